Source: an optimization exercise on an open RTL-to-GDS flow (aim: small area). Production flows keep margins and buffers that such runs may drop.
RTL that was checked went through simulation tests only; none was proved equivalent to the original.
Order is by start time. A run may have started before the one above it ended, and the first run may already hold edits.
The series may have gaps, and a smaller design here may also do less where the tests do not look.
The RTL of run 1 was laid out without a check of its function. The flow treats the clock pin as an ideal source, which a real chip does not have.

File: flow/run.sh
#!/bin/bash
# synth_recipe.tcl (not shown) runs the flow's synth.tcl, then flattens the netlist and writes it again
# the make line also repeats each setting of config.mk as NAME=value (left out here)
make -C /OpenROAD-flow-scripts/flow DESIGN_CONFIG=/design/flow/config.mk WORK_HOME=/design/flow/orfs CLKGATE_MAP_FILE= SYNTH_SCRIPT=/design/flow/synth_recipe.tcl finish
File: flow/config.mk
export PLATFORM = sky130hd
export DESIGN_NAME = ECC_array
export DESIGN_NICKNAME = ECC_array
export VERILOG_FILES = /design/flow/design.v
export SDC_FILE = /design/flow/constraint.sdc
export NUM_CORES = 4
export LEC_CHECK = 0
export CAP_MARGIN = 20
export CORE_MARGIN = 2
export CORE_UTILIZATION = 40
export SLEW_MARGIN = 20
File: flow/constraint.sdc
create_clock -name core_clock -period 3.2 [get_ports {clk}]
set_input_delay 0.6400 -clock core_clock [delete_from_list [all_inputs] [get_ports {clk}]]
set_output_delay 0.6400 -clock core_clock [all_outputs]
set_load 0.01 [all_outputs]
File: flow/design.v
`timescale 1ns / 1ps
module ECC_MODULE(
input clk,
input rst_n,
input [7:0] axis_ins_tdata,
input axis_ins_tvalid,
output axis_ins_tready,
output reg [7:0] axis_ous_tdata,
output reg axis_ous_valid,
input axis_ous_ready 
    );
assign axis_ins_tready=1'b1;
reg rst_n_1;
reg rst_n_2;
reg rst_n_3;
always@(posedge clk or negedge rst_n) begin
    if(rst_n==1'b0) begin
        rst_n_1<=1'b0;
        rst_n_2<=1'b0;
        rst_n_3<=1'b0;
    end
    else begin
        rst_n_3<=rst_n_2;
        rst_n_2<=rst_n_1;
        rst_n_1<=1'b1;
    end
end
reg [7:0] m1;
reg valid1;
always@(posedge clk) begin
    if(rst_n_3==1'b0) begin
        valid1<=1'b0;
    end
    else if(axis_ins_tvalid==1'b1)begin
        valid1<=1'b1;
    end
    else begin
        valid1<=1'b0;
    end
end
always@(posedge clk) begin
   m1<=axis_ins_tdata;
end
reg [7:0] f2;
wire [7:0] r22;
reg [7:0] m2;
reg valid2;
always@(posedge clk) begin
    if(rst_n_3==1'b0) begin
        valid2<=1'b0;
    end
    else if (valid1==1'b1) begin
        valid2<=1'b1;
    end
    else begin
        valid2<=1'b0;
    end
end
always@(posedge clk) begin
    f2<=m1^r22;
    m2<=m1;
end
reg [7:0] r23;
assign r22=r23;
reg [7:0] r13;
reg [7:0] r03;
reg [7:0] m3;
reg valid3;
always@(posedge clk) begin
    if(rst_n_3==1'b0) begin
        valid3<=1'b0;
    end
    else if (valid2==1'b1) begin
        valid3<=1'b1;
    end
    else begin
        valid3<=1'b0;
    end
end
always@(posedge clk) begin
    m3<=m2;
end
always@(posedge clk) begin
    if(rst_n_3==1'b0) begin
        r23<=8'd0;
    end
    else if (valid2==1'b1) begin
                r23[7] <= (f2[6] ^ f2[5]) ^ (f2[4]                   ^ r13[7]);
                r23[6] <= (f2[7] ^ f2[5]) ^ (f2[4] ^ f2[3])          ^ r13[6] ;
                r23[5] <= (f2[6] ^ f2[4]) ^ (f2[3] ^ f2[2])          ^ r13[5] ; 
                r23[4] <= (f2[7] ^ f2[5]) ^ (f2[3] ^ f2[2]) ^ (f2[1] ^ r13[4]);
                r23[3] <= (f2[5] ^ f2[2]) ^ (f2[1] ^ f2[0])          ^ r13[3] ;
                r23[2] <= (f2[6] ^ f2[5]) ^ (f2[1] ^ f2[0])          ^ r13[2] ;
                r23[1] <= (f2[7] ^ f2[6]) ^ (f2[0]                   ^ r13[1]);
                r23[0] <= (f2[7] ^ f2[6]) ^ (f2[5]                   ^ r13[0]);
    end
    else begin
        r23<=8'd0;
    end
end
always@(posedge clk) begin
    if(rst_n_3==1'b0) begin
        r13<=8'd0;
    end
    else if (valid2==1'b1) begin
        r13[7] <= (f2[6] ^ f2[4]) ^ (f2[3] ^ f2[2]) ^          r03[7] ;
        r13[6] <= (f2[7] ^ f2[5]) ^ (f2[3] ^ f2[2]) ^ (f2[1] ^ r03[6]);
        r13[5] <= (f2[6] ^ f2[4]) ^ (f2[2] ^ f2[1]) ^ (f2[0] ^ r03[5]);
        r13[4] <= (f2[7] ^ f2[5]) ^ (f2[3] ^ f2[1]) ^ (f2[0] ^ r03[4]);
        r13[3] <= (f2[3] ^ f2[0])                            ^ r03[3] ;          
        r13[2] <= (f2[6] ^ f2[4]) ^ (f2[3]                   ^ r03[2]);
        r13[1] <= (f2[6] ^ f2[5]) ^ (f2[4]                   ^ r03[1]);
        r13[0] <= (f2[7] ^ f2[5]) ^ (f2[4] ^ f2[3])          ^ r03[0] ;
    end
    else begin
        r13<=8'd0;
    end
end
always@(posedge clk) begin
    if(rst_n_3==1'b0) begin
        r03<=8'd0;
    end
    else if (valid2==1'b1) begin
                r03[7] <= (f2[7] ^ f2[6]) ^ (f2[5] ^ f2[1]);
                r03[6] <= (f2[6] ^ f2[5]) ^ (f2[4] ^ f2[0]);
                r03[5] <= (f2[5] ^ f2[4]) ^  f2[3];
                r03[4] <= (f2[4] ^ f2[3]) ^  f2[2];   
                r03[3] <= (f2[6] ^ f2[5]) ^ (f2[3] ^ f2[2]);
                r03[2] <= (f2[7] ^ f2[6]) ^ (f2[4] ^ f2[2]);
                r03[1] <= (f2[7] ^ f2[3]);  
                r03[0] <= (f2[7] ^ f2[6]) ^  f2[2];
    end
    else begin
        r03<=8'd0;
    end
end
reg [7:0] counter;
wire _SE4_1=(counter==8'd251)?1'b1:1'b0;
wire _SE4_2=_SE4_1;
wire _SE4_2_n=~_SE4_1;
reg SE4;
reg SE4_n;
reg [7:0] r24;
reg [7:0] r14;
reg [7:0] r04;
(* KEEP="TRUE" *)reg [7:0] m4_e;
(* KEEP="TRUE" *)reg [7:0] m4_00;
(* KEEP="TRUE" *)reg [7:0] m4_01;
reg valid4;
always@(posedge clk) begin
    if(rst_n_3==1'b0) begin
        valid4<=1'b0;
    end
    else if (valid3==1'b1) begin
        valid4<=1'b1;
    end
    else begin
        valid4<=1'b0;
    end
end
always@(posedge clk) begin
    m4_e<=m3;
end
always@(posedge clk) begin
    m4_00<=m3;
    m4_01<=m3;
end
always@(posedge clk) begin
    r24<=r23;
end
always@(posedge clk) begin
    r14<=r13;
end
always@(posedge clk) begin
    r04<=r03;
end
always@(posedge clk) begin
    if(rst_n_3==1'b0) begin
        counter<=8'd0;
    end
    else if(_SE4_1==1'b1) begin
        counter<=8'd0;
    end
    else if (valid3==1'b1) begin
        counter<=counter+8'd1;
    end
end
always@(posedge clk) begin
    if(rst_n_3==1'b0) begin
        SE4<=1'd0;
    end
    else begin
        SE4<=_SE4_2;
    end
end
always@(posedge clk) begin
    if(rst_n_3==1'b0) begin
        SE4_n<=1'd0;
    end
    else begin
        SE4_n<=_SE4_2_n;
    end
end
wire [7:0] rp; 
reg [7:0] rpe1;
reg [7:0] roe1;
reg [7:0] r0e1;
reg [7:0] r1e1;
reg [7:0] r2e1;
reg valide1;
always@(posedge clk) begin
    if(rst_n_3==1'b0) begin
        valide1<=1'b0;
    end
    else if ((valid4&SE4)==1'b1) begin
        valide1<=1'b1;
    end
    else begin
        valide1<=1'b0;
    end
end
always@(posedge clk) begin
    rpe1<=rp^r24;
end
always@(posedge clk) begin
    roe1<=m4_e;
end
always@(posedge clk) begin
    r0e1<=r04;
end
always@(posedge clk) begin
    r1e1<=r14;
end
always@(posedge clk) begin
    r2e1<=r24;
end
reg valide2;
reg [7:0] roe2;
reg [7:0] rpe2;
reg [7:0] r0e2;
reg [7:0] r1e2;
always@(posedge clk) begin
    if(rst_n_3==1'b0) begin
        valide2<=1'b0;
    end
    else if (valide1==1'b1) begin
        valide2<=1'b1;
    end
    else begin
        valide2<=1'b0;
    end
end
always@(posedge clk) begin
    rpe2<=rpe1^r1e1;
end
always@(posedge clk) begin
    r0e2<=r0e1;
end
always@(posedge clk) begin
    r1e2<=r1e1;
end
always@(posedge clk) begin
    roe2<=r2e1;
end
reg valide3;
reg [7:0] roe3;
reg [7:0] rpe3;
reg [7:0] r0e3;
always@(posedge clk) begin
    if(rst_n_3==1'b0) begin
        valide3<=1'b0;
    end
    else if (valide2==1'b1) begin
        valide3<=1'b1;
    end
    else begin
        valide3<=1'b0;
    end
end
always@(posedge clk) begin
    rpe3<=rpe2^r0e2;
end
always@(posedge clk) begin
    r0e3<=r0e2;
end
always@(posedge clk) begin
    roe3<=r1e2;
end
reg valide4;
reg [7:0] roe4;
reg [7:0] rpe4;
always@(posedge clk) begin
    if(rst_n_3==1'b0) begin
        valide4<=1'b0;
    end
    else if (valide3==1'b1) begin
        valide4<=1'b1;
    end
    else begin
        valide4<=1'b0;
    end
end
always@(posedge clk) begin
    rpe4<=rpe3;
end
always@(posedge clk) begin
    roe4<=r0e3;
end
reg valide5;
reg [7:0] roe5;
always@(posedge clk) begin
    if(rst_n_3==1'b0) begin
        valide5<=1'b0;
    end
    else if (valide4==1'b1) begin
        valide5<=1'b1;
    end
    else begin
        valide5<=1'b0;
    end
end
always@(posedge clk) begin
    roe5<=rpe4;
end
reg valid5;
reg [7:0] ro5;
reg [7:0] rp5;
assign rp=rp5;
always@(posedge clk) begin
    if(rst_n_3==1'b0) begin
        valid5<=1'b0;
    end
    else if (valid4&SE4_n==1'b1) begin
        valid5<=1'b1;
    end
    else begin
        valid5<=1'b0;
    end
end
always@(posedge clk) begin
    ro5<=m4_00;
end
always@(posedge clk) begin
    if(rst_n_3==1'b0) begin
        rp5<=8'b0;
    end
    else if (valid4&SE4_n==1'b1) begin
        rp5<=rp5^m4_01;
    end
    else begin
        rp5<=8'd0;
    end
end
reg [7:0] Ro;
reg valid;
wire [7:0] _Ro={8{valid5}}&ro5|
           {8{valide1}}& roe1|
           {8{valide2}}& roe2|
           {8{valide3}}& roe3|
           {8{valide4}}& roe4|
           {8{valide5}}& roe5;
always@(posedge clk) begin
    Ro<=_Ro;
end
wire _valid=(valid5|valide1|valide2|valide3|valide4|valide5)?1'b1:1'b0;
always@(posedge clk) begin
    if(rst_n_3==1'b0) begin
        valid<=1'b0;
    end
    else begin
        valid<=_valid;
    end
end
always@(posedge clk) begin
    axis_ous_tdata<=Ro;
end
always@(posedge clk) begin
    if(rst_n_3==1'b0) begin
        axis_ous_valid<=1'b0;
    end
    else begin
        axis_ous_valid<=valid;
    end
end
endmodule
`timescale 1ns / 1ps
module ECC_array(
input clk,
input rst_n,
input [127:0] axis_ins_tdata,
input axis_ins_tvalid,
output axis_ins_tready,
output [127:0] axis_ous_tdata,
output axis_ous_valid,
input axis_ous_ready 
    );
wire [7:0] axis_ous_tdata0;
ECC_MODULE v_ECC_MODULE_0(
.clk(clk),
.rst_n(rst_n),
.axis_ins_tdata(axis_ins_tdata[7:0]),
.axis_ins_tvalid(axis_ins_tvalid),
.axis_ins_tready(axis_ins_tready),
.axis_ous_tdata(axis_ous_tdata0),
.axis_ous_valid(axis_ous_valid),
.axis_ous_ready() 
);
wire [7:0] axis_ous_tdata1;
ECC_MODULE v_ECC_MODULE_1(
.clk(clk),
.rst_n(rst_n),
.axis_ins_tdata(axis_ins_tdata[15:8]),
.axis_ins_tvalid(axis_ins_tvalid),
.axis_ins_tready(),
.axis_ous_tdata(axis_ous_tdata1),
.axis_ous_valid(),
.axis_ous_ready() 
);
wire [7:0] axis_ous_tdata2;
ECC_MODULE v_ECC_MODULE_2(
.clk(clk),
.rst_n(rst_n),
.axis_ins_tdata(axis_ins_tdata[23:16]),
.axis_ins_tvalid(axis_ins_tvalid),
.axis_ins_tready(),
.axis_ous_tdata(axis_ous_tdata2),
.axis_ous_valid(),
.axis_ous_ready() 
);
wire [7:0] axis_ous_tdata3;
ECC_MODULE v_ECC_MODULE_3(
.clk(clk),
.rst_n(rst_n),
.axis_ins_tdata(axis_ins_tdata[31:24]),
.axis_ins_tvalid(axis_ins_tvalid),
.axis_ins_tready(),
.axis_ous_tdata(axis_ous_tdata3),
.axis_ous_valid(),
.axis_ous_ready() 
);
wire [7:0] axis_ous_tdata4;
ECC_MODULE v_ECC_MODULE_4(
.clk(clk),
.rst_n(rst_n),
.axis_ins_tdata(axis_ins_tdata[39:32]),
.axis_ins_tvalid(axis_ins_tvalid),
.axis_ins_tready(),
.axis_ous_tdata(axis_ous_tdata4),
.axis_ous_valid(),
.axis_ous_ready() 
);
wire [7:0] axis_ous_tdata5;
ECC_MODULE v_ECC_MODULE_5(
.clk(clk),
.rst_n(rst_n),
.axis_ins_tdata(axis_ins_tdata[47:40]),
.axis_ins_tvalid(axis_ins_tvalid),
.axis_ins_tready(),
.axis_ous_tdata(axis_ous_tdata5),
.axis_ous_valid(),
.axis_ous_ready() 
);
wire [7:0] axis_ous_tdata6;
ECC_MODULE v_ECC_MODULE_6(
.clk(clk),
.rst_n(rst_n),
.axis_ins_tdata(axis_ins_tdata[55:48]),
.axis_ins_tvalid(axis_ins_tvalid),
.axis_ins_tready(),
.axis_ous_tdata(axis_ous_tdata6),
.axis_ous_valid(),
.axis_ous_ready() 
);
wire [7:0] axis_ous_tdata7;
ECC_MODULE v_ECC_MODULE_7(
.clk(clk),
.rst_n(rst_n),
.axis_ins_tdata(axis_ins_tdata[63:56]),
.axis_ins_tvalid(axis_ins_tvalid),
.axis_ins_tready(),
.axis_ous_tdata(axis_ous_tdata7),
.axis_ous_valid(),
.axis_ous_ready() 
);
wire [7:0] axis_ous_tdata8;
ECC_MODULE v_ECC_MODULE_8(
.clk(clk),
.rst_n(rst_n),
.axis_ins_tdata(axis_ins_tdata[71:64]),
.axis_ins_tvalid(axis_ins_tvalid),
.axis_ins_tready(),
.axis_ous_tdata(axis_ous_tdata8),
.axis_ous_valid(),
.axis_ous_ready() 
);
wire [7:0] axis_ous_tdata9;
ECC_MODULE v_ECC_MODULE_9(
.clk(clk),
.rst_n(rst_n),
.axis_ins_tdata(axis_ins_tdata[79:72]),
.axis_ins_tvalid(axis_ins_tvalid),
.axis_ins_tready(),
.axis_ous_tdata(axis_ous_tdata9),
.axis_ous_valid(),
.axis_ous_ready() 
);
wire [7:0] axis_ous_tdata10;
ECC_MODULE v_ECC_MODULE_10(
.clk(clk),
.rst_n(rst_n),
.axis_ins_tdata(axis_ins_tdata[87:80]),
.axis_ins_tvalid(axis_ins_tvalid),
.axis_ins_tready(),
.axis_ous_tdata(axis_ous_tdata10),
.axis_ous_valid(),
.axis_ous_ready() 
);
wire [7:0] axis_ous_tdata11;
ECC_MODULE v_ECC_MODULE_11(
.clk(clk),
.rst_n(rst_n),
.axis_ins_tdata(axis_ins_tdata[95:88]),
.axis_ins_tvalid(axis_ins_tvalid),
.axis_ins_tready(),
.axis_ous_tdata(axis_ous_tdata11),
.axis_ous_valid(),
.axis_ous_ready() 
);
wire [7:0] axis_ous_tdata12;
ECC_MODULE v_ECC_MODULE_12(
.clk(clk),
.rst_n(rst_n),
.axis_ins_tdata(axis_ins_tdata[103:96]),
.axis_ins_tvalid(axis_ins_tvalid),
.axis_ins_tready(),
.axis_ous_tdata(axis_ous_tdata12),
.axis_ous_valid(),
.axis_ous_ready() 
);
wire [7:0] axis_ous_tdata13;
ECC_MODULE v_ECC_MODULE_13(
.clk(clk),
.rst_n(rst_n),
.axis_ins_tdata(axis_ins_tdata[111:104]),
.axis_ins_tvalid(axis_ins_tvalid),
.axis_ins_tready(),
.axis_ous_tdata(axis_ous_tdata13),
.axis_ous_valid(),
.axis_ous_ready() 
);
wire [7:0] axis_ous_tdata14;
ECC_MODULE v_ECC_MODULE_14(
.clk(clk),
.rst_n(rst_n),
.axis_ins_tdata(axis_ins_tdata[119:112]),
.axis_ins_tvalid(axis_ins_tvalid),
.axis_ins_tready(),
.axis_ous_tdata(axis_ous_tdata14),
.axis_ous_valid(),
.axis_ous_ready() 
);
wire [7:0] axis_ous_tdata15;
ECC_MODULE v_ECC_MODULE_15(
.clk(clk),
.rst_n(rst_n),
.axis_ins_tdata(axis_ins_tdata[127:120]),
.axis_ins_tvalid(axis_ins_tvalid),
.axis_ins_tready(),
.axis_ous_tdata(axis_ous_tdata15),
.axis_ous_valid(),
.axis_ous_ready() 
);
assign axis_ous_tdata=
{axis_ous_tdata0,
axis_ous_tdata1,
axis_ous_tdata2,
axis_ous_tdata3,
axis_ous_tdata4,
axis_ous_tdata5,
axis_ous_tdata6,
axis_ous_tdata7,
axis_ous_tdata8,
axis_ous_tdata9,
axis_ous_tdata10,
axis_ous_tdata11,
axis_ous_tdata12,
axis_ous_tdata13,
axis_ous_tdata14,
axis_ous_tdata15
};
endmodule
==> results of run 1 <==
[metal layers]
metal / track usage (%) / vias to the layer above
met4: 4.77 / 2
met5: 0 / -
met3: 2.32 / 306
met1: 16.1 / 23013
met2: 21.0 / 727
li1: - / 24491
[cells in the mapped netlist]
cell | n | area, um2
mux2i_1 | 18 | 180
nor2_1 | 573 | 2150
nand3_1 | 192 | 961
dfxtp_1 | 3974 | 79600
dfrtp_1 | 3 | 75.1
xnor3_1 | 132 | 2970
nand3b_1 | 16 | 120
conb_1 | 1 | 3.75
xnor2_4 | 16 | 440
xor3_1 | 48 | 1140
a22oi_1 | 256 | 1920
o21a_1 | 16 | 120
ha_1 | 16 | 200
xnor2_1 | 393 | 3440
or3_1 | 32 | 200
or2_2 | 38 | 238
buf_6 | 10 | 113
or2_1 | 2 | 12.5
o221a_2 | 15 | 169
inv_1 | 50 | 188
buf_4 | 8 | 60.1
xnor2_2 | 31 | 504
and3_1 | 16 | 100
nor3_1 | 52 | 260
nor3b_1 | 3 | 22.5
and2_1 | 103 | 644
nand4_1 | 35 | 219
nand2b_1 | 18 | 113
a31oi_1 | 32 | 200
and2_0 | 1 | 6.26
or2_0 | 10 | 62.6
xor2_1 | 689 | 6030
a21oi_1 | 35 | 175
buf_1 | 25 | 93.8
clkbuf_2 | 1 | 5.00
nand4_2 | 13 | 163
nand2_1 | 248 | 931
buf_2 | 118 | 591
o21ai_1 | 16 | 80.1
o221a_1 | 1 | 11.3
xnor3_2 | 13 | 309
clkbuf_1 | 94 | 353
[stage by stage]
step / utilization, % / hold slack (ns) / std cells / area [um2]
3_5_place_dp: 42.5 / 0.312 / 10901 / 111000
6_report: 47.5 / 0.164 / 11600 / 124000
5_1_grt: 47.5 / 0.0995 / 11599 / 124000
4_1_cts: 47.5 / 0.0560 / 11598 / 124000
2_1_floorplan: - / 0.310 / 7364 / 105000
3_3_place_gp: 42.5 / 0.309 / 10901 / 111000
[cells by family (layout without fill, tap and decap cells)]
| group | Yosys count | count (layout) |
|---|---|---|
| AND/OR/NAND/NOR | 1352 | 1352 |
| multiplexers | 18 | 18 |
| XOR/XNOR | 1322 | 1322 |
| flip-flops | 3977 | 3977 |
| adder cells (fa/ha/maj) | 16 | 16 |
| other | 1 | 4 |
| AO/OA/AOI/OAI | 371 | 371 |
| buffers and inverters | 306 | 1025 |
[layout by cell type, fill, tap and decap left out, types with 19 or more instances in the layout]
cell type	netlist	routed
nand4_1	35	35
xor3_1	48	48
nand2_1	248	247
clkinvlp_4	0	19
and2_1	103	102
clkbuf_8	0	67
nor2_1	573	573
a31oi_1	32	32
dfxtp_1	3974	3972
a22oi_1	256	256
clkdlybuf4s50_1	0	259
clkbuf_1	94	76
inv_1	50	49
xnor2_1	393	393
or2_2	38	38
xnor2_2	31	31
a21oi_1	35	35
xnor3_1	132	132
nand3_1	192	192
clkbuf_16	0	388
xor2_1	689	689
bufinv_16	0	41
nor3_1	52	52
clkinv_2	0	63
or3_1	32	32
[final timing paths]
path | from | to | slack, ns
setup / recovery | v_ECC_MODULE_4.axis_ous_tdata[5]$_DFF_P_ | axis_ous_tdata[93] | 0.59
min in group asynchronous | rst_n | v_ECC_MODULE_11.rst_n_2$_DFF_PN0_ | 0.52
max in group asynchronous | rst_n | v_ECC_MODULE_11.rst_n_3$_DFF_PN0_ | 2.47
setup reg to reg | v_ECC_MODULE_11.rst_n_3$_DFF_PN0_ | v_ECC_MODULE_2.rp5[0]$_SDFF_PN0_ | 1.17
hold reg to reg | v_ECC_MODULE_10.m2[3]$_DFF_P_ | v_ECC_MODULE_10.m3[3]$_DFF_P_ | 0.30
hold / removal | axis_ins_tdata[81] | v_ECC_MODULE_10.m1[1]$_DFF_P_ | 0.16
[cell type report]
class,instances,share of cell area (%)
clock buffers,531,8.77
well taps,3515,3.53
flip-flops and latches,3977,64.0
diodes,2,0.00402
inverters,50,0.151
clock inverters,165,1.87
multi-input cells,3081,19.4
repair buffers,279,2.29
[worst reg2reg max path: cells and delay by family, from the launching register on]
family | cells | cell delay, ns
buf+inv | 1 | 0.33
simple gates | 3 | 1.15
flops | 1 | 0.48
==> flow_summary.ini, run 1 <==
[sta]
fin_crit_sh_pct = 81.5
finClkSkew_ns = 0.0510
fmax_mhz = 384
slew_headroom_pct = 46.7
rsz0062_at_grt = no
tns_ns = 0
finalHoldViolCount = 0
worst_pin_slew_ns = 0.800
report.final.setup_viol = 0
period_needed_ns = 2.61
setup_ws_ns = 0.593
slew_violations = 0

[yosys]
synth-seq-cells = 3977
synth-compound-area-share_pct = 2.55
ys_seq_area_share_pct = 75.7
ys.warnings.count = 1
synth_area_um2 = 105000
synth_fa_ha_area_share_pct = 0.190
avgSynthCellArea_um2 = 14.3
synthSimpleGateAreaFrac_pct = 5.90
muxShareOfSynthArea_pct = 0.171
synth_xor_area_share_pct = 14.1
syn-instance-count = 7363
yosysUniqueCellTypes = 42
synth_top_family_by_area = XOR/XNOR gates

[die]
rows = 188
die_w_um = 517
ios = 262
fp.dieArea_um2 = 267000
die_y_um = 517
initial_core_util_pct = 40.2
coreArea_um2 = 262000

[finish]
drive_above_1_share_pct = 9.54
multiInputGateArea_um2 = 24100
seqCellArea_um2 = 79600
nets = 7917
area_growth_syn_to_layout_pct = 18.3
fillerInstances = 22620

[routing]
avgViaCountPerCell = 4.18
met2WireLength_um = 79700
drcViolationCount = 0
routed_wl_um = 170000
drt-met1-wl_um = 78900
ant_nets = 0
firstDrtPassIters = 5
post_drt_wl_per_cell_um = 14.7
route.met3.wl_um = 6570
drtIter0Drc = 1758
vias = 48539
top_layer_used = met5

[worst_setup_path]
cp_max_fo = 1
worstSetupPathDepth = 1
worstPathRequired_ns = 2.56
slowest_stage = clkdlybuf4s50_1
arrival_ns = 1.97
crit_type = flop to output port
critical_path.max_stage_delay_ns = 0.59
crit_chain = clkdlybuf4s50_1
rr_worst_depth = 4
crit_family = buffers and inverters
path_buf_inv = 1
endpoint_kind = output port
worstSetupStartpointType = flop

[place]
gp_congestion = 0.732
dp_hpwl_um = 106000
port_buffers = 259
place_ws_ns = 1.06

[hold_path]
whs_path_depth = 1
min_path_type = input pin to flop

[cts]
post_cts.repair.setup_buffers = 0
post_cts_resize_count = 0
cts_sinks = 3977
clockBufferDepth = 4
cts_tree = built
cts.htree.levels = 5
numCtsBuffers = 380
clkLatencyLatePin_ns = 0.92
clk_pin_slew_worst_paths_ns = 0.06
root_buffer = clkbuf_16
hold_buffers = 1

[run]
drv_cap = 0

[grt]
antenna_found_initial = 10
grt_pass1_vias = 49802
groute.usage.overall_pct = 12.6
grt-ovfl-total = 0
grt_first_pass_wirelength_um = 267000
grt_start_max_net_pins = 118

[outcome]
outcome = complete, no violations
Power of run 1 is not shown: the default activity estimate is doubtful for this run.
==> inputs of run 2 (changes only) <==
==> flow/design.v (replaced) <==
module ECC_MODULE(
input clk,
input [7:0] din,
input en,           
input acc_d,        
input acc_a,        
input clr_x,        
input sel_x,        
input sel_a,        
output [7:0] dout
);
reg [7:0] d, q, a2, a1, a0, x;
wire [7:0] f = {8{en}} & (d ^ q);
wire [7:0] g2, g1, g0;
assign g2[7] = f[6] ^ f[5] ^ f[4];
assign g2[6] = f[7] ^ f[5] ^ f[4] ^ f[3];
assign g2[5] = f[6] ^ f[4] ^ f[3] ^ f[2];
assign g2[4] = f[7] ^ f[5] ^ f[3] ^ f[2] ^ f[1];
assign g2[3] = f[5] ^ f[2] ^ f[1] ^ f[0];
assign g2[2] = f[6] ^ f[5] ^ f[1] ^ f[0];
assign g2[1] = f[7] ^ f[6] ^ f[0];
assign g2[0] = f[7] ^ f[6] ^ f[5];
assign g1[7] = f[6] ^ f[4] ^ f[3] ^ f[2];
assign g1[6] = f[7] ^ f[5] ^ f[3] ^ f[2] ^ f[1];
assign g1[5] = f[6] ^ f[4] ^ f[2] ^ f[1] ^ f[0];
assign g1[4] = f[7] ^ f[5] ^ f[3] ^ f[1] ^ f[0];
assign g1[3] = f[3] ^ f[0];
assign g1[2] = f[6] ^ f[4] ^ f[3];
assign g1[1] = f[6] ^ f[5] ^ f[4];
assign g1[0] = f[7] ^ f[5] ^ f[4] ^ f[3];
assign g0[7] = f[7] ^ f[6] ^ f[5] ^ f[1];
assign g0[6] = f[6] ^ f[5] ^ f[4] ^ f[0];
assign g0[5] = f[5] ^ f[4] ^ f[3];
assign g0[4] = f[4] ^ f[3] ^ f[2];
assign g0[3] = f[6] ^ f[5] ^ f[3] ^ f[2];
assign g0[2] = f[7] ^ f[6] ^ f[4] ^ f[2];
assign g0[1] = f[7] ^ f[3];
assign g0[0] = f[7] ^ f[6] ^ f[2];
always @(posedge clk) begin
    d  <= din;
    q  <= a2;
    a2 <= g2 ^ a1;
    a1 <= g1 ^ a0;
    a0 <= g0;
    x  <= {8{~clr_x}} & (x ^ ({8{acc_d}} & d) ^ ({8{acc_a}} & a2));
end
assign dout = ({8{en}} & d) | ({8{sel_x}} & x) | ({8{sel_a}} & a2);
endmodule
module ECC_array(
input clk,
input rst_n,
input [127:0] axis_ins_tdata,
input axis_ins_tvalid,
output axis_ins_tready,
output [127:0] axis_ous_tdata,
output axis_ous_valid,
input axis_ous_ready 
    );
assign axis_ins_tready = 1'b1;
reg v, t1, t2, t3, t4;
always @(posedge clk or negedge rst_n) begin
    if (!rst_n) begin
        v  <= 1'b0;
        t1 <= 1'b0;
        t2 <= 1'b0;
        t3 <= 1'b0;
        t4 <= 1'b0;
    end else begin
        v  <= axis_ins_tvalid;
        t1 <= v & ~axis_ins_tvalid;
        t2 <= t1;
        t3 <= t2;
        t4 <= t3;
    end
end
wire acc_d = axis_ins_tvalid & v;
wire clr_x = axis_ins_tvalid & ~v;
wire acc_a = ~v;
wire sel_a = t1 | t2 | t3;
assign axis_ous_valid = v | t1 | t2 | t3 | t4;
genvar l;
generate
for (l = 0; l < 16; l = l + 1) begin : lane
    ECC_MODULE u (
        .clk(clk),
        .din(axis_ins_tdata[8*l+7:8*l]),
        .en(v),
        .acc_d(acc_d),
        .acc_a(acc_a),
        .clr_x(clr_x),
        .sel_x(t4),
        .sel_a(sel_a),
        .dout(axis_ous_tdata[127-8*l:120-8*l])
    );
end
endgenerate
endmodule
==> flow_summary.ini, run 2 <==
[yosys]
synth_edf_count = 0
synth_top_cells_by_area = dfxtp_1 (48%), xnor2_1 (14%), xor2_1 (9.5%)
avgSynthCellArea_um2 = 10.0
yosysMostFrequentCell = dfxtp_1
synth_area_um2 = 31900
ys.warnings.count = 2
synth_top_cell_by_area = dfxtp_1
ys_seq_area_share_pct = 48.5
async_flop_share_pct = 0.647
yosysUniqueCellTypes = 30
synth_top_area_share_pct = 48.1
synth-seq-cells = 773
ys.flop_type = dfxtp_1
syn-instance-count = 3194
synth_common_cells = dfxtp_1 (768), xnor2_1 (495), nand2_1 (374), xor2_1 (345), a21oi_1 (256)

[cts]
root_buffer = clkbuf_16
clk_pin_slew_worst_paths_ns = 0.06
hold_buffers = 0
clockBufferDepth = 3
numCtsBuffers = 85
cts.htree.levels = 3
cts_sinks = 773
clkLatencyLatePin_ns = 0.62
cts_tree = built

[routing]
avgViaCountPerCell = 4.82
post_drt_wl_per_cell_um = 15.5
firstDrtPassIters = 8
routed_wl_um = 70400
drcViolationCount = 0
ant_nets = 0
vias = 21892
drtIter0Drc = 1516

[grt]
antenna_found_initial = 2
grt_first_pass_wirelength_um = 114000
groute.usage.overall_pct = 16.9
grt-ovfl-total = 0
grt_start_max_net_pins = 123
grt_pass1_vias = 21061

[sta]
fmax_mhz = 321
finClkSkew_ns = 0.0192
fin_crit_sh_pct = 97.2
period_needed_ns = 3.11
finalHoldViolCount = 0
hold_slack_ns = 0.247
slew_headroom_pct = 42.6
rsz0062_at_grt = yes
slew_violations = 0
report.final.setup_viol = 0
worst_pin_slew_ns = 0.855

[finish]
fillerInstances = 7304
final_common_cell = dfxtp_1
drive_above_1_share_pct = 8.37
nets = 3550
finalNonFillerCells = 4540
fin_util_pct = 48.7
final_cell_mix = dfxtp_1 (768), xnor2_1 (495), nand2_1 (374)
area_growth_syn_to_layout_pct = 20.5

[worst_setup_path]
crit_type = flop to output port
worstSetupStartpointType = flop
worstPathRequired_ns = 2.56
crit_chain = or3_4, buf_12, buf_16, a222oi_1, inv_1, clkbuf_2
r2r_slack_ns = 0.90
path_buf_inv = 4
slowest_stage = a222oi_1
endpoint_kind = output port
critical_path.max_stage_delay_ns = 0.49
cp_max_fo = 21
arrival_ns = 2.47
crit_family = buffers and inverters

[die]
die_y_um = 287
initial_core_util_pct = 40.4
die_w_um = 287
ios = 262
coreArea_um2 = 79000
fp.dieArea_um2 = 82100
rows = 103

[place]
dp_hpwl_um = 45100
gp_congestion = 0.790
dp_cells = 4373
port_buffers = 259

[run]
drv_cap = 0

[hold_path]
min_path_type = input pin to async pin

[outcome]
outcome = complete, no violations
run 2: final cells by class:
type / instances / area [um2] / share of cell area [%]
Sequential cell: 773 / 15500 / 40.3
Multi-Input combinational cell: 2126 / 15300 / 39.8
Timing Repair Buffer: 305 / 2920 / 7.57
Clock buffer: 132 / 2620 / 6.80
Tap cell: 1050 / 1310 / 3.41
Inverter: 127 / 477 / 1.24
Clock inverter: 26 / 339 / 0.881
Antenna cell: 1 / 2.50 / 0.00650
run 2: repair_timing:
action | CTS | global route
pin swaps | 66 | 53
hold endpoints to repair | 0 | 0
gates cloned | 2 | 0
endpoints found under the setup margin | 129 | 89
setup buffers | 7 | 0
gates resized for setup | 191 | 70
run 2: kinds of logic after synthesis:
family,Yosys count,share of synthesized area (%)
simple gates,707,9.97
compound gates,512,11.0
flops,773,48.5
xor+xnor,906,26.9
buf+inv,295,3.56
other cells,1,0.0117
run 2: path summary, 6_finish.rpt:
path | start | end | cells after the start
setup / recovery | t1$_DFF_PN0_ | axis_ous_tdata[61] | 6
hold / removal | rst_n | t4$_DFF_PN0_ | 1
setup reg to reg | v$_DFF_PN0_ | lane[15].u.x[2]$_DFF_P_ | 6
hold reg to reg | lane[4].u.a2[0]$_DFF_P_ | lane[4].u.q[0]$_DFF_P_ | 0
max in group asynchronous | rst_n | v$_DFF_PN0_ | 1
min in group core_clock | lane[4].u.a2[0]$_DFF_P_ | lane[4].u.q[0]$_DFF_P_ | 0
run 2: per-layer routing:
layer | global-route usage (%) | vias up | wire length (um)
li1 | - | 11044 | -
met1 | 23.4 | 10250 | 33600
met2 | 26.5 | 480 | 31300
met3 | 3.60 | 114 | 3700
met4 | 5.12 | 4 | 1690
met5 | 0 | - | 22
run 2: through the flow:
| stage | cell area, um2 | worst slack [ns] | setup TNS (ns) |
|---|---|---|---|
| floorplan | 31900 | 1.02 | 0 |
| global placement | 35700 | 0.320 | 0 |
| detailed placement | 35700 | 0.296 | 0 |
| CTS | 38700 | -0.0676 | -0.0725 |
| global route | 38500 | -0.0712 | -0.218 |
| finish | 38500 | 0.0884 | 0 |
Power of run 2 is not shown: the default activity estimate is doubtful for this run.
==> inputs of run 3 (changes only) <==
==> flow/design.v (replaced) <==
module ECC_MODULE(
input clk,
input [7:0] din,
input en,           
input sel_a,        
input sel_x,        
input acc,          
output [7:0] dout
);
reg [7:0] d, q, a2, a1, a0, x;
wire [7:0] f = {8{en}} & (d ^ q);
wire [7:0] g2, g1, g0;
wire s0 = f[4] ^ f[6];
wire s1 = f[3] ^ f[5];
wire s2 = f[7] ^ s1;
wire s3 = f[2] ^ s0;
wire s4 = f[6] ^ f[7];
wire s5 = f[0] ^ f[1];
wire s6 = f[5] ^ s0;
wire s7 = f[5] ^ s5;
wire s8 = f[1] ^ s2;
wire s9 = f[3] ^ s3;
wire s10 = f[4] ^ s2;
wire s11 = f[5] ^ s4;
wire s12 = f[2] ^ s8;
assign g2[7] = s6;
assign g2[6] = s10;
assign g2[5] = s9;
assign g2[4] = s12;
assign g2[3] = f[2] ^ s7;
assign g2[2] = f[6] ^ s7;
assign g2[1] = f[0] ^ s4;
assign g2[0] = s11;
assign g1[7] = s9;
assign g1[6] = s12;
assign g1[5] = s3 ^ s5;
assign g1[4] = s2 ^ s5;
assign g1[3] = f[0] ^ f[3];
assign g1[2] = f[3] ^ s0;
assign g1[1] = s6;
assign g1[0] = s10;
assign g0[7] = f[1] ^ s11;
assign g0[6] = f[0] ^ s6;
assign g0[5] = f[4] ^ s1;
assign g0[4] = f[2] ^ f[3] ^ f[4];
assign g0[3] = f[2] ^ f[6] ^ s1;
assign g0[2] = f[7] ^ s3;
assign g0[1] = f[3] ^ f[7];
assign g0[0] = f[2] ^ s4;
always @(posedge clk) begin
    d  <= din;
    q  <= a2;
    a2 <= g2 ^ a1;
    a1 <= g1 ^ a0;
    a0 <= g0;
    x  <= x ^ ({8{acc}} & dout);
end
assign dout = ({8{en}} & d) | ({8{sel_x}} & x) | ({8{sel_a}} & a2);
endmodule
module ECC_array(
input clk,
input rst_n,
input [127:0] axis_ins_tdata,
input axis_ins_tvalid,
output axis_ins_tready,
output [127:0] axis_ous_tdata,
output axis_ous_valid,
input axis_ous_ready 
    );
assign axis_ins_tready = 1'b1;
reg v, t1, t2, t3, t4, rs;
always @(posedge clk or negedge rst_n) begin
    if (!rst_n) begin
        v  <= 1'b0;
        t1 <= 1'b0;
        t2 <= 1'b0;
        t3 <= 1'b0;
        t4 <= 1'b0;
    end else begin
        v  <= axis_ins_tvalid;
        t1 <= v & ~axis_ins_tvalid;
        t2 <= t1;
        t3 <= t2;
        t4 <= t3;
    end
end
always @(posedge clk or negedge rst_n) begin
    if (!rst_n)
        rs <= 1'b1;
    else
        rs <= 1'b0;
end
wire acc = ~(v & ~axis_ins_tvalid);
wire sel_a = t1 | t2 | t3;
wire sel_x = t4 | rs;
assign axis_ous_valid = v | t1 | t2 | t3 | t4;
genvar l;
generate
for (l = 0; l < 16; l = l + 1) begin : lane
    ECC_MODULE u (
        .clk(clk),
        .din(axis_ins_tdata[8*l+7:8*l]),
        .en(v),
        .sel_a(sel_a),
        .sel_x(sel_x),
        .acc(acc),
        .dout(axis_ous_tdata[127-8*l:120-8*l])
    );
end
endgenerate
endmodule
==> flow_summary.ini, run 3 <==
[yosys]
ys.warnings.count = 2
syn-instance-count = 2930
ys.flop_type = dfxtp_1
avgSynthCellArea_um2 = 10.5
async_flop_share_pct = 0.775
synth_top_cell_by_area = dfxtp_1
synth_fa_ha_area_share_pct = 0
synth_edf_count = 0
synthSimpleGateAreaFrac_pct = 11.2
synth_xor_area_share_pct = 28.1
synth-compound-area-share_pct = 8.31
yosysMostFrequentCell = dfxtp_1
synth-seq-cells = 774
synth_common_cells = dfxtp_1 (768), xnor2_1 (565), nand2_1 (471), xor2_1 (228), nor2b_1 (156)
synth_top_area_share_pct = 49.9
ys_seq_area_share_pct = 50.3
muxShareOfSynthArea_pct = 0.357
synth_top_cells_by_area = dfxtp_1 (50%), xnor2_1 (16%), xor2_1 (6.5%)
synth_top_family_by_area = XOR/XNOR gates
synth_area_um2 = 30800
yosysUniqueCellTypes = 33

[worst_setup_path]
r2r_slack_ns = 0.69
cp_max_fo = 16
r2r-end = lane[8].u.x[0]$_DFF_P_
worstPathRequired_ns = 2.56
crit_start = t1$_DFF_PN0_
crit_chain = or3_4, buf_16, a22oi_2, nand2_1, clkdlybuf4s50_1
crit_type = flop to output port
arrival_ns = 2.55
rr_worst_depth = 7
worstSetupPathDepth = 5
endpoint_kind = output port
r2r_start = v$_DFF_PN0_
crit_family = buffers and inverters
slowest_stage = or3_4
critical_path.max_stage_delay_ns = 0.50
endpoint = axis_ous_tdata[110]
worstSetupStartpointType = flop
path_buf_inv = 2

[routing]
routed_wl_um = 69000
drtIter0Drc = 813
firstDrtPassIters = 7
vias = 20047
ant_nets = 0
post_drt_wl_per_cell_um = 15.9
drcViolationCount = 0
avgViaCountPerCell = 4.63

[grt]
antenna_found_initial = 3
grt_first_pass_wirelength_um = 108000
grt-ovfl-total = 0
groute.usage.overall_pct = 17.0
grt_pass1_vias = 20505
grt_start_max_net_pins = 107

[cts]
clkLatencyLatePin_ns = 0.63
clk_pin_slew_worst_paths_ns = 0.06
clockBufferDepth = 3
cts_sinks = 774
numCtsBuffers = 83
cts.htree.levels = 3
cts_tree = built
root_buffer = clkbuf_16
hold_buffers = 0

[finish]
nets = 3356
drive_above_1_share_pct = 13.5
area_growth_syn_to_layout_pct = 25.6
fillerInstances = 6887
final_common_cell = dfxtp_1
multiInputGateArea_um2 = 15500
final_cell_mix = dfxtp_1 (768), xnor2_1 (565), nand2_1 (464)
seqCellArea_um2 = 15500

[sta]
slew_headroom_pct = 42.1
rsz0062_at_grt = yes
worst_pin_slew_ns = 0.863
fin_crit_sh_pct = 99.7
finClkSkew_ns = 0.0190
slew_violations = 0
report.final.setup_viol = 0
period_needed_ns = 3.19
tns_ns = 0
finalHoldViolCount = 0
fmax_mhz = 313

[run]
drv_cap = 0

[place]
gp_congestion = 0.798
dp_hpwl_um = 42500
port_buffers = 259

[hold_path]
min_path_type = input pin to async pin

[die]
initial_core_util_pct = 40.5
rows = 101
ios = 262
fp.dieArea_um2 = 79300
die_w_um = 282
die_y_um = 282
coreArea_um2 = 76100

[outcome]
outcome = complete, no violations
-- run 3: worst min-delay path by stage --
stage	start	to	slack, ns	cells after the start
4_1_cts	rst_n	t4$_DFF_PN0_	0.25	1
3_3_place_gp	lane[9].u.a2[2]$_DFF_P_	lane[9].u.q[2]$_DFF_P_	0.34	0
3_5_place_dp	lane[11].u.a2[1]$_DFF_P_	lane[11].u.q[1]$_DFF_P_	0.34	0
5_1_grt	rst_n	t4$_DFF_PN0_	0.28	1
2_1_floorplan	lane[0].u.a2[0]$_DFF_P_	lane[0].u.q[0]$_DFF_P_	0.33	0
6_report	rst_n	t4$_DFF_PN0_	0.29	1
-- run 3: repair_timing --
item,in CTS,in global routing
pin swaps,58,39
endpoints found under the hold margin,0,0
endpoints found under the setup margin,129,61
buffers inserted,3,24
resized for setup,212,77
gates cloned,4,3
-- run 3: worst reg2reg max path: stages (launching register included) --
cell and delay (ns):
dfrtp_4 0.59, buf_4 0.39, inv_2 0.26, nor2_4 0.21, buf_4 0.30, buf_12 0.30
o21ai_0 0.26, o31ai_1 0.10
-- run 3: stage by stage --
step           setup WS, ns  hold WS (ns)  utilization (%)  cells  cell area [um2]
3_3_place_gp          0.397         0.336             45.6   4136            34700
5_1_grt             -0.0867         0.277             50.9   4324            38700
3_5_place_dp          0.371         0.337             45.6   4136            34700
4_1_cts              -0.212         0.247             50.3   4296            38200
6_report            0.00890         0.286             50.9   4327            38700
2_1_floorplan         0.923         0.331                -   2930            30800
-- run 3: logic make-up after synthesis --
logic type                after synthesis
AOI/OAI and AO/OA                     384
DFF                                   774
and+or+nand+nor                       750
muxes                                  11
other                                   2
xor gates and xnor gates              883
buffers and inverters                 126
-- run 3: cell type report --
cell class              instances  share of cell area [%]
well taps                    1030                    3.33
flip-flops and latches        774                    40.1
clock buffers                 111                    6.10
diodes                          5                  0.0323
clock inverters                42                    1.60
multi-input cells            2030                    40.0
repair buffers                334                    8.82
inverters                       1                 0.00969
-- run 3: per-layer routing --
layer | vias up | GRT usage, % | wire, um
li1 | 10056 | - | -
met1 | 9563 | 22.2 | 31700
met2 | 331 | 28.9 | 33000
met3 | 97 | 2.90 | 3030
met4 | 0 | 5.14 | 1350
met5 | - | 0 | 0
Power of run 3 is not shown: the default activity estimate is doubtful for this run.
==> inputs of run 4 (changes only) <==
==> flow/design.v (replaced) <==
module ECC_MODULE(
input clk,
input [7:0] din,
input en,           
input sel_a,        
input sel_x,        
input acc,          
output [7:0] dout
);
reg [7:0] d, q, a2, a1, a0, x;
wire [7:0] f = {8{en}} & (d ^ q);
wire [7:0] g2, g1, g0;
wire s0 = f[5] ^ f[6];
wire s1 = f[3] ^ f[4];
wire s2 = f[2] ^ f[6];
wire s3 = f[1] ^ s0;
wire s4 = f[7] ^ s2;
wire s5 = f[0] ^ s3;
wire s6 = f[4] ^ s0;
wire s7 = f[5] ^ s1;
wire s8 = s2 ^ s5;
wire s9 = f[2] ^ s1;
wire s10 = f[4] ^ s4;
wire s11 = f[6] ^ s9;
wire s12 = f[2] ^ s11;
wire s13 = f[0] ^ s6;
wire s14 = f[7] ^ s7;
wire s15 = s13 ^ s14;
wire s16 = f[7] ^ s3;
wire s17 = f[1] ^ s16;
wire s18 = f[3] ^ f[7];
wire s19 = s10 ^ s14;
wire s20 = s3 ^ s15;
wire s21 = f[3] ^ s15;
wire s22 = f[0] ^ f[3];
wire s23 = s6 ^ s8;
wire s24 = s4 ^ s5;
wire s25 = s22 ^ s24;
assign g2[7] = s6;
assign g2[6] = s14;
assign g2[5] = s11;
assign g2[4] = s25;
assign g2[3] = s8;
assign g2[2] = s5;
assign g2[1] = s21;
assign g2[0] = s17;
assign g1[7] = s11;
assign g1[6] = s25;
assign g1[5] = s23;
assign g1[4] = s20;
assign g1[3] = s22;
assign g1[2] = s12;
assign g1[1] = s6;
assign g1[0] = s14;
assign g0[7] = s16;
assign g0[6] = s13;
assign g0[5] = s7;
assign g0[4] = s9;
assign g0[3] = s19;
assign g0[2] = s10;
assign g0[1] = s18;
assign g0[0] = s4;
always @(posedge clk) begin
    d  <= din;
    q  <= a2;
    a2 <= g2 ^ a1;
    a1 <= g1 ^ a0;
    a0 <= g0;
    x  <= x ^ ({8{acc}} & dout);
end
assign dout = ({8{en}} & d) | ({8{sel_x}} & x) | ({8{sel_a}} & a2);
endmodule
module ECC_array(
input clk,
input rst_n,
input [127:0] axis_ins_tdata,
input axis_ins_tvalid,
output axis_ins_tready,
output [127:0] axis_ous_tdata,
output axis_ous_valid,
input axis_ous_ready 
    );
assign axis_ins_tready = 1'b1;
reg v, t1, t2, t3, t4, sa, vo, rs;
wire last = v & ~axis_ins_tvalid;
always @(posedge clk or negedge rst_n) begin
    if (!rst_n) begin
        v  <= 1'b0;
        t1 <= 1'b0;
        t2 <= 1'b0;
        t3 <= 1'b0;
        t4 <= 1'b0;
        sa <= 1'b0;
        vo <= 1'b0;
    end else begin
        v  <= axis_ins_tvalid;
        t1 <= last;
        t2 <= t1;
        t3 <= t2;
        t4 <= t3;
        sa <= last | t1 | t2;
        vo <= axis_ins_tvalid | v | t1 | t2 | t3;
    end
end
always @(posedge clk or negedge rst_n) begin
    if (!rst_n)
        rs <= 1'b1;
    else
        rs <= 1'b0;
end
wire acc = ~last;
wire sel_x = t4 | rs;
assign axis_ous_valid = vo;
genvar l;
generate
for (l = 0; l < 16; l = l + 1) begin : lane
    ECC_MODULE u (
        .clk(clk),
        .din(axis_ins_tdata[8*l+7:8*l]),
        .en(v),
        .sel_a(sa),
        .sel_x(sel_x),
        .acc(acc),
        .dout(axis_ous_tdata[127-8*l:120-8*l])
    );
end
endgenerate
endmodule
==> flow/flow/run.sh (new file) <==
#!/bin/bash
# Standard ORFS layout (standard.sh) with three changes:
#  - synthesis maps the logic with an area-oriented ABC script (flow/synth.tcl)
#  - ports are buffered with the smallest buffer, sky130_fd_sc_hd__buf_1
#  - CTS uses clkbuf_16 buffers, larger sink clusters and no dummy loads
# Each tool's output goes to a log file in the work folder.
set -euo pipefail
W=$(pwd)
export OWN_ABC_SCRIPT=$W/flow/abc_area.script
export BUFFER_PORTS_ARGS="-buffer_cell sky130_fd_sc_hd__buf_1"
export CTS_ARGS="-sink_clustering_enable -repair_clock_nets -buf_list sky130_fd_sc_hd__clkbuf_16 -sink_clustering_size 35 -sink_clustering_max_diameter 70 -dont_use_dummy_load"
bash standard.sh SYNTH_SCRIPT=$W/flow/synth.tcl finish > $W/standard_make.log 2>&1
==> flow/flow/abc_area.script (new file) <==
strash
&get -n
&st
&dch
&nf -R 1000
&put
topo
==> flow/flow/synth.tcl (new file) <==
# The standard synthesis (synth_recipe.tcl), with an area-oriented ABC
# mapping script in place of ORFS's: only the combinational mapping changes.
proc synth {args} { yosys synth -nofsm -noshare {*}$args }
proc abc {args} {
  set i [lsearch -exact $args -script]
  if { $i >= 0 } {
    set args [lreplace $args [expr {$i + 1}] [expr {$i + 1}] $::env(OWN_ABC_SCRIPT)]
  }
  yosys abc {*}$args
}
source $::env(SCRIPTS_DIR)/synth.tcl
# left out here: clear keep_hierarchy, flatten, clean up, hide names made inside functions, write 1_2_yosys.v
==> flow/standard.sh (new file) <==
#!/bin/bash
# synth_recipe.tcl (not shown) runs the flow's synth.tcl, then flattens the netlist and writes it again
# the make line also repeats each setting of config.mk as NAME=value (left out here)
make -C /OpenROAD-flow-scripts/flow DESIGN_CONFIG=/design/flow/config.mk WORK_HOME=/design/flow/orfs CLKGATE_MAP_FILE= SYNTH_SCRIPT=/design/flow/synth_recipe.tcl "${@:-finish}"
--- a/flow/config.mk
+++ b/flow/config.mk
@@ -8,4 +8,4 @@
 export CAP_MARGIN = 20
 export CORE_MARGIN = 2
-export CORE_UTILIZATION = 40
+export CORE_UTILIZATION = 60
 export SLEW_MARGIN = 20
removed: flow/run.sh
==> flow_summary.ini, run 4 <==
[sta]
fin_crit_sh_pct = 94.1
rsz0062_at_grt = no
slew_headroom_pct = 56.0
slew_violations = 0
worst_pin_slew_ns = 0.660
finClkSkew_ns = 0.0400
finalHoldViolCount = 0
report.final.setup_viol = 0
fmax_mhz = 332
hold_slack_ns = 0.146
period_needed_ns = 3.01

[routing]
drcViolationCount = 0
ant_nets = 0
vias = 15851
post_drt_wl_per_cell_um = 15.4
drtIter0Drc = 687
avgViaCountPerCell = 4.83
routed_wl_um = 50500
firstDrtPassIters = 4

[yosys]
synthSimpleGateAreaFrac_pct = 7.31
synth_top_area_share_pct = 57.7
synth_top_family_by_area = XOR/XNOR gates
synth-compound-area-share_pct = 3.65
synth_edf_count = 0
synth_top_cells_by_area = dfxtp_1 (58%), xor2_1 (15%), xnor2_1 (15%)
synth-seq-cells = 776
synth_xor_area_share_pct = 30.5
synth_fa_ha_area_share_pct = 0
yosysMostFrequentCell = dfxtp_1
ys.flop_type = dfxtp_1
yosysUniqueCellTypes = 16
synth_common_cells = dfxtp_1 (768), nand2_1 (513), xor2_1 (471), xnor2_1 (456), a22oi_1 (128)
synth_area_um2 = 26600
syn-instance-count = 2354
avgSynthCellArea_um2 = 11.3
synth_top_cell_by_area = dfxtp_1
ys.warnings.count = 2
async_flop_share_pct = 1.03
ys_seq_area_share_pct = 58.5
muxShareOfSynthArea_pct = 0

[place]
gp_congestion = 0.804
port_buffers = 259
dp_cells = 3240
dp_hpwl_um = 35900

[die]
coreArea_um2 = 44000
die_w_um = 215
rows = 77
initial_core_util_pct = 60.5
die_y_um = 215
ios = 262
fp.dieArea_um2 = 46100

[cts]
clkLatencyLatePin_ns = 0.59
numCtsBuffers = 37
cts.htree.levels = 2
clk_pin_slew_worst_paths_ns = 0.12
clockBufferDepth = 3
post_cts_resize_count = 0
cts_tree = built
cts_sinks = 776
root_buffer = clkbuf_16

[grt]
groute.usage.overall_pct = 21.9
grt_start_max_net_pins = 48
grt_first_pass_wirelength_um = 82600
grt-ovfl-total = 0
antenna_found_initial = 1
grt_pass1_vias = 16454

[finish]
finalNonFillerCells = 3279
final_cell_mix = dfxtp_1 (768), nand2_1 (513), xor2_1 (423)
final_common_cell = dfxtp_1
area_growth_syn_to_layout_pct = 14.7
fillerInstances = 3492
drive_above_1_share_pct = 7.33
nets = 2820

[outcome]
outcome = complete, no violations

[worst_setup_path]
cp_max_fo = 38
crit_type = flop to output port
endpoint_kind = output port
arrival_ns = 2.37
worstPathRequired_ns = 2.56
rr_worst_depth = 7
worstSetupStartpointType = flop

[run]
drv_cap = 0

[hold_path]
min_path_type = input pin to flop
whs_path_depth = 1
run 4: routing by layer:
metal | track usage (%) | share of wire, % | vias to the layer above
met1 | 29.5 | 46 | 7563
met5 | 0 | 0.032 | -
met3 | 3.30 | 3.9 | 66
met2 | 37.0 | 47 | 214
met4 | 6.20 | 2.3 | 2
li1 | - | - | 8006
run 4: area by class of cell:
class                   instances  area, um2  area share [%]
multi-input cells            1576      11900            39.1
clock buffers                  37        926            3.03
repair buffers                296       1350            4.43
diodes                          1       2.50         0.00819
flip-flops and latches        776      15600            51.0
well taps                     592        741            2.42
inverters                       1       3.75          0.0123
run 4: critical path, cell delays in order (launching register included):
cell     delay, ns
dfstp_2       0.54
or2_4         0.46
buf_4         0.38
nand2_1       0.08
nand2_1       0.13
buf_1         0.17
run 4: repair_timing:
item | in CTS | in global routing
hold buffers | 1 | 0
endpoints found under the setup margin | 0 | 0
setup buffers | 0 | 0
hold endpoints to repair | 7 | 0
run 4: cells by family after synthesis:
logic type / Yosys count
xor+xnor: 927
flops: 776
simple gates: 517
compound gates: 130
buf+inv: 2
other cells: 2
run 4: final timing paths:
kind	endpoint	slack, ns	from
worst min-delay path	lane[7].u.d[3]$_DFF_P_	0.15	axis_ins_tdata[59]
worst max-delay path	axis_ous_tdata[120]	0.19	rs$_DFF_PN1_
worst min register to register	lane[15].u.q[0]$_DFF_P_	0.33	lane[15].u.a2[0]$_DFF_P_
max in group asynchronous	sa$_DFF_PN0_	2.33	rst_n
min in group asynchronous	t2$_DFF_PN0_	0.51	rst_n
worst max register to register	lane[2].u.a1[5]$_DFF_P_	0.43	v$_DFF_PN0_
run 4: per-stage QoR:
stage | utilization, % | setup TNS, ns | worst slack [ns] | instance area (um2)
final | 69.4 | 0 | 0.189 | 30600
after global placement | 67.3 | 0 | 0.563 | 29600
after CTS | 69.4 | 0 | 0.160 | 30600
after global routing | 69.4 | 0 | 0.0424 | 30600
after detailed placement | 67.3 | 0 | 0.459 | 29600
after floorplan | - | -201.39 | -1.21 | 27500
Power of run 4 is not shown: the default activity estimate is doubtful for this run.
==> inputs of run 5 (changes only) <==
==> flow/flow/run.sh (replaced) <==
#!/bin/bash
# Standard ORFS layout (standard.sh) with these changes:
#  - synthesis maps the logic with an area-oriented ABC script (flow/synth.tcl)
#  - ports are buffered with the smallest buffer, sky130_fd_sc_hd__buf_1
#  - CTS uses clkbuf_16 buffers, larger sink clusters and no dummy loads
#  - the floorplan step does not resize gates for timing before placement
#    (REMOVE_ABC_BUFFERS=1; the ABC script above inserts no buffers)
# Each tool's output goes to a log file in the work folder.
set -euo pipefail
W=$(pwd)
export OWN_ABC_SCRIPT=$W/flow/abc_area.script
export REMOVE_ABC_BUFFERS=1
export BUFFER_PORTS_ARGS="-buffer_cell sky130_fd_sc_hd__buf_1"
export CTS_ARGS="-sink_clustering_enable -repair_clock_nets -buf_list sky130_fd_sc_hd__clkbuf_16 -sink_clustering_size 30 -sink_clustering_max_diameter 100 -dont_use_dummy_load"
bash standard.sh SYNTH_SCRIPT=$W/flow/synth.tcl finish > $W/standard_make.log 2>&1
==> flow_summary.ini, run 5 <==
[place]
port_buffers = 259
gp_congestion = 0.849
dp_cells = 3255
dp_hpwl_um = 35800

[yosys]
synth-seq-cells = 776
synth_xor_area_share_pct = 30.5
synth_area_um2 = 26600
synth_common_cells = dfxtp_1 (768), nand2_1 (513), xor2_1 (471), xnor2_1 (456), a22oi_1 (128)
synthSimpleGateAreaFrac_pct = 7.31
ys.flop_type = dfxtp_1
synth_top_cell_by_area = dfxtp_1
muxShareOfSynthArea_pct = 0
synth-compound-area-share_pct = 3.65
ys.warnings.count = 2
async_flop_share_pct = 1.03
yosysUniqueCellTypes = 16
avgSynthCellArea_um2 = 11.3
ys_seq_area_share_pct = 58.5
yosysMostFrequentCell = dfxtp_1
synth_fa_ha_area_share_pct = 0
synth_edf_count = 0
synth_top_cells_by_area = dfxtp_1 (58%), xor2_1 (15%), xnor2_1 (15%)
synth_top_family_by_area = XOR/XNOR gates
syn-instance-count = 2354
synth_top_area_share_pct = 57.7

[finish]
drive_above_1_share_pct = 3.16
final_cell_mix = dfxtp_1 (768), nand2_1 (513), xor2_1 (471)
final_common_cell = dfxtp_1
finalNonFillerCells = 3289
nets = 2827
area_growth_syn_to_layout_pct = 11.2

[routing]
firstDrtPassIters = 4
ant_nets = 0
routed_wl_um = 49800
post_drt_wl_per_cell_um = 15.1
drtIter0Drc = 757
drcViolationCount = 0
vias = 15883
avgViaCountPerCell = 4.83

[sta]
finClkSkew_ns = 0.0140
fmax_mhz = 329
report.final.setup_viol = 0
rsz0062_at_grt = no
worst_pin_slew_ns = 0.681
slew_violations = 0
finalHoldViolCount = 0
slew_headroom_pct = 54.6
period_needed_ns = 3.04
fin_crit_sh_pct = 94.8

[cts]
clockBufferDepth = 3
cts_sinks = 776
root_buffer = clkbuf_16
post_cts.repair.setup_buffers = 0
hold_buffers = 1
cts.htree.levels = 1
cts_tree = built
clkLatencyLatePin_ns = 0.61
post_cts_resize_count = 0
numCtsBuffers = 29
clk_pin_slew_worst_paths_ns = 0.11

[worst_setup_path]
crit_chain = or2_4, buf_4, nand2_1, nand2_1, buf_1
crit_type = flop to output port
crit_start = rs$_DFF_PN1_
worstPathRequired_ns = 2.56
crit_family = simple AND/OR/NAND/NOR gates
arrival_ns = 2.40
cp_max_fo = 34
r2r_start = v$_DFF_PN0_
slowest_stage = dfstp_2
path_buf_inv = 2
critical_path.max_stage_delay_ns = 0.54
endpoint_kind = output port
cp_common_cell = nand2_1
worstSetupStartpointType = flop

[run]
drv_cap = 0

[die]
ios = 262
fp.dieArea_um2 = 46100
coreArea_um2 = 44000
initial_core_util_pct = 60.5
rows = 77
die_y_um = 215
die_w_um = 215

[grt]
grt_start_max_net_pins = 67
grt_pass1_vias = 16298
grt-ovfl-total = 0
grt_first_pass_wirelength_um = 81600
groute.usage.overall_pct = 21.5
antenna_found_initial = 6

[hold_path]
min_path_type = input pin to flop
hold_start = axis_ins_tdata[89]

[outcome]
outcome = complete, no violations
## run 5: cell counts after synthesis
No cell type changed its count.
## run 5: final cells by class
| class | count | area (um2) |
|---|---|---|
| fill | 3660 | 14400 |
| tap | 592 | 741 |
| timing repair buffer | 311 | 1490 |
| inverter | 1 | 3.75 |
| multi-input combinational | 1576 | 11100 |
| sequential | 776 | 15600 |
| clock buffer | 29 | 726 |
| antenna | 4 | 10.0 |
## run 5: routing by layer
metal  GRT usage (%)  share of wire [%]  vias up
met1            29.1                 47     7524
li1                -                  -     8058
met4            5.86                2.7        4
met2            36.4                 47      225
met3            2.78                3.2       72
met5               0              0.054        -
## run 5: worst reg2reg max path: cells and delay by family, from the launching register on
kind	cells	cell delay (ns)
and+or+nand+nor	1	0.22
xor gates and xnor gates	5	1.53
DFF	1	0.66
buffers and inverters	1	0.26
## run 5: cell families (layout without fill, tap and decap cells)
kind of cell / Yosys count / after routing
AO/OA/AOI/OAI: 130 / 130
flip-flops: 776 / 776
other: 2 / 6
AND/OR/NAND/NOR: 517 / 517
buffers and inverters: 2 / 341
XOR/XNOR: 927 / 927
## run 5: worst paths after layout
check / to / slack, ns / cells after the start
max: axis_ous_tdata[21] / 0.16 / 5
min: lane[11].u.d[1]$_DFF_P_ / 0.11 / 1
max reg2reg: lane[3].u.a1[4]$_DFF_P_ / 0.45 / 7
min reg2reg: lane[4].u.q[0]$_DFF_P_ / 0.35 / 0
max in group asynchronous: v$_DFF_PN0_ / 2.41 / 2
min in group asynchronous: t4$_DFF_PN0_ / 0.47 / 2
## run 5: stage by stage
| step | instance area [um2] | setup WS (ns) | utilization, % | hold WS (ns) | setup TNS, ns |
|---|---|---|---|---|---|
| 2_1_floorplan | 26600 | -5.15 | - | 0.331 | -2000.98 |
| 3_3_place_gp | 28900 | 0.513 | 65.6 | 0.335 | 0 |
| 3_5_place_dp | 28900 | 0.454 | 65.6 | 0.337 | 0 |
| 4_1_cts | 29600 | 0.123 | 67.2 | 0.0750 | 0 |
| 5_1_grt | 29600 | 0.0738 | 67.2 | 0.0837 | 0 |
| 6_report | 29600 | 0.165 | 67.2 | 0.114 | 0 |
Power of run 5 is not shown: the default activity estimate is doubtful for this run.
==> inputs of run 6 (changes only) <==
--- a/flow/design.v
+++ b/flow/design.v
@@ -82,5 +82,5 @@
     );
 assign axis_ins_tready = 1'b1;
-reg v, t1, t2, t3, t4, sa, vo, rs;
+reg v, t1, t2, t3, sa, sx, vo;
 wire last = v & ~axis_ins_tvalid;
 always @(posedge clk or negedge rst_n) begin
@@ -90,5 +90,4 @@
         t2 <= 1'b0;
         t3 <= 1'b0;
-        t4 <= 1'b0;
         sa <= 1'b0;
         vo <= 1'b0;
@@ -98,5 +97,4 @@
         t2 <= t1;
         t3 <= t2;
-        t4 <= t3;
         sa <= last | t1 | t2;
         vo <= axis_ins_tvalid | v | t1 | t2 | t3;
@@ -105,10 +103,9 @@
 always @(posedge clk or negedge rst_n) begin
     if (!rst_n)
-        rs <= 1'b1;
+        sx <= 1'b1;
     else
-        rs <= 1'b0;
+        sx <= t3;
 end
 wire acc = ~last;
-wire sel_x = t4 | rs;
 assign axis_ous_valid = vo;
 genvar l;
@@ -120,5 +117,5 @@
         .en(v),
         .sel_a(sa),
-        .sel_x(sel_x),
+        .sel_x(sx),
         .acc(acc),
         .dout(axis_ous_tdata[127-8*l:120-8*l])
--- a/flow/flow/run.sh
+++ b/flow/flow/run.sh
@@ -12,4 +12,4 @@
 export REMOVE_ABC_BUFFERS=1
 export BUFFER_PORTS_ARGS="-buffer_cell sky130_fd_sc_hd__buf_1"
-export CTS_ARGS="-sink_clustering_enable -repair_clock_nets -buf_list sky130_fd_sc_hd__clkbuf_16 -sink_clustering_size 30 -sink_clustering_max_diameter 100 -dont_use_dummy_load"
+export CTS_ARGS="-sink_clustering_enable -repair_clock_nets -buf_list sky130_fd_sc_hd__clkbuf_16 -sink_clustering_size 34 -sink_clustering_max_diameter 120 -dont_use_dummy_load"
 bash standard.sh SYNTH_SCRIPT=$W/flow/synth.tcl finish > $W/standard_make.log 2>&1
--- a/flow/config.mk
+++ b/flow/config.mk
@@ -9,3 +9,4 @@
 export CORE_MARGIN = 2
 export CORE_UTILIZATION = 60
+export GPL_TIMING_DRIVEN = 0
 export SLEW_MARGIN = 20
==> flow_summary.ini, run 6 <==
[outcome]
outcome = complete, no violations

[sta]
worst_pin_slew_ns = 0.634
report.final.setup_viol = 0
fin_crit_sh_pct = 95.3
period_needed_ns = 3.05
finClkSkew_ns = 0.0336
slew_violations = 0
finalHoldViolCount = 0
fmax_mhz = 328
slew_headroom_pct = 57.4
tns_ns = 0

[worst_setup_path]
worstPathRequired_ns = 2.56
worstSetupStartpointType = flop
cp_max_fo = 39
crit_type = flop to output port
rr_worst_depth = 8
arrival_ns = 2.41
crit_family = buffers and inverters
slowest_stage = dfrtp_4
path_buf_inv = 3
critical_path.max_stage_delay_ns = 0.79
endpoint_kind = output port
crit_chain = buf_12, buf_12, a22oi_1, nand2_1, buf_1
worstSetupPathDepth = 5
cp_common_cell = buf_12

[cts]
cts_tree = built
clk_pin_slew_worst_paths_ns = 0.12
numCtsBuffers = 26
clockBufferDepth = 3
cts.htree.levels = 1
clkLatencyLatePin_ns = 0.60
root_buffer = clkbuf_16
cts_sinks = 775

[routing]
drt-met1-wl_um = 23900
route.met3.wl_um = 1990
drtIter0Drc = 659
post_drt_wl_per_cell_um = 15.7
met2WireLength_um = 24100
vias = 15798
ant_nets = 0
avgViaCountPerCell = 4.87
routed_wl_um = 51000
firstDrtPassIters = 5
top_layer_used = met5
drcViolationCount = 0

[place]
port_buffers = 259
dp_hpwl_um = 35200
gp_congestion = 0.805

[yosys]
ys.flop_type = dfxtp_1
synth_common_cells = dfxtp_1 (768), nand2_1 (492), xnor2_1 (468), xor2_1 (459), a22oi_1 (121)
ys.warnings.count = 2
synth_edf_count = 0
synth_area_um2 = 26600
syn-instance-count = 2344
synth-seq-cells = 775
synth_top_cells_by_area = dfxtp_1 (58%), xnor2_1 (15%), xor2_1 (15%)
yosysMostFrequentCell = dfxtp_1
yosysUniqueCellTypes = 16
synth_top_cell_by_area = dfxtp_1
synth_top_area_share_pct = 57.8
ys_seq_area_share_pct = 58.5
async_flop_share_pct = 0.903
avgSynthCellArea_um2 = 11.3

[die]
ios = 262
coreArea_um2 = 43900
initial_core_util_pct = 60.5
die_w_um = 215
die_y_um = 215
fp.dieArea_um2 = 46000
rows = 77

[finish]
nets = 2779
fillerInstances = 3513
final_common_cell = dfxtp_1
drive_above_1_share_pct = 2.65
final_cell_mix = dfxtp_1 (768), nand2_1 (492), xnor2_1 (456)
area_growth_syn_to_layout_pct = 11.0

[run]
drv_cap = 0

[hold_path]
whs_path_depth = 1
min_path_type = input pin to flop

[grt]
groute.usage.overall_pct = 21.7
antenna_found_initial = 5
grt_first_pass_wirelength_um = 82100
grt_pass1_vias = 16166
grt_start_max_net_pins = 66
grt-ovfl-total = 0
run 6: stage by stage:
stage | instances | hold slack [ns] | cell area [um2] | setup slack [ns] | util [%]
3_5_place_dp | 3204 | 0.338 | 28600 | -0.195 | 65.0
4_1_cts | 3234 | 0.0765 | 29300 | 0.0216 | 66.6
2_1_floorplan | 2343 | 0.331 | 26600 | -5.15 | -
6_report | 3241 | 0.114 | 29500 | 0.151 | 67.2
3_3_place_gp | 3194 | 0.334 | 28300 | -13.69 | 64.4
5_1_grt | 3239 | 0.0811 | 29500 | -0.0327 | 67.2
run 6: final cells by class:
type | count | area, um2 | area share (%)
tap | 592 | 741 | 2.51
antenna | 4 | 10.0 | 0.0339
sequential | 775 | 15600 | 52.7
timing repair buffer | 276 | 1330 | 4.49
multi-input combinational | 1560 | 11200 | 37.9
inverter | 8 | 30.0 | 0.102
clock buffer | 26 | 651 | 2.20
run 6: routing by layer:
layer	up-vias	global-route usage, %
met5	-	0
met4	4	5.16
met3	53	3.28
met2	223	36.8
met1	7563	29.2
li1	7955	-
run 6: path summary, 6_finish.rpt:
path	from	endpoint	slack, ns
min	axis_ins_tdata[6]	lane[0].u.d[6]$_DFF_P_	0.11
max in group asynchronous	rst_n	sx$_DFF_PN1_	2.38
max	sa$_DFF_PN0_	axis_ous_tdata[103]	0.15
min in group asynchronous	rst_n	v$_DFF_PN0_	0.51
max reg2reg	v$_DFF_PN0_	lane[12].u.a2[3]$_DFF_P_	0.17
min reg2reg	lane[4].u.a2[5]$_DFF_P_	lane[4].u.q[5]$_DFF_P_	0.36
run 6: cell families (layout without fill, tap and decap cells):
group / after synthesis / after routing / share of synthesized area (%)
flops: 775 / 775 / 58.5
compound gates: 130 / 130 / 3.72
other cells: 1 / 5 / 0.0141
xor+xnor: 927 / 927 / 30.5
buf+inv: 9 / 310 / 0.141
simple gates: 502 / 502 / 7.10
run 6: what timing repair did:
| item | 4_1_cts | 5_1_grt |
|---|---|---|
| hold endpoints to repair | 6 | 0 |
| cloned | 0 | 1 |
| buffers inserted | 3 | 2 |
| gates resized for setup | 0 | 24 |
| hold buffers | 1 | 0 |
| setup endpoints to repair | 67 | 70 |
Power of run 6 is not shown: the default activity estimate is doubtful for this run.
==> inputs of run 7 (changes only) <==
==> flow/design.v (replaced) <==
module ECC_MODULE(
input clk,
input [7:0] din,
input en,           
input sel_d,        
input sel_a,        
input sel_x,        
input acc,          
output [7:0] dout
);
reg [7:0] d, f, a2, a1, a0, x;
wire [7:0] fe = {8{en}} & f;
wire [7:0] g2, g1, g0;
wire s0 = fe[3] ^ fe[7];
wire s1 = fe[0] ^ fe[3];
wire s2 = fe[4] ^ fe[6];
wire s3 = fe[6] ^ fe[7];
wire s4 = fe[5] ^ s3;
wire s5 = fe[3] ^ s2;
wire s6 = fe[2] ^ s5;
wire s7 = fe[1] ^ s4;
wire s8 = fe[5] ^ s2;
wire s9 = fe[6] ^ s6;
wire s10 = fe[2] ^ s3;
wire s11 = s4 ^ s5;
wire s12 = s7 ^ s10;
wire s13 = s1 ^ s7;
wire s14 = fe[0] ^ s8;
wire s15 = s8 ^ s9;
wire s16 = s0 ^ s12;
wire s17 = s0 ^ s6;
wire s18 = s0 ^ s13;
wire s19 = s12 ^ s14;
wire s20 = fe[7] ^ s11;
wire s21 = fe[0] ^ s3;
wire s22 = fe[6] ^ s13;
wire s23 = fe[0] ^ s12;
assign g2[7] = s8;
assign g2[6] = s11;
assign g2[5] = s6;
assign g2[4] = s16;
assign g2[3] = s23;
assign g2[2] = s18;
assign g2[1] = s21;
assign g2[0] = s4;
assign g1[7] = s6;
assign g1[6] = s16;
assign g1[5] = s19;
assign g1[4] = s22;
assign g1[3] = s1;
assign g1[2] = s5;
assign g1[1] = s8;
assign g1[0] = s11;
assign g0[7] = s7;
assign g0[6] = s14;
assign g0[5] = s20;
assign g0[4] = s9;
assign g0[3] = s15;
assign g0[2] = s17;
assign g0[1] = s0;
assign g0[0] = s10;
always @(posedge clk) begin
    d  <= din;
    f  <= din ^ a2;
    a2 <= g2 ^ a1;
    a1 <= g1 ^ a0;
    a0 <= g0;
    x  <= x ^ ({8{acc}} & dout);
end
assign dout = ({8{sel_d}} & d) | ({8{sel_a}} & a2) | ({8{sel_x}} & x);
endmodule
module ECC_array(
input clk,
input rst_n,
input [127:0] axis_ins_tdata,
input axis_ins_tvalid,
output axis_ins_tready,
output [127:0] axis_ous_tdata,
output axis_ous_valid,
input axis_ous_ready 
    );
assign axis_ins_tready = 1'b1;
reg v, t1, t2, t3, sa, sx, rs, sd, vo;
wire last = v & ~axis_ins_tvalid;
always @(posedge clk or negedge rst_n) begin
    if (!rst_n) begin
        v  <= 1'b0;
        t1 <= 1'b0;
        t2 <= 1'b0;
        t3 <= 1'b0;
        sa <= 1'b0;
        sd <= 1'b0;
        vo <= 1'b0;
    end else begin
        v  <= axis_ins_tvalid;
        t1 <= last;
        t2 <= t1;
        t3 <= t2;
        sa <= last | t1 | t2;
        sd <= ~(last | t1 | t2 | t3 | rs);
        vo <= axis_ins_tvalid | v | t1 | t2 | t3;
    end
end
always @(posedge clk or negedge rst_n) begin
    if (!rst_n) begin
        sx <= 1'b1;
        rs <= 1'b1;
    end else begin
        sx <= t3;
        rs <= 1'b0;
    end
end
wire acc = (v & axis_ins_tvalid) | sa | sx;
assign axis_ous_valid = vo;
genvar l;
generate
for (l = 0; l < 16; l = l + 1) begin : lane
    ECC_MODULE u (
        .clk(clk),
        .din(axis_ins_tdata[8*l+7:8*l]),
        .en(v),
        .sel_d(sd),
        .sel_a(sa),
        .sel_x(sx),
        .acc(acc),
        .dout(axis_ous_tdata[127-8*l:120-8*l])
    );
end
endgenerate
endmodule
==> flow_summary.ini, run 7 <==
[sta]
slew_violations = 0
fin_crit_sh_pct = 96.0
finClkSkew_ns = 0.0260
period_needed_ns = 3.07
slew_headroom_pct = 60.2
hold_slack_ns = 0.167
finalHoldViolCount = 0
worst_pin_slew_ns = 0.595
fmax_mhz = 325
rsz0062_at_grt = no
report.final.setup_viol = 0

[place]
gp_congestion = 0.799
port_buffers = 259
dp_hpwl_um = 34600

[yosys]
yosysUniqueCellTypes = 15
synth_top_area_share_pct = 58.5
synth_area_um2 = 26300
synth_xor_area_share_pct = 29.9
synth-compound-area-share_pct = 4.90
synth-seq-cells = 777
muxShareOfSynthArea_pct = 0
synth_top_family_by_area = XOR/XNOR gates
syn-instance-count = 2211
ys.warnings.count = 2
avgSynthCellArea_um2 = 11.9
synth_common_cells = dfxtp_1 (768), xor2_1 (656), xnor2_1 (240), clkinv_1 (144)
ys_seq_area_share_pct = 59.4
synthSimpleGateAreaFrac_pct = 3.77
synth_top_cells_by_area = dfxtp_1 (58%), xor2_1 (22%), xnor2_1 (8.0%)
synth_fa_ha_area_share_pct = 0
yosysMostFrequentCell = dfxtp_1
synth_edf_count = 0
synth_top_cell_by_area = dfxtp_1
ys.flop_type = dfxtp_1
async_flop_share_pct = 1.16

[worst_setup_path]
crit_chain = buf_16, a222oi_1, buf_4, clkinv_1, buf_1
critical_path.max_stage_delay_ns = 0.94
worstSetupStartpointType = flop
crit_type = flop to output port
arrival_ns = 2.43
cp_max_fo = 59
endpoint_kind = output port
slowest_stage = dfstp_4
worstPathRequired_ns = 2.56

[routing]
drtIter0Drc = 1318
ant_nets = 0
avgViaCountPerCell = 5.00
vias = 15562
post_drt_wl_per_cell_um = 16.6
routed_wl_um = 51600
firstDrtPassIters = 9
drcViolationCount = 0

[grt]
grt_pass1_vias = 15362
antenna_found_initial = 7
grt_first_pass_wirelength_um = 79500
groute.usage.overall_pct = 21.9
grt_start_max_net_pins = 64
grt-ovfl-total = 0

[die]
fp.dieArea_um2 = 45500
initial_core_util_pct = 60.9
coreArea_um2 = 43200
rows = 76
ios = 262
die_y_um = 213
die_w_um = 213

[finish]
drive_above_1_share_pct = 4.16
area_growth_syn_to_layout_pct = 12.0
seqCellArea_um2 = 15600
fillerInstances = 3423
multiInputGateArea_um2 = 10400
nets = 2660
final_common_cell = dfxtp_1
final_cell_mix = dfxtp_1 (768), xor2_1 (636), buf_1 (259)

[cts]
cts_sinks = 777
clockBufferDepth = 3
cts_tree = built
clkLatencyLatePin_ns = 0.60
root_buffer = clkbuf_16
clk_pin_slew_worst_paths_ns = 0.12
numCtsBuffers = 26
cts.htree.levels = 1

[run]
drv_cap = 0

[outcome]
outcome = complete, no violations

[hold_path]
min_path_type = input pin to flop
run 7: critical path, delay by kind of cell (launching register included):
kind | cells | cell delay [ns]
buffers and inverters | 4 | 0.72
AOI/OAI and AO/OA | 1 | 0.15
DFF | 1 | 0.94
run 7: cell type report:
class	instances	area share, %
multi-input combinational	1289	35.5
tap	585	2.49
timing repair buffer	290	4.96
clock buffer	26	2.21
inverter	144	1.84
sequential	777	53.0
antenna	1	0.00850
run 7: kinds of logic after synthesis:
kind of cell           after synthesis
AO/OA/AOI/OAI                      129
buffers and inverters              145
flip-flops                         777
AND/OR/NAND/NOR                    262
XOR/XNOR                           896
other                                2
run 7: what timing repair did:
item,in CTS,in global routing
hold endpoints to repair,7,0
endpoints found under the setup margin,51,30
buffers inserted,7,4
pin swaps,8,9
hold buffers,1,0
cloned,0,2
resized for setup,22,21
run 7: per-layer routing:
metal	share of wire, %	global-route usage (%)	wire, um
met1	46	30.0	23500
met2	47	36.4	24100
met3	5.8	4.28	3000
met4	1.7	3.76	880
met5	0.17	0	86
run 7: through the flow:
stage | setup WS [ns] | TNS, ns | util (%) | cells | area (um2)
floorplan | -6.17 | -975.48 | - | 2210 | 26300
global placement | -16.54 | -3450.40 | 64.8 | 3054 | 28000
detailed placement | -0.251 | -2.13 | 65.6 | 3071 | 28300
CTS | 0.0363 | 0 | 67.7 | 3105 | 29200
global route | 0.00794 | 0 | 68.2 | 3111 | 29400
finish | 0.127 | 0 | 68.2 | 3112 | 29400
run 7: path summary, 6_finish.rpt:
check | from | endpoint | slack (ns) | cells past startpoint
min in group asynchronous | rst_n | vo$_DFF_PN0_ | 0.50 | 2
max reg2reg | v$_DFF_PN0_ | lane[1].u.a1[6]$_DFF_P_ | 0.22 | 8
min reg2reg | t1$_DFF_PN0_ | t2$_DFF_PN0_ | 0.40 | 0
max | sx$_DFF_PN1_ | axis_ous_tdata[65] | 0.13 | 5
min | axis_ins_tdata[94] | lane[11].u.d[6]$_DFF_P_ | 0.17 | 1
max in group asynchronous | rst_n | sa$_DFF_PN0_ | 2.34 | 2
Power of run 7 is not shown: the default activity estimate is doubtful for this run.
==> inputs of run 8 (changes only) <==
--- a/flow/design.v
+++ b/flow/design.v
@@ -13,51 +13,52 @@
 wire [7:0] g2, g1, g0;
 wire s0 = fe[3] ^ fe[7];
-wire s1 = fe[0] ^ fe[3];
-wire s2 = fe[4] ^ fe[6];
-wire s3 = fe[6] ^ fe[7];
-wire s4 = fe[5] ^ s3;
-wire s5 = fe[3] ^ s2;
-wire s6 = fe[2] ^ s5;
-wire s7 = fe[1] ^ s4;
-wire s8 = fe[5] ^ s2;
-wire s9 = fe[6] ^ s6;
-wire s10 = fe[2] ^ s3;
-wire s11 = s4 ^ s5;
-wire s12 = s7 ^ s10;
-wire s13 = s1 ^ s7;
-wire s14 = fe[0] ^ s8;
-wire s15 = s8 ^ s9;
-wire s16 = s0 ^ s12;
-wire s17 = s0 ^ s6;
-wire s18 = s0 ^ s13;
-wire s19 = s12 ^ s14;
-wire s20 = fe[7] ^ s11;
-wire s21 = fe[0] ^ s3;
-wire s22 = fe[6] ^ s13;
-wire s23 = fe[0] ^ s12;
-assign g2[7] = s8;
-assign g2[6] = s11;
-assign g2[5] = s6;
-assign g2[4] = s16;
-assign g2[3] = s23;
-assign g2[2] = s18;
-assign g2[1] = s21;
-assign g2[0] = s4;
-assign g1[7] = s6;
-assign g1[6] = s16;
+wire s1 = fe[4] ^ fe[6];
+wire s2 = fe[5] ^ s1;
+wire s3 = fe[1] ^ fe[5];
+wire s4 = fe[6] ^ fe[7];
+wire s5 = fe[2] ^ s4;
+wire s6 = fe[0] ^ s3;
+wire s7 = fe[3] ^ s1;
+wire s8 = fe[5] ^ s4;
+wire s9 = fe[2] ^ s6;
+wire s10 = fe[2] ^ s7;
+wire s11 = fe[6] ^ s10;
+wire s12 = s7 ^ s8;
+wire s13 = s0 ^ s10;
+wire s14 = fe[6] ^ s6;
+wire s15 = fe[0] ^ fe[3];
+wire s16 = fe[1] ^ s8;
+wire s17 = s6 ^ s16;
+wire s18 = fe[7] ^ s12;
+wire s19 = s2 ^ s9;
+wire s20 = s0 ^ s6;
+wire s21 = fe[0] ^ s2;
+wire s22 = fe[2] ^ s0;
+wire s23 = s3 ^ s22;
+wire s24 = s8 ^ s22;
+assign g2[7] = s2;
+assign g2[6] = s12;
+assign g2[5] = s10;
+assign g2[4] = s23;
+assign g2[3] = s9;
+assign g2[2] = s14;
+assign g2[1] = s17;
+assign g2[0] = s8;
+assign g1[7] = s10;
+assign g1[6] = s23;
 assign g1[5] = s19;
-assign g1[4] = s22;
-assign g1[3] = s1;
-assign g1[2] = s5;
-assign g1[1] = s8;
-assign g1[0] = s11;
-assign g0[7] = s7;
-assign g0[6] = s14;
-assign g0[5] = s20;
-assign g0[4] = s9;
-assign g0[3] = s15;
-assign g0[2] = s17;
+assign g1[4] = s20;
+assign g1[3] = s15;
+assign g1[2] = s7;
+assign g1[1] = s2;
+assign g1[0] = s12;
+assign g0[7] = s16;
+assign g0[6] = s21;
+assign g0[5] = s18;
+assign g0[4] = s11;
+assign g0[3] = s24;
+assign g0[2] = s13;
 assign g0[1] = s0;
-assign g0[0] = s10;
+assign g0[0] = s5;
 always @(posedge clk) begin
     d  <= din;
==> flow_summary.ini, run 8 <==
[outcome]
outcome = complete, no violations

[sta]
rsz0062_at_grt = no
worst_pin_slew_ns = 0.673
finalHoldViolCount = 0
finClkSkew_ns = 0.0327
report.final.setup_viol = 0
slew_headroom_pct = 55.0
slew_violations = 0
fin_crit_sh_pct = 96.6
fmax_mhz = 324
tns_ns = 0
period_needed_ns = 3.09

[finish]
area_growth_syn_to_layout_pct = 10.9
finalNonFillerCells = 3113
final_area_um2 = 29200
drive_above_1_share_pct = 2.53
fin_util_pct = 67.6
nets = 2660
final_cell_mix = dfxtp_1 (768), xor2_1 (566), xnor2_1 (346)
fillerInstances = 3488
final_common_cell = dfxtp_1

[worst_setup_path]
cp_max_fo = 35
crit_family = buffers and inverters
critical_path.max_stage_delay_ns = 0.59
arrival_ns = 2.45
worstPathRequired_ns = 2.56
worstSetupStartpointType = flop
crit_chain = buf_16, buf_12, a222oi_1, clkinv_1, buf_1
endpoint_kind = output port
path_buf_inv = 4
slowest_stage = dfstp_4
crit_type = flop to output port

[grt]
grt_pass1_vias = 15590
grt-ovfl-total = 0
use_met3_pct = 3.31
met2_usage_pct = 37.5
grt_use_met1_pct = 30.6
groute.usage.overall_pct = 22.3
grt_most_used_layer = met2
grt_start_max_net_pins = 58
antenna_found_initial = 4
grt_first_pass_wirelength_um = 80700

[yosys]
synth_top_cell_by_area = dfxtp_1
synth_fa_ha_area_share_pct = 0
synth-compound-area-share_pct = 4.89
synth-seq-cells = 777
synth_area_um2 = 26400
synth_xor_area_share_pct = 30.3
avgSynthCellArea_um2 = 11.9
ys_seq_area_share_pct = 59.2
synthSimpleGateAreaFrac_pct = 3.76
synth_top_family_by_area = XOR/XNOR gates
synth_common_cells = dfxtp_1 (768), xor2_1 (566), xnor2_1 (346), nand2_1 (129), nor2_1 (129)
async_flop_share_pct = 1.16
ys.warnings.count = 2
synth_top_area_share_pct = 58.3
synth_edf_count = 0
ys.flop_type = dfxtp_1
syn-instance-count = 2211
synth_top_cells_by_area = dfxtp_1 (58%), xor2_1 (19%), xnor2_1 (11%)
yosysMostFrequentCell = dfxtp_1
yosysUniqueCellTypes = 15
muxShareOfSynthArea_pct = 0

[die]
die_y_um = 214
fp.dieArea_um2 = 45600
coreArea_um2 = 43300
initial_core_util_pct = 60.9
ios = 262
rows = 76
die_w_um = 214

[place]
dp_cells = 3071
gp_congestion = 0.811
port_buffers = 259
place_area_um2 = 28400
dp_hpwl_um = 35600

[cts]
cts.htree.levels = 1
clkLatencyLatePin_ns = 0.60
clk_pin_slew_worst_paths_ns = 0.12
cts_tree = built
root_buffer = clkbuf_16
numCtsBuffers = 26
cts_sinks = 777
clockBufferDepth = 3

[hold_path]
min_path_type = input pin to flop

[routing]
routed_wl_um = 51900
drcViolationCount = 0
avgViaCountPerCell = 4.99
firstDrtPassIters = 9
drtIter0Drc = 1054
vias = 15546
post_drt_wl_per_cell_um = 16.7
ant_nets = 0

[run]
drv_cap = 0
run 8: routing by layer:
| metal | wire (um) | vias to the layer above |
|---|---|---|
| met4 | 963 | 4 |
| met3 | 2490 | 56 |
| met2 | 24400 | 319 |
| li1 | - | 7707 |
| met1 | 23900 | 7460 |
| met5 | 25 | - |
run 8: cell type report:
cell class              count  area, um2  share of cell area, %
flip-flops and latches    777      15600                   53.4
multi-input cells        1305      10300                   35.2
repair buffers            290       1460                   4.98
well taps                 585        732                   2.50
clock buffers              26        651                   2.23
inverters                 128        480                   1.64
diodes                      2       5.00                 0.0171
run 8: path summary, 6_finish.rpt:
kind	start	endpoint	slack [ns]	cells past startpoint
setup / recovery	sx$_DFF_PN1_	axis_ous_tdata[91]	0.11	5
min in group asynchronous	rst_n	t1$_DFF_PN0_	0.48	2
hold / removal	axis_ins_tdata[93]	lane[11].u.d[5]$_DFF_P_	0.17	1
max in group asynchronous	rst_n	sa$_DFF_PN0_	2.36	2
hold reg to reg	t2$_DFF_PN0_	t3$_DFF_PN0_	0.39	0
setup reg to reg	v$_DFF_PN0_	lane[4].u.a1[0]$_DFF_P_	0.25	7
run 8: timing repair:
action	4_1_cts	5_1_grt
pin swaps	2	6
setup buffers	8	4
setup endpoints to repair	39	14
endpoints found under the hold margin	7	0
gates cloned	0	1
gates resized for setup	0	2
hold buffers	1	0
run 8: cells by family (layout without fill, tap and decap cells):
group                  Yosys count  in the layout
AND/OR/NAND/NOR                262            262
flip-flops                     777            777
AO/OA/AOI/OAI                  129            129
buffers and inverters          129            444
other                            2              4
XOR/XNOR                       912            912
run 8: per-stage QoR:
stage / setup WS, ns / hold slack [ns]
finish: 0.110 / 0.166
global route: 0.0182 / 0.142
CTS: 0.00999 / 0.133
detailed placement: 0.265 / 0.370
global placement: -16.67 / 0.360
floorplan: -6.17 / 0.344
Power of run 8 is not shown: the default activity estimate is doubtful for this run.
==> inputs of run 9 (changes only) <==
--- a/flow/config.mk
+++ b/flow/config.mk
@@ -8,5 +8,5 @@
 export CAP_MARGIN = 20
 export CORE_MARGIN = 2
-export CORE_UTILIZATION = 60
+export CORE_UTILIZATION = 70
 export GPL_TIMING_DRIVEN = 0
 export SLEW_MARGIN = 20
==> flow_summary.ini, run 9 <==
[yosys]
synth_top_area_share_pct = 58.3
synth-seq-cells = 777
syn-instance-count = 2211
synth_top_cell_by_area = dfxtp_1
synth_top_cells_by_area = dfxtp_1 (58%), xor2_1 (19%), xnor2_1 (11%)
ys.flop_type = dfxtp_1
synth_edf_count = 0
ys.warnings.count = 2
async_flop_share_pct = 1.16
yosysUniqueCellTypes = 15
synth_common_cells = dfxtp_1 (768), xor2_1 (566), xnor2_1 (346), nand2_1 (129), nor2_1 (129)
ys_seq_area_share_pct = 59.2
avgSynthCellArea_um2 = 11.9
synth_area_um2 = 26400
yosysMostFrequentCell = dfxtp_1

[die]
die_y_um = 198
die_w_um = 198
initial_core_util_pct = 70.5
coreArea_um2 = 37400
rows = 71
ios = 262
fp.dieArea_um2 = 39200

[cts]
clockBufferDepth = 3
numCtsBuffers = 26
cts.htree.levels = 1
root_buffer = clkbuf_16
clkLatencyLatePin_ns = 0.58
cts_sinks = 777
cts_tree = built
clk_pin_slew_worst_paths_ns = 0.12
post_cts_resize_count = 0

[routing]
routed_wl_um = 49800
ant_nets = 0
post_drt_wl_per_cell_um = 16.4
firstDrtPassIters = 9
avgViaCountPerCell = 5.20
drtIter0Drc = 1072
drcViolationCount = 0
vias = 15753

[place]
port_buffers = 259
place_ws_ns = 0.581
place_area_um2 = 28300
gp_congestion = 0.838
dp_hpwl_um = 34300

[worst_setup_path]
rr_worst_depth = 7
cp_max_fo = 52
crit_type = flop to output port
endpoint_kind = output port
r2r_start = sa$_DFF_PN0_
worstPathRequired_ns = 2.56
r2r-end = lane[14].u.x[6]$_DFF_P_
arrival_ns = 2.49
r2r_slack_ns = 0.53
worstSetupStartpointType = flop

[finish]
fillerInstances = 2578
final_common_cell = dfxtp_1
drive_above_1_share_pct = 2.11
final_cell_mix = dfxtp_1 (768), xor2_1 (566), xnor2_1 (346)
final_area_um2 = 29000
fin_util_pct = 77.6
area_growth_syn_to_layout_pct = 10.1
nets = 2651

[hold_path]
min_to = lane[13].u.d[5]$_DFF_P_
whs_path_depth = 1
min_path_type = input pin to flop
hold_start = axis_ins_tdata[109]

[sta]
fmax_mhz = 320
period_needed_ns = 3.13
fin_crit_sh_pct = 97.8
slew_violations = 0
slew_headroom_pct = 52.3
report.final.setup_viol = 0
finalHoldViolCount = 0
tns_ns = 0
worst_pin_slew_ns = 0.713
setup_ws_ns = 0.0707
finClkSkew_ns = 0.0229

[grt]
grt-ovfl-total = 0
grt_use_met1_pct = 33.0
groute.usage.overall_pct = 24.9
use_met3_pct = 3.80
grt_first_pass_wirelength_um = 79300
grt_pass1_vias = 15828
met2_usage_pct = 43.6
grt_most_used_layer = met2
antenna_found_initial = 8
grt_start_max_net_pins = 57

[outcome]
outcome = complete, no violations

[run]
drv_cap = 0
==> run 9: cell counts after synthesis <==
Identical to the previous run, type by type.
==> run 9: stage by stage <==
step                      instances  hold WS (ns)
after floorplan                2210         0.344
after global placement         2980         0.360
after detailed placement       2997         0.370
after CTS                      3024         0.146
after global routing           3029         0.156
final                          3032         0.181
==> run 9: critical path, stage by stage, from the launching register on <==
cell and delay (ns):
dfrtp_4 0.69, buf_16 0.30, a222oi_1 0.50, clkinv_1 0.23, buf_1 0.17
==> run 9: how the worst max path moves through the flow <==
| stage | startpoint | end | slack, ns | depth (start not counted) |
|---|---|---|---|---|
| floorplan | v$_DFF_PN0_ | lane[0].u.x[0]$_DFF_P_ | -6.17 | 3 |
| global placement | v$_DFF_PN0_ | lane[15].u.x[4]$_DFF_P_ | -16.35 | 3 |
| detailed placement | sa$_DFF_PN0_ | lane[14].u.x[1]$_DFF_P_ | 0.58 | 7 |
| CTS | sd$_DFF_PN0_ | axis_ous_tdata[127] | 0.06 | 4 |
| global route | sa$_DFF_PN0_ | axis_ous_tdata[127] | -0.003 | 4 |
| finish | sa$_DFF_PN0_ | axis_ous_tdata[127] | 0.07 | 4 |
==> run 9: area by class of cell <==
class                      count  area [um2]  share of cell area, %
sequential                   777       15600                   53.8
multi-input combinational   1305       10300                   35.4
timing repair buffer         281        1350                   4.66
clock buffer                  26         651                   2.24
tap                          511         639                   2.20
inverter                     128         480                   1.65
antenna                        4        10.0                 0.0345
==> run 9: logic make-up (layout without fill, tap and decap cells) <==
| kind of cell | after synthesis | count (layout) | synth area share (%) |
|---|---|---|---|
| xor gates and xnor gates | 912 | 912 | 30.3 |
| DFF | 777 | 777 | 59.2 |
| and+or+nand+nor | 262 | 262 | 3.76 |
| AOI/OAI and AO/OA | 129 | 129 | 4.89 |
| buffers and inverters | 129 | 435 | 1.85 |
| other | 2 | 6 | 0.0285 |
==> run 9: repair_timing <==
action	CTS	global route
hold endpoints to repair	7	0
buffers inserted	0	4
endpoints found under the setup margin	0	5
hold buffers	1	0
==> run 9: routing by layer <==
| metal | wire [um] | part of all wire [%] | up-vias |
|---|---|---|---|
| met4 | 914 | 1.8 | 8 |
| met1 | 21900 | 44 | 7630 |
| met5 | 54 | 0.11 | - |
| met3 | 2760 | 5.5 | 58 |
| met2 | 24200 | 49 | 356 |
| li1 | - | - | 7701 |
Power of run 9 is not shown: the default activity estimate is doubtful for this run.
==> inputs of run 10 (changes only) <==
--- a/flow/config.mk
+++ b/flow/config.mk
@@ -10,3 +10,4 @@
 export CORE_UTILIZATION = 70
 export GPL_TIMING_DRIVEN = 0
+export PLACE_DENSITY = 0.85
 export SLEW_MARGIN = 20
==> flow_summary.ini, run 10 <==
[outcome]
outcome = complete, no violations

[finish]
final_cell_mix = dfxtp_1 (768), xor2_1 (566), xnor2_1 (346)
area_growth_syn_to_layout_pct = 9.99
nets = 2647
final_common_cell = dfxtp_1
drive_above_1_share_pct = 1.95
final_area_um2 = 29000

[place]
port_buffers = 259
place_ws_ns = 0.500
dp_hpwl_um = 35100
place_area_um2 = 28300
gp_congestion = 0.867

[cts]
cts_tree = built
clk_pin_slew_worst_paths_ns = 0.12
cts_sinks = 777
clockBufferDepth = 3
clkLatencyLatePin_ns = 0.59
hold_buffers = 1
post_cts_resize_count = 0
root_buffer = clkbuf_16
post_cts.repair.setup_buffers = 0
cts.htree.levels = 1
numCtsBuffers = 26

[routing]
routed_wl_um = 50300
ant_nets = 0
avgViaCountPerCell = 5.23
post_drt_wl_per_cell_um = 16.6
drcViolationCount = 0
vias = 15841
firstDrtPassIters = 7
drtIter0Drc = 1151

[yosys]
synth_common_cells = dfxtp_1 (768), xor2_1 (566), xnor2_1 (346), nand2_1 (129), nor2_1 (129)
ys.warnings.count = 2
syn-instance-count = 2211
synth_top_area_share_pct = 58.3
synth_area_um2 = 26400
yosysMostFrequentCell = dfxtp_1
synth_top_cell_by_area = dfxtp_1
synth_edf_count = 0
synth_top_cells_by_area = dfxtp_1 (58%), xor2_1 (19%), xnor2_1 (11%)
ys_seq_area_share_pct = 59.2
yosysUniqueCellTypes = 15
ys.flop_type = dfxtp_1
avgSynthCellArea_um2 = 11.9
synth-seq-cells = 777
async_flop_share_pct = 1.16

[sta]
finalHoldViolCount = 0
report.final.setup_viol = 0
rsz0062_at_grt = no
setup_ws_ns = 0.167
slew_headroom_pct = 44.6
slew_violations = 0
period_needed_ns = 3.03
tns_ns = 0
fin_crit_sh_pct = 94.8
finClkSkew_ns = 0.0182
fmax_mhz = 330
worst_pin_slew_ns = 0.828

[worst_setup_path]
cp_max_fo = 52
arrival_ns = 2.39
worstPathRequired_ns = 2.56
endpoint_kind = output port
crit_type = flop to output port
worstSetupStartpointType = flop

[hold_path]
min_path_type = input pin to flop

[run]
drv_cap = 0

[die]
initial_core_util_pct = 70.5
die_w_um = 198
rows = 71
coreArea_um2 = 37400
ios = 262
fp.dieArea_um2 = 39200
die_y_um = 198

[grt]
grt_first_pass_wirelength_um = 80400
grt_start_max_net_pins = 62
groute.usage.overall_pct = 25.3
grt-ovfl-total = 0
antenna_found_initial = 8
grt_pass1_vias = 16217
==> run 10: changes by cell type in the layout (fill, tap and decap cells not counted), sizes merged <==
cell | before | now
buf | 280 | 276
diode | 4 | 6
==> run 10: final timing paths <==
path	from	end	cells past startpoint	slack [ns]
min	axis_ins_tdata[19]	lane[2].u.d[3]$_DFF_P_	1	0.18
max in group asynchronous	rst_n	sd$_DFF_PN0_	2	2.27
min in group asynchronous	rst_n	v$_DFF_PN0_	2	0.57
max	sa$_DFF_PN0_	axis_ous_tdata[69]	4	0.17
max reg2reg	v$_DFF_PN0_	lane[6].u.x[1]$_DFF_P_	7	0.49
min reg2reg	t1$_DFF_PN0_	t2$_DFF_PN0_	0	0.40
==> run 10: critical path, stage by stage, from the launching register on <==
cell and delay [ns]:
dfrtp_4 0.66, buf_16 0.26, a222oi_1 0.46, clkinv_1 0.23, buf_1 0.17
==> run 10: per-layer routing <==
| metal | vias up | GRT usage, % | share of wire [%] |
|---|---|---|---|
| li1 | 7681 | - | - |
| met1 | 7730 | 32.7 | 44 |
| met2 | 347 | 44.2 | 49 |
| met3 | 77 | 3.36 | 4.4 |
| met4 | 6 | 7.66 | 2.5 |
| met5 | - | 0 | 0.078 |
==> run 10: through the flow <==
stage	hold slack (ns)	util, %	cells
after detailed placement	0.371	75.7	2997
after CTS	0.149	77.5	3024
after global placement	0.358	74.8	2980
after global routing	0.151	77.5	3028
after floorplan	0.344	-	2210
final	0.179	77.5	3030
==> run 10: cell families after synthesis <==
kind of cell    after synthesis  synth area share (%)
compound gates              129                  4.89
simple gates                262                  3.76
other cells                   2                0.0285
xor+xnor                    912                  30.3
buf+inv                     129                  1.85
flops                       777                  59.2
==> run 10: cell type report <==
class / count / area, um2
antenna: 6 / 15.0
clock buffer: 26 / 651
fill: 2379 / 8400
inverter: 128 / 480
multi-input combinational: 1305 / 10300
sequential: 777 / 15600
tap: 511 / 639
timing repair buffer: 277 / 1310
Power of run 10 is not shown: the default activity estimate is doubtful for this run.
==> inputs of run 11 (changes only) <==
==> flow/run.sh (new file) <==
#!/bin/bash
# synth_recipe.tcl (not shown) runs the flow's synth.tcl, then flattens the netlist and writes it again
# the make line also repeats each setting of config.mk as NAME=value (left out here)
make -C /OpenROAD-flow-scripts/flow DESIGN_CONFIG=/design/flow/config.mk WORK_HOME=/design/flow/orfs CLKGATE_MAP_FILE= SYNTH_SCRIPT=/design/flow/synth_recipe.tcl finish
--- a/flow/config.mk
+++ b/flow/config.mk
@@ -6,7 +6,11 @@
 export NUM_CORES = 4
 export LEC_CHECK = 0
+export ABC_AREA = 0
 export CAP_MARGIN = 20
 export CORE_MARGIN = 2
 export CORE_UTILIZATION = 70
+export CTS_BUF_LIST = sky130_fd_sc_hd__clkbuf_16
+export CTS_CLUSTER_DIAMETER = 120
+export CTS_CLUSTER_SIZE = 34
 export GPL_TIMING_DRIVEN = 0
 export PLACE_DENSITY = 0.85
removed: flow/flow/run.sh
removed: flow/flow/abc_area.script
removed: flow/flow/synth.tcl
removed: flow/standard.sh
==> flow_summary.ini, run 11 <==
[sta]
report.final.setup_viol = 0
tns_ns = 0
fmax_mhz = 316
slew_headroom_pct = 24.7
rsz0062_at_grt = yes
setup_ws_ns = 0.0352
period_needed_ns = 3.16
finClkSkew_ns = 0.0138
finalHoldViolCount = 0
fin_crit_sh_pct = 98.9
worst_pin_slew_ns = 1.13
slew_violations = 0

[worst_setup_path]
crit_type = flop to output port
cp_max_fo = 10
worstPathRequired_ns = 2.56
endpoint_kind = output port
worstSetupStartpointType = flop
arrival_ns = 2.52

[yosys]
synth-seq-cells = 777
synth_area_um2 = 29400
synth_top_area_share_pct = 52.2
synth_edf_count = 0
ys.flop_type = dfxtp_1
avgSynthCellArea_um2 = 10.8
yosysUniqueCellTypes = 38
async_flop_share_pct = 1.16
syn-instance-count = 2735
synth_top_cells_by_area = dfxtp_1 (52%), xnor2_1 (14%), xor2_1 (11%)
ys_seq_area_share_pct = 53.0
yosysMostFrequentCell = dfxtp_1
synth_top_cell_by_area = dfxtp_1
synth_common_cells = dfxtp_1 (768), nand2_1 (541), xnor2_1 (480), xor2_1 (357), a22oi_1 (127)
ys.warnings.count = 2

[run]
drv_cap = 0

[cts]
cts_tree = built
clk_pin_slew_worst_paths_ns = 0.12
cts_sinks = 777
numCtsBuffers = 26
clockBufferDepth = 3
hold_buffers = 0
cts.htree.levels = 1
clkLatencyLatePin_ns = 0.61
root_buffer = clkbuf_16

[place]
dp_hpwl_um = 48600
dp_cells = 3533
place_ws_ns = -0.344
gp_congestion = 0.926
place_area_um2 = 32700
port_buffers = 259

[routing]
vias = 18894
avgViaCountPerCell = 5.30
drcViolationCount = 0
routed_wl_um = 68600
drtIter0Drc = 1330
firstDrtPassIters = 5
ant_nets = 0
post_drt_wl_per_cell_um = 19.2

[finish]
nets = 3154
area_growth_syn_to_layout_pct = 13.9
final_cell_mix = dfxtp_1 (768), nand2_1 (541), xnor2_1 (480)
final_common_cell = dfxtp_1
finalNonFillerCells = 3566
final_area_um2 = 33500
drive_above_1_share_pct = 7.47

[grt]
grt_most_used_layer = met2
groute.usage.overall_pct = 31.3
use_met3_pct = 4.31
grt_pass1_vias = 19360
grt_use_met1_pct = 41.7
grt_start_max_net_pins = 36
met2_usage_pct = 53.2
grt_first_pass_wirelength_um = 107000
grt-ovfl-total = 0
antenna_found_initial = 4

[die]
rows = 75
ios = 262
coreArea_um2 = 41800
die_w_um = 209
fp.dieArea_um2 = 43700
initial_core_util_pct = 70.5
die_y_um = 209

[outcome]
outcome = complete, no violations

[hold_path]
min_path_type = input pin to async pin
[run 11: changes by cell type after synthesis, sizes merged, moves of 112 or more]
| cell | previous run | this run |
|---|---|---|
| nand2 | 129 | 541 |
| xnor2 | 346 | 482 |
| xor2 | 566 | 381 |
| buf | 1 | 113 |
| a22oi | 0 | 127 |
| a222oi | 128 | 1 |
| clkinv | 128 | 0 |
[run 11: area by class of cell]
cell class,count,area (um2)
flip-flops and latches,777,15600
clock buffers,27,676
fillers,2692,8240
repair buffers,259,2590
well taps,539,674
clock inverters,3,15.0
plain buffers,144,870
diodes,3,7.51
multi-input cells,1811,13100
inverters,3,11.3
[run 11: critical path, stage by stage (launching register included)]
cell             delay (ns)
dfstp_2                0.58
clkbuf_8               0.25
buf_6                  0.24
a22oi_1                0.10
nand2_1                0.15
clkdlybuf4s50_1        0.57
[run 11: cells by family after synthesis]
group | synth area share, %
XOR/XNOR | 29.5
flip-flops | 53.0
AND/OR/NAND/NOR | 10.4
buffers and inverters | 2.58
AO/OA/AOI/OAI | 3.39
multiplexers | 1.15
other | 0.0255
[run 11: stage by stage]
| stage | hold WS [ns] | util (%) |
|---|---|---|
| after floorplan | 0.344 | - |
| after global placement | 0.381 | 78.3 |
| after detailed placement | 0.395 | 78.3 |
| after CTS | 0.327 | 80.2 |
| after global routing | 0.333 | 80.3 |
| final | 0.321 | 80.3 |
[run 11: worst paths after layout]
path	startpoint	endpoint	slack [ns]	depth (start not counted)
worst max-delay path	sx$_DFF_PN1_	axis_ous_tdata[31]	0.04	5
worst min-delay path	rst_n	t3$_DFF_PN0_	0.32	1
worst max register to register	v$_DFF_PN0_	lane[5].u.a0[4]$_DFF_P_	0.37	5
worst min register to register	t3$_DFF_PN0_	sx$_DFF_PN1_	0.42	0
max in group asynchronous	rst_n	sx$_DFF_PN1_	2.54	1
min in group core_clock	t3$_DFF_PN0_	sx$_DFF_PN1_	0.42	0
[run 11: metal layers]
| metal | routed length [um] | up-vias | part of all wire [%] |
|---|---|---|---|
| met5 | 16 | - | 0.023 |
| met4 | 2220 | 2 | 3.2 |
| met3 | 3790 | 121 | 5.5 |
| met2 | 32700 | 561 | 48 |
| met1 | 29900 | 9168 | 44 |
| li1 | - | 9042 | - |
[run 11: what timing repair did]
action	CTS	global route
pin swaps	0	0
setup endpoints to repair	128	48
endpoints found under the hold margin	0	0
buffers inserted	0	0
resized for setup	52	17
Power of run 11 is not shown: the default activity estimate is doubtful for this run.
==> inputs of run 12 (changes only) <==
--- a/flow/config.mk
+++ b/flow/config.mk
@@ -6,11 +6,10 @@
 export NUM_CORES = 4
 export LEC_CHECK = 0
-export ABC_AREA = 0
 export CAP_MARGIN = 20
 export CORE_MARGIN = 2
 export CORE_UTILIZATION = 70
 export CTS_BUF_LIST = sky130_fd_sc_hd__clkbuf_16
-export CTS_CLUSTER_DIAMETER = 120
-export CTS_CLUSTER_SIZE = 34
+export CTS_CLUSTER_DIAMETER = 100
+export CTS_CLUSTER_SIZE = 30
 export GPL_TIMING_DRIVEN = 0
 export PLACE_DENSITY = 0.85
==> flow_summary.ini, run 12 <==
[place]
dp_hpwl_um = 48600
dp_cells = 3533
port_buffers = 259
gp_congestion = 0.926

[cts]
root_buffer = clkbuf_16
clkLatencyLatePin_ns = 0.62
cts_tree = built
numCtsBuffers = 29
cts.htree.levels = 1
clockBufferDepth = 3
cts_sinks = 777
clk_pin_slew_worst_paths_ns = 0.11

[yosys]
yosysMostFrequentCell = dfxtp_1
synth_top_cell_by_area = dfxtp_1
syn-instance-count = 2735
synth_top_area_share_pct = 52.2
ys.warnings.count = 2
synth-seq-cells = 777
synth_common_cells = dfxtp_1 (768), nand2_1 (541), xnor2_1 (480), xor2_1 (357), a22oi_1 (127)
synth_top_cells_by_area = dfxtp_1 (52%), xnor2_1 (14%), xor2_1 (11%)
async_flop_share_pct = 1.16
synth-compound-area-share_pct = 3.39
muxShareOfSynthArea_pct = 1.15
ys.flop_type = dfxtp_1
synth_edf_count = 0
synth_area_um2 = 29400
synthSimpleGateAreaFrac_pct = 10.4
synth_fa_ha_area_share_pct = 0
yosysUniqueCellTypes = 38
ys_seq_area_share_pct = 53.0
synth_xor_area_share_pct = 29.5
synth_top_family_by_area = XOR/XNOR gates
avgSynthCellArea_um2 = 10.8

[grt]
groute.usage.overall_pct = 31.6
grt_pass1_vias = 19469
antenna_found_initial = 4
grt_start_max_net_pins = 32
grt-ovfl-total = 0
grt_first_pass_wirelength_um = 107000

[routing]
firstDrtPassIters = 7
drcViolationCount = 0
routed_wl_um = 69000
avgViaCountPerCell = 5.29
drtIter0Drc = 1248
post_drt_wl_per_cell_um = 19.3
vias = 18860
ant_nets = 0

[worst_setup_path]
endpoint_kind = output port
worstSetupStartpointType = flop
cp_max_fo = 10
arrival_ns = 2.52
crit_type = flop to output port
worstPathRequired_ns = 2.56

[sta]
slew_violations = 0
fin_crit_sh_pct = 98.7
finClkSkew_ns = 0.0126
worst_pin_slew_ns = 1.18
fmax_mhz = 317
slew_headroom_pct = 21.3
finalHoldViolCount = 0
period_needed_ns = 3.16
rsz0062_at_grt = yes
report.final.setup_viol = 0

[run]
drv_cap = 0

[finish]
nets = 3156
final_cell_mix = dfxtp_1 (768), nand2_1 (541), xnor2_1 (480)
fillerInstances = 2708
area_growth_syn_to_layout_pct = 14.0
drive_above_1_share_pct = 7.50
finalNonFillerCells = 3567
final_common_cell = dfxtp_1

[die]
initial_core_util_pct = 70.5
die_w_um = 209
rows = 75
die_y_um = 209
fp.dieArea_um2 = 43700
ios = 262
coreArea_um2 = 41800

[outcome]
outcome = complete, no violations

[hold_path]
min_path_type = input pin to async pin
[run 12: cell counts after synthesis]
No cell type changed its count.
[run 12: critical path: stages, from the launching register on]
cell	delay [ns]
dfstp_2	0.58
clkbuf_8	0.25
buf_4	0.25
a22oi_1	0.09
nand2_1	0.17
clkdlybuf4s50_1	0.56
[run 12: metal layers]
layer  share of wire, %  global-route usage (%)  vias to the layer above
met2                 48                    52.9                      573
met5              0.016                       0                        -
li1                   -                       -                     9029
met1                 43                    42.0                     9138
met4                3.6                    11.6                        2
met3                5.8                    4.36                      118
[run 12: cell families after synthesis]
kind of cell,count (synthesis)
xor+xnor,903
flops,777
simple gates,745
buf+inv,147
compound gates,134
mux,27
other cells,2
[run 12: final cells by class]
| type | count | area [um2] | area share (%) |
|---|---|---|---|
| Timing Repair Buffer | 259 | 2590 | 7.72 |
| Multi-Input combinational cell | 1811 | 13100 | 39.0 |
| Antenna cell | 3 | 7.51 | 0.0224 |
| Inverter | 3 | 11.3 | 0.0336 |
| Buffer | 143 | 863 | 2.57 |
| Sequential cell | 777 | 15600 | 46.5 |
| Clock inverter | 3 | 12.5 | 0.0373 |
| Tap cell | 539 | 674 | 2.01 |
| Clock buffer | 29 | 726 | 2.16 |
[run 12: through the flow]
stage          hold slack (ns)  setup WS (ns)  instance area, um2  TNS (ns)  utilization, %
2_1_floorplan            0.344           1.28               29400         0               -
3_3_place_gp             0.381         -0.342               32700    -10.64            78.3
3_5_place_dp             0.395         -0.344               32700    -11.38            78.3
4_1_cts                  0.319        0.00217               33500         0            80.3
5_1_grt                  0.332       -0.00679               33600  -0.00861            80.4
6_report                 0.324         0.0429               33600         0            80.4
[run 12: timing repair]
item | in CTS | in global routing
hold buffers | 0 | 0
endpoints found under the setup margin | 128 | 74
cloned | 0 | 0
setup buffers | 0 | 0
resized for setup | 47 | 27
[run 12: final timing paths]
check                      slack, ns    startpoint  cells past startpoint                 endpoint
min                             0.32         rst_n                      1              v$_DFF_PN0_
max reg2reg                     0.38   v$_DFF_PN0_                      5  lane[5].u.a0[4]$_DFF_P_
min reg2reg                     0.41  t3$_DFF_PN0_                      0             sx$_DFF_PN1_
max                             0.04  sx$_DFF_PN1_                      5      axis_ous_tdata[122]
min in group core_clock         0.41  t3$_DFF_PN0_                      0             sx$_DFF_PN1_
max in group asynchronous       2.54         rst_n                      1             rs$_DFF_PN1_
Power of run 12 is not shown: the default activity estimate is doubtful for this run.

afterwards: timing with drivers on the ports:
In the flow no input, the clock included, has a driving cell. The finished layouts below were timed again as built, in two steps. Step 1 assumes that a clkbuf_16 drives the clock port and a buf_2 every other input. Step 2 times the ports against the registers' clock, not the clock port: input delays grow and output delays shrink by t, the midpoint of the rising clock arrivals with the driver on. Slacks: ideal / step 1 / step 2; pairs: ideal / step 1.
run	shift t [ns]	slack for setup (ns)	hold slack, ns	clock arrival spread, ns
run 1	0.974	0.593 / 0.512 / 1.172	0.164 / 0.104 / 0.299	0.055 / 0.056
run 2	0.675	0.088 / 0.029 / 0.704	0.247 / 0.279 / 0.378	0.020 / 0.020
run 3	0.681	0.009 / -0.054 / 0.627	0.286 / 0.258 / 0.359	0.023 / 0.023
run 4	0.624	0.189 / 0.132 / 0.427	0.146 / 0.112 / 0.331	0.043 / 0.042
run 5	0.655	0.165 / 0.108 / 0.446	0.114 / 0.082 / 0.346	0.018 / 0.018
run 6	0.645	0.151 / 0.093 / 0.169	0.114 / 0.078 / 0.356	0.037 / 0.037
run 7	0.645	0.127 / 0.068 / 0.223	0.167 / 0.131 / 0.396	0.037 / 0.037
run 8	0.649	0.110 / 0.047 / 0.251	0.166 / 0.122 / 0.395	0.036 / 0.036
run 9	0.623	0.071 / 0.016 / 0.533	0.181 / 0.151 / 0.395	0.032 / 0.032
run 10	0.632	0.167 / 0.113 / 0.495	0.179 / 0.151 / 0.403	0.020 / 0.020
run 11	0.667	0.035 / -0.023 / 0.369	0.321 / 0.285 / 0.420	0.016 / 0.016
run 12	0.670	0.043 / -0.015 / 0.379	0.324 / 0.287 / 0.412	0.014 / 0.014
After both steps every run listed still meets setup and hold.
